Source: an optimization exercise on an open RTL-to-GDS flow (aim: small area). Production flows keep margins and buffers that such runs may drop.
At most, simulation tests tie the RTL to the original design; equivalence was not proved.
Runs are listed by start time; runs that overlapped did not see each other's results, and the first one shown may already differ from the original design.
The series may have gaps, and a smaller design here may also do less where the tests do not look.
Function not checked in runs 5, 6 and 8 to 10: the RTL went through the layout flow alone.

==> design/flow/design.v <==
module fft_1(reset, x_re0, x_re1, x_im0, x_im1, y_re0, y_re1, y_im0, y_im1, x_re2, x_re3, x_re4, x_re5, x_re6, x_re7, x_im2, x_im3, x_im4, x_im5, x_im6, x_im7, y_re2, y_re3, y_re4, y_re5, y_re6, y_re7,  y_im2, y_im3, y_im4, y_im5, y_im6, y_im7, clk);
  input signed [15:0] x_re0, x_re1, x_re2, x_re3, x_re4, x_re5, x_re6, x_re7;
  input signed [15:0] x_im0, x_im1, x_im2, x_im3, x_im4, x_im5, x_im6, x_im7;
  input reset;
  output wire signed [15:0] y_re0, y_re1, y_re2, y_re3, y_re4, y_re5, y_re6, y_re7;
  output wire signed [15:0] y_im0, y_im1, y_im2, y_im3, y_im4, y_im5, y_im6, y_im7;
  input clk;
  wire signed [7:0] w0_re = 8'b01111111;
  wire signed [7:0] w0_im = 8'b00000000;
  wire signed [7:0] w1_re = 8'b01011010;
  wire signed [7:0] w1_im = 8'b10100100;
  wire signed [7:0] w2_re = 8'b00000000;
  wire signed [7:0] w2_im = 8'b10000000;
  wire signed [7:0] w3_re = 8'b10100100;
  wire signed [7:0] w3_im = 8'b10100100;
  reg [15:0] temp_re [0:7];
  reg [15:0] temp_im [0:7];
  wire [15:0] temp_re_temp [0:7];
  wire [15:0] temp_im_temp [0:7];
  wire [15:0] temp_re_2 [0:7];
  wire [15:0] temp_im_2 [0:7];
  always@(posedge clk) begin
    if(reset) begin
      temp_re[0] <= x_re0;
      temp_re[1] <= x_re1;
      temp_re[2] <= x_re2;
      temp_re[3] <= x_re3;
      temp_re[4] <= x_re4;
      temp_re[5] <= x_re5;
      temp_re[6] <= x_re6;
      temp_re[7] <= x_re7;
      temp_im[0] <= x_im0;
      temp_im[1] <= x_im1;
      temp_im[2] <= x_im2;
      temp_im[3] <= x_im3;
      temp_im[4] <= x_im4;
      temp_im[5] <= x_im5;
      temp_im[6] <= x_im6;
      temp_im[7] <= x_im7;
    end
  end
  butterfly B10(
    .inRe1(temp_re[0]),
    .inRe2(temp_re[4]),
    .inIm1(temp_im[0]),
    .inIm2(temp_im[4]),
    .outRe1(temp_re_temp[0]),
    .outRe2(temp_re_temp[4]),
    .outIm1(temp_im_temp[0]),
    .outIm2(temp_im_temp[4]),
    .twiddle_re(w0_re),
    .twiddle_im(w0_im)
  );
  butterfly B11(
    .inRe1(temp_re[1]),
    .inRe2(temp_re[5]),
    .inIm1(temp_im[1]),
    .inIm2(temp_im[5]),
    .outRe1(temp_re_temp[1]),
    .outRe2(temp_re_temp[5]),
    .outIm1(temp_im_temp[1]),
    .outIm2(temp_im_temp[5]),
    .twiddle_re(w1_re),
    .twiddle_im(w1_im)
  );
  butterfly B12(
    .inRe1(temp_re[2]),
    .inRe2(temp_re[6]),
    .inIm1(temp_im[2]),
    .inIm2(temp_im[6]),
    .outRe1(temp_re_temp[2]),
    .outRe2(temp_re_temp[6]),
    .outIm1(temp_im_temp[2]),
    .outIm2(temp_im_temp[6]),
    .twiddle_re(w2_re),
    .twiddle_im(w2_im)
  );
  butterfly B13(
    .inRe1(temp_re[3]),
    .inRe2(temp_re[7]),
    .inIm1(temp_im[3]),
    .inIm2(temp_im[7]),
    .outRe1(temp_re_temp[3]),
    .outRe2(temp_re_temp[7]),
    .outIm1(temp_im_temp[3]),
    .outIm2(temp_im_temp[7]),
    .twiddle_re(w3_re),
    .twiddle_im(w3_im)
  );
  butterfly B20(
    .inRe1(temp_re_temp[0]),
    .inRe2(temp_re_temp[2]),
    .inIm1(temp_im_temp[0]),
    .inIm2(temp_im_temp[2]),
    .outRe1(temp_re_2[0]),
    .outRe2(temp_re_2[2]),
    .outIm1(temp_im_2[0]),
    .outIm2(temp_im_2[2]),
    .twiddle_re(w0_re),
    .twiddle_im(w0_im)
  );
  butterfly B21(
    .inRe1(temp_re_temp[1]),
    .inRe2(temp_re_temp[3]),
    .inIm1(temp_im_temp[1]),
    .inIm2(temp_im_temp[3]),
    .outRe1(temp_re_2[1]),
    .outRe2(temp_re_2[3]),
    .outIm1(temp_im_2[1]),
    .outIm2(temp_im_2[3]),
    .twiddle_re(w2_re),
    .twiddle_im(w2_im)
  );
  butterfly B22(
    .inRe1(temp_re_temp[4]),
    .inRe2(temp_re_temp[6]),
    .inIm1(temp_im_temp[4]),
    .inIm2(temp_im_temp[6]),
    .outRe1(temp_re_2[4]),
    .outRe2(temp_re_2[6]),
    .outIm1(temp_im_2[4]),
    .outIm2(temp_im_2[6]),
    .twiddle_re(w0_re),
    .twiddle_im(w0_im)
  );
  butterfly B23(
    .inRe1(temp_re_temp[5]),
    .inRe2(temp_re_temp[7]),
    .inIm1(temp_im_temp[5]),
    .inIm2(temp_im_temp[7]),
    .outRe1(temp_re_2[5]),
    .outRe2(temp_re_2[7]),
    .outIm1(temp_im_2[5]),
    .outIm2(temp_im_2[7]),
    .twiddle_re(w2_re),
    .twiddle_im(w2_im)
  );
  butterfly B30(
    .inRe1(temp_re_2[0]),
    .inRe2(temp_re_2[1]),
    .inIm1(temp_im_2[0]),
    .inIm2(temp_im_2[1]),
    .outRe1(y_re0),
    .outRe2(y_re4),
    .outIm1(y_im0),
    .outIm2(y_im4),
    .twiddle_re(w0_re),
    .twiddle_im(w0_im)
  );
  butterfly B31(
    .inRe1(temp_re_2[2]),
    .inRe2(temp_re_2[3]),
    .inIm1(temp_im_2[2]),
    .inIm2(temp_im_2[3]),
    .outRe1(y_re2),
    .outRe2(y_re6),
    .outIm1(y_im2),
    .outIm2(y_im6),
    .twiddle_re(w0_re),
    .twiddle_im(w0_im)
  );
  butterfly B32(
    .inRe1(temp_re_2[4]),
    .inRe2(temp_re_2[5]),
    .inIm1(temp_im_2[4]),
    .inIm2(temp_im_2[5]),
    .outRe1(y_re1),
    .outRe2(y_re5),
    .outIm1(y_im1),
    .outIm2(y_im5),
    .twiddle_re(w0_re),
    .twiddle_im(w0_im)
  );
  butterfly B33(
    .inRe1(temp_re_2[6]),
    .inRe2(temp_re_2[7]),
    .inIm1(temp_im_2[6]),
    .inIm2(temp_im_2[7]),
    .outRe1(y_re3),
    .outRe2(y_re7),
    .outIm1(y_im3),
    .outIm2(y_im7),
    .twiddle_re(w0_re),
    .twiddle_im(w0_im)
  );
endmodule
module butterfly(inRe1, inIm1, inRe2, inIm2, outRe1, outIm1, outRe2, outIm2, twiddle_re, twiddle_im);
  input signed [15:0] inRe1;
  input signed [15:0] inRe2;
  input signed [15:0] inIm1;
  input signed [15:0] inIm2;
  input signed [7:0] twiddle_re;
  input signed [7:0] twiddle_im;
  output signed [15:0] outRe1;
  output signed [15:0] outRe2;
  output signed [15:0] outIm1;
  output signed [15:0] outIm2;
  reg [23:0] temp_outRe2;
  reg [23:0] temp_outIm2;
  always@(*) begin
    temp_outRe2 <= ( (twiddle_re)*(inRe1-inRe2) - (twiddle_im)*(inIm1-inIm2) );    
    temp_outIm2 <= ( (twiddle_im)*(inRe1-inRe2) + (twiddle_re)*(inIm1-inIm2) );
  end
   assign outRe1 = (inRe1 + inRe2);
   assign outIm1 = (inIm1 + inIm2);
   assign outRe2 = {temp_outRe2[22:7]};
   assign outIm2 = {temp_outIm2[22:7]};
endmodule
==> design/flow/run.sh <==
#!/bin/bash
# synth_recipe.tcl (not shown) runs the flow's synth.tcl, then flattens the netlist and writes it again
# the make line also repeats each setting of config.mk as NAME=value (left out here)
make -C /OpenROAD-flow-scripts/flow DESIGN_CONFIG=/design/flow/config.mk WORK_HOME=/design/flow/orfs CLKGATE_MAP_FILE= SYNTH_SCRIPT=/design/flow/synth_recipe.tcl finish
==> design/flow/config.mk <==
export PLATFORM = sky130hd
export DESIGN_NAME = fft_1
export DESIGN_NICKNAME = fft_1
export VERILOG_FILES = /design/flow/design.v
export SDC_FILE = /design/flow/constraint.sdc
export NUM_CORES = 4
export LEC_CHECK = 0
export CAP_MARGIN = 20
export CORE_MARGIN = 2
export CORE_UTILIZATION = 45
export PLACE_DENSITY = 0.6
export SLEW_MARGIN = 20
==> design/flow/constraint.sdc <==
create_clock -name core_clock -period 25.0 [get_ports {clk}]
set_input_delay 5.0000 -clock core_clock [delete_from_list [all_inputs] [get_ports {clk}]]
set_output_delay 5.0000 -clock core_clock [all_outputs]
set_load 0.01 [all_outputs]
==> results of run 1 <==
[sequential cells by signal (all words and copies together), names as in the netlist]
name	cells
temp_re	128
temp_im	128
[worst max path at each step]
| stage | from | endpoint | slack, ns |
|---|---|---|---|
| after floorplan | temp_re[0][0]$_DFFE_PP_ | y_re7[15] | 3.70 |
| after global placement | temp_re[0][0]$_DFFE_PP_ | y_re7[15] | 1.56 |
| after detailed placement | temp_re[0][0]$_DFFE_PP_ | y_re7[15] | 1.48 |
| after CTS | temp_re[0][0]$_DFFE_PP_ | y_re7[15] | 0.84 |
| after global routing | temp_im[4][1]$_DFFE_PP_ | y_im7[15] | 0.02 |
| final | temp_im[4][0]$_DFFE_PP_ | y_im7[15] | 1.17 |
[metal layers]
metal	global-route usage	routed length, µm
met5	0	68
met4	0.0577	6560
met3	0.0188	10200
met2	0.397	117000
met1	0.332	117000
[logic make-up after synthesis]
family,share of synthesized area
AOI/OAI and AO/OA,0.129
xor gates and xnor gates,0.101
adders and majority gates,0.486
buffers and inverters,0.119
DFF,0.0824
muxes,0.00213
and+or+nand+nor,0.0802
[timing repair]
| action | 4_1_cts | 5_1_grt |
|---|---|---|
| gates resized for setup | 0 | 4 |
| endpoints found under the setup margin | 0 | 5 |
| buffers inserted | 0 | 0 |
[Yosys cell counts, drive strengths merged, types with 43 or more instances]
master,count,share of area
nand2b,82,0.0055
edfxtp,256,0.082
o21bai,298,0.024
or3,43,0.0029
nand2,248,0.010
nor3,217,0.012
and3,60,0.0040
nor2b,95,0.0064
o21ai,293,0.016
ha,1738,0.23
a21oi,653,0.035
xor2,239,0.022
nor2,576,0.023
xnor2,815,0.077
a21o,116,0.0093
a211oi,43,0.0035
nand3,62,0.0033
fa,1178,0.25
a31oi,52,0.0035
clkbuf,95,0.0038
o21a,130,0.010
inv,2839,0.11
[stage by stage]
step	cell area, µm²	util	cells	setup WS, ns
after global placement	102000	0.492	13800	1.56
final	103000	0.498	13800	1.17
after global routing	103000	0.498	13800	0.0238
after CTS	103000	0.497	13800	0.842
after detailed placement	102000	0.492	13800	1.48
after floorplan	93300	-	10600	3.70
[layout make-up]
| type | count | area, µm² | area share |
|---|---|---|---|
| Antenna cell | 4 | 10.0 | 0.0000973 |
| Clock buffer | 39 | 891 | 0.00866 |
| Clock inverter | 22 | 239 | 0.00232 |
| Sequential cell | 256 | 7690 | 0.0748 |
| Tap cell | 2704 | 3380 | 0.0329 |
| Multi-Input combinational cell | 7430 | 74600 | 0.725 |
| Timing Repair Buffer | 544 | 5380 | 0.0523 |
| Inverter | 2843 | 10700 | 0.104 |
==> flow_summary.ini, run 1 <==
[run_status]
outcome = finished clean

[clock_network]
cts-hold-fix-buffers = 0
tritoncts_num_sinks = 256
cts_inserted_buffers = 34
clock_tree.htree_level_count = 2
cts_tree = yes
cts_max_path_buffers = 3
worst_setup_hold_path_clk_slew_ns = 0.06
root_buffer = clkbuf_16

[worst_setup_path]
worst_setup_path_end_kind = output port
worstPathMaxFanout = 9
cp_top_family = adder cells
worst-endpoint-required_ns = 20.00
combined_buffer_and_inverter_count_along_the_critical_path = 10
critPathArrivalTime_ns = 18.83
critical-path-top-cell-by-count = fa_1
setup.worst_path.class = reg -> out
worst_setup_path_start_kind = register
crit_path_depth = 64
max_stage_delay_ns = 0.83
worst_path_max_delay_cell = xnor2_1

[grt]
number_of_antenna_violations_at_the_first_check_in_global_routing = 9
grt_pass1_vias = 71300
combined_global_route_utilization_of_all_metal_layers = 0.237
grt_pass1_wl_um = 393000
pin_count_of_the_biggest_net_entering_global_routing = 107
gr-total-overflow = 0

[hold_path]
worst_hold_path_type = in -> reg
whs_endpoint = temp_re[6][2]$_DFFE_PP_
hold_start = reset
hold_depth = 1

[logic_synthesis]
synth_flop_cell = edfxtp_1
number_of_warnings_issued_by_yosys = 6
synth_async_sr_flop_share = 0
post_synthesis_register_bit_count = 256
synth_cell_types = 94
synth.net_count = 13800
yosysSeqAreaShare = 0.0824
cell_area_after_synthesis_um2 = 93300
synthesis.instances = 10600
synth_enable_flop_cells = 256
synth.avg_cell_area_um2 = 8.77

[timing]
slew_violations = 0
slew_headroom = 0.269
period_share = 0.953
hold_slack_ns = 4.92
achievable-frequency_ghz = 0.0420
rsz0062_at_grt = false
layout_min_cycle_time_ns = 23.83
setup_viol = 0
hold_viol_final = 0
worst_slew_pin_slew_ns = 1.09
fin_tns_setup_ns = 0

[placed_design]
dp_hpwl_um = 228000
gp_congestion = 0.935
numPortBuffers = 513

[die]
floorplan.initialDensity = 0.451
core_area_um2 = 207000
horizontal_die_dimension_um = 459
core.rowCount = 167
io-pin-count = 514
die_y_um = 459
die_area_um2 = 211000

[drt]
drt_drc_violations_left = 0
first_pass_iters = 6
vias = 70100
post_drt_wl_per_cell_um = 18.1
route.final.wire_length_um = 251000
drt_first_iter_violations = 3821
routed_via_density = 5.06
drt.antenna.violating_nets = 0

[flow_run]
number_of_maximum_capacitance_constraint_violations = 0

[final_layout]
syn_to_final_growth_pct = 10.2
layout_fillers = 19600
most-common-layout-cells = inv_1 (2827), ha_1 (1738), fa_1 (1178)
nNetsFinal = 14300
mostFrequentLayoutCell = inv_1
proportion_of_layout_cells_with_a_drive_suffix_above_1 = 0.0156
Power of run 1 is not shown: default switching activity piles up to over one toggle a cycle in this logic, so the estimate is an artifact.
==> run 2: changes to the inputs <==
==> design/flow/design.v (replaced) <==
module fft1_rca #(parameter N = 16) (
  input  [N-1:0] a,
  input  [N-1:0] b,
  input          ci,
  output [N-1:0] s
);
  wire [N:0] c;
  assign c[0] = ci;
  genvar i;
  generate
    for (i = 0; i < N; i = i + 1) begin : g_bit
      wire p = a[i] ^ b[i];
      assign s[i]   = p ^ c[i];
      assign c[i+1] = (a[i] & b[i]) | (p & c[i]);
    end
  endgenerate
endmodule
module fft1_sub17 (
  input  [15:0] u,
  input  [15:0] v,
  output [16:0] d
);
  fft1_rca #(17) add (.a({u[15], u}), .b(~{v[15], v}), .ci(1'b1), .s(d));
endmodule
module fft1_scale127 (
  input  [16:0] d,
  output [15:0] y
);
  fft1_rca #(16) add (.a(d[15:0]), .b(~{{6{d[16]}}, d[16:7]}), .ci(~|d[6:0]), .s(y));
endmodule
module fft1_bf_w0 (
  input  [15:0] ar, ai, br, bi,
  output [15:0] sr, si, dr_o, di_o
);
  wire [16:0] dr, di;
  fft1_rca #(16) add_r (.a(ar), .b(br), .ci(1'b0), .s(sr));
  fft1_rca #(16) add_i (.a(ai), .b(bi), .ci(1'b0), .s(si));
  fft1_sub17 sub_r (.u(ar), .v(br), .d(dr));
  fft1_sub17 sub_i (.u(ai), .v(bi), .d(di));
  fft1_scale127 sc_r (.d(dr), .y(dr_o));
  fft1_scale127 sc_i (.d(di), .y(di_o));
endmodule
module fft1_bf_w2 (
  input  [15:0] ar, ai, br, bi,
  output [15:0] sr, si, dr_o, di_o
);
  fft1_rca #(16) add_r (.a(ar), .b(br), .ci(1'b0), .s(sr));
  fft1_rca #(16) add_i (.a(ai), .b(bi), .ci(1'b0), .s(si));
  fft1_rca #(16) sub_r (.a(ai), .b(~bi), .ci(1'b1), .s(dr_o));
  fft1_rca #(16) sub_i (.a(br), .b(~ar), .ci(1'b1), .s(di_o));
endmodule
module fft1_bf_w1 (
  input  [15:0] ar, ai, br, bi,
  output [15:0] sr, si, dr_o, di_o
);
  wire [16:0] dr, di;
  wire [17:0] s, t;
  wire [21:0] s5, s45, x, t5, t45, y;
  fft1_rca #(16) add_r (.a(ar), .b(br), .ci(1'b0), .s(sr));
  fft1_rca #(16) add_i (.a(ai), .b(bi), .ci(1'b0), .s(si));
  fft1_sub17 sub_r (.u(ar), .v(br), .d(dr));
  fft1_sub17 sub_i (.u(ai), .v(bi), .d(di));
  fft1_rca #(18) add_s (.a({dr[16], dr}), .b({di[16], di}), .ci(1'b0), .s(s));
  fft1_rca #(18) add_t (.a({di[16], di}), .b(~{dr[16], dr}), .ci(1'b1), .s(t));
  fft1_rca #(22) m5s  (.a({{4{s[17]}}, s}), .b({{2{s[17]}}, s, 2'b00}), .ci(1'b0), .s(s5));
  fft1_rca #(22) m45s (.a(s5), .b({s5[18:0], 3'b000}), .ci(1'b0), .s(s45));
  fft1_rca #(22) ax   (.a(s45), .b({{5{di[16]}}, di}), .ci(1'b0), .s(x));
  fft1_rca #(22) m5t  (.a({{4{t[17]}}, t}), .b({{2{t[17]}}, t, 2'b00}), .ci(1'b0), .s(t5));
  fft1_rca #(22) m45t (.a(t5), .b({t5[18:0], 3'b000}), .ci(1'b0), .s(t45));
  fft1_rca #(22) ay   (.a(t45), .b(~{{5{dr[16]}}, dr}), .ci(1'b1), .s(y));
  assign dr_o = x[21:6];
  assign di_o = y[21:6];
endmodule
module fft1_bf_w3 (
  input  [15:0] ar, ai, br, bi,
  output [15:0] sr, si, dr_o, di_o
);
  wire [16:0] dr, di;
  wire [17:0] s, t;
  wire [20:0] t3, t23, s3, s23n;
  fft1_rca #(16) add_r (.a(ar), .b(br), .ci(1'b0), .s(sr));
  fft1_rca #(16) add_i (.a(ai), .b(bi), .ci(1'b0), .s(si));
  fft1_sub17 sub_r (.u(ar), .v(br), .d(dr));
  fft1_sub17 sub_i (.u(ai), .v(bi), .d(di));
  fft1_rca #(18) add_s (.a({dr[16], dr}), .b({di[16], di}), .ci(1'b0), .s(s));
  fft1_rca #(18) add_t (.a({di[16], di}), .b(~{dr[16], dr}), .ci(1'b1), .s(t));
  fft1_rca #(21) m3t  (.a({{3{t[17]}}, t}), .b({{2{t[17]}}, t, 1'b0}), .ci(1'b0), .s(t3));
  fft1_rca #(21) m23t (.a({t3[17:0], 3'b000}), .b(~{{3{t[17]}}, t}), .ci(1'b1), .s(t23));
  fft1_rca #(21) m3s  (.a({{3{s[17]}}, s}), .b({{2{s[17]}}, s, 1'b0}), .ci(1'b0), .s(s3));
  fft1_rca #(21) m23s (.a({{3{s[17]}}, s}), .b(~{s3[17:0], 3'b000}), .ci(1'b1), .s(s23n));
  assign dr_o = t23[20:5];
  assign di_o = s23n[20:5];
endmodule
module fft_1(reset, x_re0, x_re1, x_im0, x_im1, y_re0, y_re1, y_im0, y_im1, x_re2, x_re3, x_re4, x_re5, x_re6, x_re7, x_im2, x_im3, x_im4, x_im5, x_im6, x_im7, y_re2, y_re3, y_re4, y_re5, y_re6, y_re7,  y_im2, y_im3, y_im4, y_im5, y_im6, y_im7, clk);
  input signed [15:0] x_re0, x_re1, x_re2, x_re3, x_re4, x_re5, x_re6, x_re7;
  input signed [15:0] x_im0, x_im1, x_im2, x_im3, x_im4, x_im5, x_im6, x_im7;
  input reset;
  output wire signed [15:0] y_re0, y_re1, y_re2, y_re3, y_re4, y_re5, y_re6, y_re7;
  output wire signed [15:0] y_im0, y_im1, y_im2, y_im3, y_im4, y_im5, y_im6, y_im7;
  input clk;
  reg [15:0] temp_re [0:7];
  reg [15:0] temp_im [0:7];
  always @(posedge clk) begin
    if (reset) begin
      temp_re[0] <= x_re0; temp_re[1] <= x_re1; temp_re[2] <= x_re2; temp_re[3] <= x_re3;
      temp_re[4] <= x_re4; temp_re[5] <= x_re5; temp_re[6] <= x_re6; temp_re[7] <= x_re7;
      temp_im[0] <= x_im0; temp_im[1] <= x_im1; temp_im[2] <= x_im2; temp_im[3] <= x_im3;
      temp_im[4] <= x_im4; temp_im[5] <= x_im5; temp_im[6] <= x_im6; temp_im[7] <= x_im7;
    end
  end
  wire [15:0] ar [0:7];
  wire [15:0] ai [0:7];
  wire [15:0] br [0:7];
  wire [15:0] bi [0:7];
  fft1_bf_w0 B10 (.ar(temp_re[0]), .ai(temp_im[0]), .br(temp_re[4]), .bi(temp_im[4]),
                  .sr(ar[0]), .si(ai[0]), .dr_o(ar[4]), .di_o(ai[4]));
  fft1_bf_w1 B11 (.ar(temp_re[1]), .ai(temp_im[1]), .br(temp_re[5]), .bi(temp_im[5]),
                  .sr(ar[1]), .si(ai[1]), .dr_o(ar[5]), .di_o(ai[5]));
  fft1_bf_w2 B12 (.ar(temp_re[2]), .ai(temp_im[2]), .br(temp_re[6]), .bi(temp_im[6]),
                  .sr(ar[2]), .si(ai[2]), .dr_o(ar[6]), .di_o(ai[6]));
  fft1_bf_w3 B13 (.ar(temp_re[3]), .ai(temp_im[3]), .br(temp_re[7]), .bi(temp_im[7]),
                  .sr(ar[3]), .si(ai[3]), .dr_o(ar[7]), .di_o(ai[7]));
  fft1_bf_w0 B20 (.ar(ar[0]), .ai(ai[0]), .br(ar[2]), .bi(ai[2]),
                  .sr(br[0]), .si(bi[0]), .dr_o(br[2]), .di_o(bi[2]));
  fft1_bf_w2 B21 (.ar(ar[1]), .ai(ai[1]), .br(ar[3]), .bi(ai[3]),
                  .sr(br[1]), .si(bi[1]), .dr_o(br[3]), .di_o(bi[3]));
  fft1_bf_w0 B22 (.ar(ar[4]), .ai(ai[4]), .br(ar[6]), .bi(ai[6]),
                  .sr(br[4]), .si(bi[4]), .dr_o(br[6]), .di_o(bi[6]));
  fft1_bf_w2 B23 (.ar(ar[5]), .ai(ai[5]), .br(ar[7]), .bi(ai[7]),
                  .sr(br[5]), .si(bi[5]), .dr_o(br[7]), .di_o(bi[7]));
  fft1_bf_w0 B30 (.ar(br[0]), .ai(bi[0]), .br(br[1]), .bi(bi[1]),
                  .sr(y_re0), .si(y_im0), .dr_o(y_re4), .di_o(y_im4));
  fft1_bf_w0 B31 (.ar(br[2]), .ai(bi[2]), .br(br[3]), .bi(bi[3]),
                  .sr(y_re2), .si(y_im2), .dr_o(y_re6), .di_o(y_im6));
  fft1_bf_w0 B32 (.ar(br[4]), .ai(bi[4]), .br(br[5]), .bi(bi[5]),
                  .sr(y_re1), .si(y_im1), .dr_o(y_re5), .di_o(y_im5));
  fft1_bf_w0 B33 (.ar(br[6]), .ai(bi[6]), .br(br[7]), .bi(bi[7]),
                  .sr(y_re3), .si(y_im3), .dr_o(y_re7), .di_o(y_im7));
endmodule
==> run 2 against run 1 <==
Net effect: utilization is 5.0 points higher; cell count fell by 69%; critical path type unchanged; via count decreased by 71%; final area decreased by 57%; setup slack gained 0.21 ns; fmax up 0.88%; synthesized cell count shrank 74%; count of clock-buffer cells in the layout fell by 5; still clean on timing, DRC and antenna.
==> flow_summary.ini, run 2 <==
[timing]
period_share = 0.945
worst_slew_pin_slew_ns = 1.07
fin_tns_setup_ns = 0
setup_viol = 0
achievable-frequency_ghz = 0.0423
slew_headroom = 0.288
layout_min_cycle_time_ns = 23.62
slew_violations = 0
rsz0062_at_grt = false
hold_viol_final = 0

[worst_setup_path]
max_stage_delay_ns = 0.62
worst-endpoint-required_ns = 20.00
worst_path_max_delay_cell = fa_1
worst_setup_path_start_kind = register
cp_top_family = adder cells
combined_buffer_and_inverter_count_along_the_critical_path = 11
critPathArrivalTime_ns = 18.62
setup.worst_path.class = reg -> out
worstPathMaxFanout = 2
critical-path-top-cell-by-count = fa_1
worst_setup_path_end_kind = output port

[clock_network]
cts_setup_buffers = 0
tritoncts_num_sinks = 256
cts_tree = yes
root_buffer = clkbuf_16
cts_inserted_buffers = 31
clock_tree.htree_level_count = 1
cts-hold-fix-buffers = 0
cts_max_path_buffers = 3
post_cts_resized = 0
worst_setup_hold_path_clk_slew_ns = 0.07

[logic_synthesis]
number_of_warnings_issued_by_yosys = 5
yosysSeqAreaShare = 0.210
post_synth_main_area_contributors = fa_1 (61%), edfxtp_1 (21%), inv_1 (12%)
synth_most_common_cell = inv_1
cell_area_after_synthesis_um2 = 36500
synthesis.instances = 2729
synth.net_count = 4198
synth.cells.most_frequent = inv_1 (1130), fa_1 (1120), edfxtp_1 (256)
synth_async_sr_flop_share = 0
synth_enable_flop_cells = 256
synth_cell_types = 25
post_synthesis_register_bit_count = 256
synth.avg_cell_area_um2 = 13.4
yosys.area.top_type_share = 0.614
synth_flop_cell = edfxtp_1
synth_area_leader_cell = fa_1

[drt]
vias = 20600
routed_via_density = 4.73
first_pass_iters = 7
drt_first_iter_violations = 1133
post_drt_wl_per_cell_um = 25.6
drt.antenna.violating_nets = 0
drt_drc_violations_left = 0
route.final.wire_length_um = 111000

[hold_path]
worst_hold_path_type = in -> reg

[final_layout]
diodes = 0
most-common-layout-cells = inv_1 (1130), fa_1 (1120), clkdlybuf4s50_1 (512)
proportion_of_layout_cells_with_a_drive_suffix_above_1 = 0.0173
nNetsFinal = 4738
postLayoutCoreUtil = 0.547
finish.cell_count_without_fillers = 4354
mostFrequentLayoutCell = inv_1
syn_to_final_growth_pct = 20.5
largestRegisters = temp_im: 128 flops, temp_re: 128 flops
layout_fillers = 6841

[grt]
combined_global_route_utilization_of_all_metal_layers = 0.281
pin_count_of_the_biggest_net_entering_global_routing = 100
use_met2 = 0.466
grt_pass1_wl_um = 162000
number_of_antenna_violations_at_the_first_check_in_global_routing = 2
global_route.usage.met3 = 0.0633
grt_most_used_layer = met2
grt_pass1_vias = 24600
gr-total-overflow = 0
met1_usage = 0.369

[die]
horizontal_die_dimension_um = 289
io-pin-count = 514
die_y_um = 289
core.rowCount = 104
die_area_um2 = 83500
floorplan.initialDensity = 0.454
core_area_um2 = 80400

[placed_design]
gp_congestion = 0.955
placedCellCount = 4296
dp_hpwl_um = 105000
numPortBuffers = 513

[run_status]
outcome = finished clean

[flow_run]
number_of_maximum_capacitance_constraint_violations = 0
## run 2: stage by stage
step                      setup WS (ns)  instance area (µm²)  hold WS (ns)
after global placement             2.21                42900          5.55
after global routing              0.587                44000          4.93
after detailed placement           1.96                42900          5.56
final                              1.38                44000          4.90
after floorplan                    3.49                36500          5.10
after CTS                          1.31                44000          4.92
## run 2: routing by layer
metal / wire length [µm] / part of all wire
met1: 43200 / 0.39
met2: 54800 / 0.49
met3: 8450 / 0.076
met4: 4890 / 0.044
met5: 7 / 0.000063
## run 2: area by class of cell
class / count / area [µm²] / area share
tap: 1060 / 1330 / 0.0301
inverter: 1131 / 4250 / 0.0965
clock inverter: 24 / 268 / 0.00609
clock buffer: 34 / 787 / 0.0179
multi-input combinational: 1334 / 24500 / 0.558
timing repair buffer: 515 / 5150 / 0.117
sequential: 256 / 7690 / 0.175
## run 2: kinds of logic (layout without fill, tap and decap cells)
group	after synthesis	after routing	synth area share
buffers and inverters	1139	1704	0.118
flip-flops	256	256	0.210
AND/OR/NAND/NOR	34	34	0.00579
AO/OA/AOI/OAI	12	12	0.00195
XOR/XNOR	77	77	0.0189
adder cells (fa/ha/maj)	1211	1211	0.645
## run 2: worst paths after layout
kind / endpoint / cells after the start / start
max: y_im7[15] / 54 / temp_im[4][0]$_DFFE_PP_
min: temp_im[4][0]$_DFFE_PP_ / 1 / reset
Power of run 2 is left out for the same reason.
--- run 3: outline of the changes from run 2 ---
design/flow/design.v: 139 -> 3728 lines; modules unchanged: 0
  fft1_fa: new, 4 lines
  fft_1: edited, 46 -> 3724 lines, shown in part
  removed: fft1_rca, fft1_sub17, fft1_scale127, fft1_bf_w0, fft1_bf_w2, fft1_bf_w1, fft1_bf_w3
==> module fft1_fa as of run 3 <==
module fft1_fa (input a, input b, input c, output s, output co);
  assign s = a ^ b ^ c;
  assign co = (a & b) | (a & c) | (b & c);
endmodule
==> module fft_1 as of run 3, first 34 of 3724 lines <==
module fft_1(reset, x_re0, x_re1, x_im0, x_im1, y_re0, y_re1, y_im0, y_im1, x_re2, x_re3, x_re4, x_re5, x_re6, x_re7, x_im2, x_im3, x_im4, x_im5, x_im6, x_im7, y_re2, y_re3, y_re4, y_re5, y_re6, y_re7,  y_im2, y_im3, y_im4, y_im5, y_im6, y_im7, clk);
  input signed [15:0] x_re0, x_re1, x_re2, x_re3, x_re4, x_re5, x_re6, x_re7;
  input signed [15:0] x_im0, x_im1, x_im2, x_im3, x_im4, x_im5, x_im6, x_im7;
  input reset;
  output wire signed [15:0] y_re0, y_re1, y_re2, y_re3, y_re4, y_re5, y_re6, y_re7;
  output wire signed [15:0] y_im0, y_im1, y_im2, y_im3, y_im4, y_im5, y_im6, y_im7;
  input clk;
  reg [15:0] temp_re [0:7];
  reg [15:0] temp_im [0:7];
  always @(posedge clk) begin
    if (reset) begin
      temp_re[0] <= x_re0; temp_re[1] <= x_re1; temp_re[2] <= x_re2; temp_re[3] <= x_re3;
      temp_re[4] <= x_re4; temp_re[5] <= x_re5; temp_re[6] <= x_re6; temp_re[7] <= x_re7;
      temp_im[0] <= x_im0; temp_im[1] <= x_im1; temp_im[2] <= x_im2; temp_im[3] <= x_im3;
      temp_im[4] <= x_im4; temp_im[5] <= x_im5; temp_im[6] <= x_im6; temp_im[7] <= x_im7;
    end
  end
  wire g1;
  assign g1 = temp_re[0][0] ^ temp_re[4][0];
  wire g2;
  assign g2 = temp_re[0][0] & temp_re[4][0];
  wire s3, c4;
  fft1_fa us3 (.a(temp_re[0][1]), .b(temp_re[4][1]), .c(g2), .s(s3), .co(c4));
  wire s5, c6;
  fft1_fa us5 (.a(temp_re[0][2]), .b(temp_re[4][2]), .c(c4), .s(s5), .co(c6));
  wire s7, c8;
  fft1_fa us7 (.a(temp_re[0][3]), .b(temp_re[4][3]), .c(c6), .s(s7), .co(c8));
  wire s9, c10;
  fft1_fa us9 (.a(temp_re[0][4]), .b(temp_re[4][4]), .c(c8), .s(s9), .co(c10));
  wire s11, c12;
  fft1_fa us11 (.a(temp_re[0][5]), .b(temp_re[4][5]), .c(c10), .s(s11), .co(c12));
  wire s13, c14;
  fft1_fa us13 (.a(temp_re[0][6]), .b(temp_re[4][6]), .c(c12), .s(s13), .co(c14));
  wire s15, c16;
--- a/design/flow/config.mk
+++ b/design/flow/config.mk
@@ -11,2 +11,3 @@
 export PLACE_DENSITY = 0.6
 export SLEW_MARGIN = 20
+export SYNTH_HIERARCHICAL = 1
==> run 3 against run 2 <==
Net effect: sequential cell count unchanged; hold slack gained 0.0067 ns; via count decreased by 8.2%; non-clock buffer count is 6 higher; first-iteration DRC count increased by 1.9%; cell count fell by 12%; sequential share of layout area is 0.50 points higher; count of clock-buffer cells in the layout grew 2; wire length fell by 2.5%; final area is 2.8% lower; synthesized area down 4.2%; fmax fell by 2.9%; highest routed layer unchanged.
==> flow_summary.ini, run 3 <==
[timing]
period_share = 0.973
fin_tns_setup_ns = 0
achievable-frequency_ghz = 0.0411
final_critical_path_setup_slack_ns = 0.665
hold_viol_final = 0
slew_headroom = 0.349
rsz0062_at_grt = false
setup_viol = 0
layout_min_cycle_time_ns = 24.33
slew_violations = 0
worst_slew_pin_slew_ns = 0.974

[final_layout]
mostFrequentLayoutCell = fa_1
syn_to_final_growth_pct = 22.2
nNetsFinal = 4205
finish.cell_count_without_fillers = 3832
largestRegisters = temp_im: 128 flops, temp_re: 128 flops
proportion_of_layout_cells_with_a_drive_suffix_above_1 = 0.0312
most-common-layout-cells = fa_1 (1110), inv_1 (600), clkdlybuf4s50_1 (512)
postLayoutCoreUtil = 0.554

[flow_run]
number_of_maximum_capacitance_constraint_violations = 0

[clock_network]
cts_inserted_buffers = 34
cts_setup_buffers = 0
cts_tree = yes
tritoncts_num_sinks = 256
root_buffer = clkbuf_16
clock_tree.htree_level_count = 2
cts-hold-fix-buffers = 0
worst_setup_hold_path_clk_slew_ns = 0.06
cts_max_path_buffers = 3

[grt]
gr-total-overflow = 0
combined_global_route_utilization_of_all_metal_layers = 0.284
pin_count_of_the_biggest_net_entering_global_routing = 79
grt_pass1_vias = 22600
grt_pass1_wl_um = 157000
number_of_antenna_violations_at_the_first_check_in_global_routing = 7

[worst_setup_path]
critical-path-top-cell-by-count = fa_1
worst_path_max_delay_cell = fa_1
critPathArrivalTime_ns = 19.33
worst-endpoint-required_ns = 20.00
max_stage_delay_ns = 0.68
setup.worst_path.class = reg -> out
worst_setup_path_start_kind = register
worstPathMaxFanout = 2
worst_setup_path_end_kind = output port

[drt]
first_pass_iters = 5
drt_drc_violations_left = 0
route.final.wire_length_um = 109000
post_drt_wl_per_cell_um = 28.3
routed_via_density = 4.94
drt_first_iter_violations = 1155
drt.antenna.violating_nets = 0
vias = 18900

[hold_path]
worst_hold_path_type = in -> reg
whs_endpoint = temp_re[7][8]$_DFFE_PP_
hold_start = reset
hold_depth = 1

[logic_synthesis]
synth_most_common_cell = fa_1
synth_async_sr_flop_share = 0
synth.avg_cell_area_um2 = 15.9
post_synthesis_register_bit_count = 256
synth_area_leader_cell = fa_1
synth_enable_flop_cells = 256
cell_area_after_synthesis_um2 = 35000
post_synth_main_area_contributors = fa_1 (64%), edfxtp_1 (22%), inv_1 (6.4%)
synth.net_count = 3648
synth.cells.most_frequent = fa_1 (1122), inv_1 (600), edfxtp_1 (256)
synth_flop_cell = edfxtp_1
yosysSeqAreaShare = 0.220
synth_cell_types = 24
synthesis.instances = 2206
yosys.area.top_type_share = 0.642
number_of_warnings_issued_by_yosys = 11

[run_status]
outcome = finished clean

[placed_design]
gp_congestion = 0.930
dp_hpwl_um = 102000
placedCellCount = 3766
numPortBuffers = 513
preCtsSetupSlack_ns = 0.896

[die]
die_area_um2 = 80000
die_y_um = 283
horizontal_die_dimension_um = 283
core.rowCount = 102
floorplan.initialDensity = 0.453
io-pin-count = 514
core_area_um2 = 77200
==> run 3: cell types whose count changed after synthesis, moves of 5 or more <==
cell,change
inv_1,-530
ha_1,-29
xor2_1,+13
xnor3_1,+12
or4_1,+10
buf_4,-8
maj3_1,+8
nand4_1,-8
xor3_1,+8
xor3_2,+5
==> run 3: repair_timing <==
item                                   in CTS  in global routing
endpoints found under the hold margin       0                  0
gates resized for setup                     0                 15
setup endpoints to repair                   0                  2
==> run 3: worst max-delay path by stage <==
| stage | start | end | slack, ns | cells after the start |
|---|---|---|---|---|
| after global placement | temp_re[0][0]$_DFFE_PP_ | y_re7[15] | 1.27 | 49 |
| after CTS | temp_re[0][0]$_DFFE_PP_ | y_re7[15] | 0.30 | 49 |
| after floorplan | temp_im[0][0]$_DFFE_PP_ | y_im7[15] | 2.49 | 48 |
| after global routing | temp_re[0][0]$_DFFE_PP_ | y_re7[15] | 0.01 | 50 |
| final | temp_re[0][0]$_DFFE_PP_ | y_re7[15] | 0.67 | 50 |
| after detailed placement | temp_re[0][0]$_DFFE_PP_ | y_re7[15] | 0.90 | 49 |
==> run 3: final cells by class <==
cell class                      instances  area (µm²)
Fill cell                            6298       34400
Multi-Input combinational cell       1349       25100
Sequential cell                       256        7690
Timing Repair Buffer                  521        5200
Inverter                              601        2260
Tap cell                             1040        1300
Clock buffer                           36         858
Clock inverter                         24         338
Antenna cell                            5        12.5
==> run 3: worst max-delay path, delay by kind of cell, from the launching register on <==
family | cells | cell delay, ns
DFF | 1 | 0.40
xor gates and xnor gates | 3 | 0.48
buffers and inverters | 6 | 0.97
adders and majority gates | 41 | 16.93
==> run 3: routing by layer <==
layer,vias up,track usage,share of wire
met5,-,0,0.00026
met4,4,0.0718,0.026
met3,112,0.0793,0.082
met2,641,0.467,0.50
met1,10600,0.376,0.39
li1,7597,-,-
==> run 3: cells by family after synthesis <==
logic type                 count (synthesis)  share of synthesized area
AOI/OAI and AO/OA                          7                    0.00157
xor gates and xnor gates                 116                     0.0417
adders and majority gates               1192                      0.666
DFF                                      256                      0.220
and+or+nand+nor                           34                    0.00661
buffers and inverters                    601                     0.0644
==> run 3: stage by stage <==
step,hold WS [ns],cell area (µm²)
2_1_floorplan,5.10,35000
3_3_place_gp,5.52,41500
4_1_cts,4.92,42700
5_1_grt,4.95,42800
6_report,4.91,42800
3_5_place_dp,5.52,41500
==> run 3: modules after synthesis (local to each module, per instance) <==
module,cells,area [µm²],flip-flops and latches,times used
fft1_fa,1,20.0,0,1122
fft_1,1084,12500,256,1
Power of run 3 is left out for the same reason.
==> run 4: changes to the inputs <==
==> design/flow/flow/run.sh (new file) <==
#!/bin/bash
# Standard ORFS layout, with the port buffers made of the smallest buffer
# (buffer_ports otherwise picks clkdlybuf4s50_1, a delay cell).
set -euo pipefail
export BUFFER_PORTS_ARGS="-buffer_cell sky130_fd_sc_hd__buf_1"
bash standard.sh > standard.log 2>&1
==> design/flow/standard.sh (new file) <==
#!/bin/bash
# synth_recipe.tcl (not shown) runs the flow's synth.tcl, then flattens the netlist and writes it again
# the make line also repeats each setting of config.mk as NAME=value (left out here)
make -C /OpenROAD-flow-scripts/flow DESIGN_CONFIG=/design/flow/config.mk WORK_HOME=/design/flow/orfs CLKGATE_MAP_FILE= SYNTH_SCRIPT=/design/flow/synth_recipe.tcl "${@:-finish}"
removed: design/flow/run.sh
==> run 4 against run 3 <==
Net effect: still clean on timing, DRC and antenna; utilization shrank 4.2 points; count of clock-buffer cells in the layout grew 5; fmax grew 0.67%; sequential share of layout area grew 1.5 points; wire length shrank 1.2%; die area is the same; sequential cell count is the same; non-clock buffer count shrank 1; via count grew 1.3%; first-iteration DRC count grew 21%; largest cell class unchanged.
==> flow_summary.ini, run 4 <==
[worst_setup_path]
combined_buffer_and_inverter_count_along_the_critical_path = 6
worst_setup_path_end_kind = output port
critPathArrivalTime_ns = 19.17
worst_path_max_delay_cell = fa_1
setup.worst_path.class = reg -> out
worstPathMaxFanout = 2
max_stage_delay_ns = 0.61
worst_setup_path_start_kind = register
worst-endpoint-required_ns = 20.00
cp_top_family = adder cells
critical-path-top-cell-by-count = fa_1

[final_layout]
proportion_of_layout_cells_with_a_drive_suffix_above_1 = 0.0272
mostFrequentLayoutCell = fa_1
most-common-layout-cells = fa_1 (1122), inv_1 (600), buf_1 (512)
syn_to_final_growth_pct = 12.9
multi_input_logic_area_um2 = 25100
layout_fillers = 6637
largestRegisters = temp_im: 128 flops, temp_re: 128 flops
nNetsFinal = 4206
seqCellArea_um2 = 7690

[logic_synthesis]
synth_most_common_cell = fa_1
yosys.area.top_type_share = 0.642
post_synth_main_area_contributors = fa_1 (64%), edfxtp_1 (22%), inv_1 (6.4%)
synth.cells.most_frequent = fa_1 (1122), inv_1 (600), edfxtp_1 (256)
post_synthesis_register_bit_count = 256
synth_area_leader_cell = fa_1
synth_cell_types = 24
synth.avg_cell_area_um2 = 15.9
synth_flop_cell = edfxtp_1
yosysSeqAreaShare = 0.220
synthesis.instances = 2206
synth.net_count = 3648
cell_area_after_synthesis_um2 = 35000
number_of_warnings_issued_by_yosys = 11
synth_async_sr_flop_share = 0
synth_enable_flop_cells = 256

[clock_network]
cts_setup_buffers = 0
worst_setup_hold_path_clk_slew_ns = 0.06
cts_inserted_buffers = 36
clock_tree.htree_level_count = 2
cts_max_path_buffers = 3
root_buffer = clkbuf_16
tritoncts_num_sinks = 256
cts_tree = yes

[die]
die_area_um2 = 80000
die_y_um = 283
io-pin-count = 514
core_area_um2 = 77200
horizontal_die_dimension_um = 283
core.rowCount = 102
floorplan.initialDensity = 0.453

[run_status]
outcome = finished clean

[grt]
grt_pass1_wl_um = 155000
combined_global_route_utilization_of_all_metal_layers = 0.280
number_of_antenna_violations_at_the_first_check_in_global_routing = 6
pin_count_of_the_biggest_net_entering_global_routing = 71
gr-total-overflow = 0
grt_pass1_vias = 22700

[timing]
hold_viol_final = 0
setup_viol = 0
layout_min_cycle_time_ns = 24.17
rsz0062_at_grt = false
fin_tns_setup_ns = 0
worst_slew_pin_slew_ns = 1.04
slew_headroom = 0.305
slew_violations = 0
achievable-frequency_ghz = 0.0414
period_share = 0.967

[drt]
route.final.wire_length_um = 107000
post_drt_wl_per_cell_um = 27.9
routed_via_density = 4.99
drt_first_iter_violations = 1396
drt_drc_violations_left = 0
first_pass_iters = 5
drt.antenna.violating_nets = 0
vias = 19200

[placed_design]
dp_hpwl_um = 101000
numPortBuffers = 513
gp_congestion = 0.943

[hold_path]
hold_start = x_re0[3]
hold_depth = 1
whs_endpoint = temp_re[0][3]$_DFFE_PP_
worst_hold_path_type = in -> reg

[flow_run]
number_of_maximum_capacitance_constraint_violations = 0
==> run 4: cell counts after synthesis <==
Identical to the previous run, type by type.
==> run 4: how the worst max path moves through the flow <==
stage	depth (start not counted)	slack, ns	to	start
final	50	0.83	y_re7[15]	temp_re[0][0]$_DFFE_PP_
after floorplan	48	2.49	y_im7[15]	temp_im[0][0]$_DFFE_PP_
after global routing	49	0.14	y_im7[15]	temp_im[0][0]$_DFFE_PP_
after global placement	49	1.69	y_re7[15]	temp_re[0][0]$_DFFE_PP_
after detailed placement	49	1.22	y_re7[15]	temp_re[0][0]$_DFFE_PP_
after CTS	49	0.62	y_re7[15]	temp_re[0][0]$_DFFE_PP_
==> run 4: metal layers <==
layer  wire length (µm)  up-vias  GRT usage
met3               7900      105     0.0569
met2              54200      657      0.466
met5                  0        -          0
met1              42600    10800      0.382
met4               2500        0     0.0640
li1                   -     7610          -
==> run 4: repair_timing <==
item,CTS,global route
resized for setup,0,1
endpoints found under the setup margin,0,1
hold buffers,0,0
==> run 4: logic make-up (layout without fill, tap and decap cells) <==
logic type      Yosys count  count (layout)  share of synthesized area
fa+ha+maj              1192            1192                      0.666
buf+inv                 601            1186                     0.0644
flops                   256             256                      0.220
xor+xnor                116             116                     0.0417
simple gates             34              34                    0.00661
compound gates            7               7                    0.00157
other cells               0               6                          0
==> run 4: final cells by class <==
type,count,area share
flip-flops and latches,256,0.195
multi-input cells,1349,0.634
clock inverters,24,0.00734
diodes,6,0.000380
inverters,601,0.0571
clock buffers,41,0.0233
well taps,1040,0.0329
repair buffers,520,0.0501
==> run 4: per-module statistics from Yosys (local to each module, per instance) <==
module | cells | times used | flip-flops and latches
fft1_fa | 1 | 1122 | 0
fft_1 | 1084 | 1 | 256
==> run 4: per-stage QoR <==
stage	cell area, µm²	utilization	hold WS, ns	instances	setup slack (ns)
global route	39500	0.512	4.58	3836	0.144
global placement	38300	0.496	5.17	3766	1.69
finish	39500	0.512	4.60	3837	0.827
CTS	39500	0.512	4.56	3831	0.616
floorplan	35000	-	5.10	2206	2.49
detailed placement	38300	0.496	5.17	3766	1.22
Power of run 4 is left out for the same reason.
## Run 5: large edit since run 4, in outline
design/flow/design.v: 3728 -> 3666 lines; modules unchanged: 1
  fft_1: edited, 3724 -> 3662 lines, shown in part
==> module fft_1, changes in run 5, first 41 of 7342 lines <==
@@ -16,3709 +16,3647 @@
     end
   end
+  wire g0;
+  assign g0 = temp_re[0][0] ^ temp_re[4][0];
   wire g1;
-  assign g1 = temp_re[0][0] ^ temp_re[4][0];
+  assign g1 = temp_re[0][0] & temp_re[4][0];
   wire g2;
-  assign g2 = temp_re[0][0] & temp_re[4][0];
-  wire s3, c4;
-  fft1_fa us3 (.a(temp_re[0][1]), .b(temp_re[4][1]), .c(g2), .s(s3), .co(c4));
-  wire s5, c6;
-  fft1_fa us5 (.a(temp_re[0][2]), .b(temp_re[4][2]), .c(c4), .s(s5), .co(c6));
-  wire s7, c8;
-  fft1_fa us7 (.a(temp_re[0][3]), .b(temp_re[4][3]), .c(c6), .s(s7), .co(c8));
-  wire s9, c10;
-  fft1_fa us9 (.a(temp_re[0][4]), .b(temp_re[4][4]), .c(c8), .s(s9), .co(c10));
-  wire s11, c12;
-  fft1_fa us11 (.a(temp_re[0][5]), .b(temp_re[4][5]), .c(c10), .s(s11), .co(c12));
-  wire s13, c14;
-  fft1_fa us13 (.a(temp_re[0][6]), .b(temp_re[4][6]), .c(c12), .s(s13), .co(c14));
-  wire s15, c16;
-  fft1_fa us15 (.a(temp_re[0][7]), .b(temp_re[4][7]), .c(c14), .s(s15), .co(c16));
-  wire s17, c18;
-  fft1_fa us17 (.a(temp_re[0][8]), .b(temp_re[4][8]), .c(c16), .s(s17), .co(c18));
-  wire s19, c20;
-  fft1_fa us19 (.a(temp_re[0][9]), .b(temp_re[4][9]), .c(c18), .s(s19), .co(c20));
-  wire s21, c22;
-  fft1_fa us21 (.a(temp_re[0][10]), .b(temp_re[4][10]), .c(c20), .s(s21), .co(c22));
-  wire s23, c24;
-  fft1_fa us23 (.a(temp_re[0][11]), .b(temp_re[4][11]), .c(c22), .s(s23), .co(c24));
-  wire s25, c26;
-  fft1_fa us25 (.a(temp_re[0][12]), .b(temp_re[4][12]), .c(c24), .s(s25), .co(c26));
-  wire s27, c28;
-  fft1_fa us27 (.a(temp_re[0][13]), .b(temp_re[4][13]), .c(c26), .s(s27), .co(c28));
-  wire s29, c30;
-  fft1_fa us29 (.a(temp_re[0][14]), .b(temp_re[4][14]), .c(c28), .s(s29), .co(c30));
+  assign g2 = temp_re[0][15] ^ temp_re[4][15] ^ c13;
+  wire g3;
+  assign g3 = temp_im[0][0] ^ temp_im[4][0];
--- a/design/flow/config.mk
+++ b/design/flow/config.mk
@@ -8,6 +8,9 @@
 export CAP_MARGIN = 20
 export CORE_MARGIN = 2
-export CORE_UTILIZATION = 45
-export PLACE_DENSITY = 0.6
+export CORE_UTILIZATION = 60
+export CTS_BUF_LIST = sky130_fd_sc_hd__clkbuf_8
+export CTS_CLUSTER_DIAMETER = 60
+export CTS_CLUSTER_SIZE = 16
+export PLACE_DENSITY = 0.7
 export SLEW_MARGIN = 20
 export SYNTH_HIERARCHICAL = 1
==> run 5 against run 4 <==
Net effect: via count grew 0.61%; utilization rose by 16 points; non-clock buffer count is the same; cell count fell by 8.1%; fmax is 0.22% higher; largest cell class unchanged; critical path type unchanged; synthesized cell count is 1.0% lower; count of clock-buffer cells in the layout decreased by 10; first-iteration DRC count shrank 0.36%; global-route usage is 7.8 points higher.
==> flow_summary.ini, run 5 <==
[clock_network]
cts_max_path_buffers = 3
cts_setup_buffers = 0
cts_inserted_buffers = 31
post_cts_resized = 0
clock_tree.htree_level_count = 1
tritoncts_num_sinks = 256
worst_setup_hold_path_clk_slew_ns = 0.10
root_buffer = clkbuf_8
cts-hold-fix-buffers = 0
cts_tree = yes

[logic_synthesis]
synth_simple_gate_area_share = 0.00685
cell_area_after_synthesis_um2 = 34900
yosys-mux-area-fraction = 0
synth.avg_cell_area_um2 = 16.0
synth_enable_flop_cells = 256
synth_flop_cell = edfxtp_1
post_synthesis_adder_cell_area_fraction = 0.668
synth.net_count = 3625
synthesis.instances = 2184
synth.cells.most_frequent = fa_1 (1122), inv_1 (568), edfxtp_1 (256)
synth_cell_types = 27
post_synth_main_area_contributors = fa_1 (64%), edfxtp_1 (22%), inv_1 (6.1%)
synth_area_leader_cell = fa_1
post_synthesis_register_bit_count = 256
synth_async_sr_flop_share = 0
synth_top_family_by_area = adder cells
yosys.area.top_type_share = 0.643
synth_most_common_cell = fa_1
synth_xor_xnor_area_share = 0.0428
yosysSeqAreaShare = 0.220
synth_compound_gate_area_share = 0.00118
number_of_warnings_issued_by_yosys = 11

[worst_setup_path]
worst_path_max_delay_cell = fa_1
max_stage_delay_ns = 0.57
worst-endpoint-required_ns = 20.00
setup.worst_path.class = reg -> out
worst_setup_path_end_kind = output port
critPathArrivalTime_ns = 19.12
worstPathMaxFanout = 6
critical-path-top-cell-by-count = fa_1
worst_setup_path_start_kind = register

[drt]
routed_via_density = 5.46
first_pass_iters = 5
post_drt_wl_per_cell_um = 28.6
drt_first_iter_violations = 1391
drt_drc_violations_left = 0
vias = 19300
route.final.wire_length_um = 101000
drt.antenna.violating_nets = 0

[grt]
gr-total-overflow = 0
grt_pass1_vias = 22700
combined_global_route_utilization_of_all_metal_layers = 0.357
pin_count_of_the_biggest_net_entering_global_routing = 82
grt_pass1_wl_um = 146000
number_of_antenna_violations_at_the_first_check_in_global_routing = 7

[timing]
achievable-frequency_ghz = 0.0415
worst_slew_pin_slew_ns = 1.08
rsz0062_at_grt = false
setup_viol = 0
period_share = 0.965
hold_viol_final = 0
slew_violations = 0
hold_slack_ns = 4.48
fin_tns_setup_ns = 0
layout_min_cycle_time_ns = 24.12
slew_headroom = 0.277

[die]
horizontal_die_dimension_um = 245
core.rowCount = 88
die_y_um = 245
die_area_um2 = 60100
core_area_um2 = 57600
io-pin-count = 514
floorplan.initialDensity = 0.606

[final_layout]
mostFrequentLayoutCell = fa_1
nNetsFinal = 4178
proportion_of_layout_cells_with_a_drive_suffix_above_1 = 0.0257
largestRegisters = temp_im: 128 flops, temp_re: 128 flops
syn_to_final_growth_pct = 10.4
most-common-layout-cells = fa_1 (1122), inv_1 (570), buf_1 (512)
layout_fillers = 4315

[placed_design]
numPortBuffers = 513
dp_hpwl_um = 95400
gp_congestion = 0.994

[flow_run]
number_of_maximum_capacitance_constraint_violations = 0

[run_status]
outcome = finished clean

[hold_path]
worst_hold_path_type = in -> reg
[run 5: path summary, 6_finish.rpt]
| check | startpoint | end | slack [ns] | depth (start not counted) |
|---|---|---|---|---|
| min | x_re2[5] | temp_re[2][5]$_DFFE_PP_ | 4.48 | 1 |
| max | temp_re[0][0]$_DFFE_PP_ | y_re7[15] | 0.88 | 53 |
[run 5: final cells by class]
class | instances | area [µm²] | share of cell area
tap | 765 | 957 | 0.0248
inverter | 569 | 2140 | 0.0554
antenna | 2 | 5.00 | 0.000130
sequential | 256 | 7690 | 0.199
clock buffer | 31 | 427 | 0.0111
multi-input combinational | 1359 | 25100 | 0.651
clock inverter | 25 | 277 | 0.00717
timing repair buffer | 520 | 1980 | 0.0514
[run 5: worst max-delay path: cells and delay by family, from the launching register on]
| family | cells | cell delay, ns |
|---|---|---|
| adder cells (fa/ha/maj) | 39 | 15.68 |
| XOR/XNOR | 8 | 1.84 |
| buffers and inverters | 6 | 0.53 |
| flip-flops | 1 | 0.41 |
[run 5: per-layer routing]
layer / global-route usage / share of wire / vias to the layer above
li1: - / - / 7542
met1: 0.496 / 0.39 / 10700
met2: 0.559 / 0.48 / 842
met3: 0.0904 / 0.087 / 151
met4: 0.129 / 0.045 / 4
met5: 0 / 0.00026 / -
[run 5: cells by family (layout without fill, tap and decap cells)]
logic type	count (synthesis)	count (layout)
buf+inv	569	1145
simple gates	38	38
flops	256	256
compound gates	5	5
fa+ha+maj	1192	1192
other cells	0	2
xor+xnor	124	124
[run 5: stage by stage]
step	util	cells	cell area, µm²	setup slack, ns
after floorplan	-	2184	34900	2.56
after global placement	0.657	3469	37900	1.85
after detailed placement	0.657	3469	37900	1.42
after CTS	0.670	3525	38600	0.731
after global routing	0.670	3526	38600	0.0442
final	0.670	3527	38600	0.881
[run 5: modules after synthesis (local to each module, per instance)]
module | cells | flip-flops and latches | cell area, µm²
fft_1 | 1062 | 256 | 12500
fft1_fa | 1 | 0 | 20.0
Power of run 5 is left out for the same reason.
==> run 6: changes to the inputs <==
--- a/design/flow/config.mk
+++ b/design/flow/config.mk
@@ -9,7 +9,7 @@
 export CORE_MARGIN = 2
 export CORE_UTILIZATION = 60
-export CTS_BUF_LIST = sky130_fd_sc_hd__clkbuf_8
-export CTS_CLUSTER_DIAMETER = 60
-export CTS_CLUSTER_SIZE = 16
+export CTS_BUF_LIST = sky130_fd_sc_hd__clkbuf_4
+export CTS_CLUSTER_DIAMETER = 50
+export CTS_CLUSTER_SIZE = 10
 export PLACE_DENSITY = 0.7
 export SLEW_MARGIN = 20
==> run 6 against run 5 <==
Net effect: cell count up 0.48%; fmax down 0.54%; sequential cell count unchanged; global-route usage up 0.22 points; first-iteration DRC count down 2.7%; synthesized cell count unchanged; final area down 0.20%; critical endpoint is now y_im7[15]; largest cell class unchanged.
==> flow_summary.ini, run 6 <==
[die]
floorplan.initialDensity = 0.606
core_area_um2 = 57600
io-pin-count = 514
horizontal_die_dimension_um = 245
die_y_um = 245
core.rowCount = 88
die_area_um2 = 60100

[logic_synthesis]
yosysSeqAreaShare = 0.220
synth_enable_flop_cells = 256
post_synth_main_area_contributors = fa_1 (64%), edfxtp_1 (22%), inv_1 (6.1%)
number_of_warnings_issued_by_yosys = 11
synth.avg_cell_area_um2 = 16.0
post_synthesis_register_bit_count = 256
synth_cell_types = 27
synth_flop_cell = edfxtp_1
yosys.area.top_type_share = 0.643
cell_area_after_synthesis_um2 = 34900
synthesis.instances = 2184
synth.cells.most_frequent = fa_1 (1122), inv_1 (568), edfxtp_1 (256)
synth_async_sr_flop_share = 0
synth_area_leader_cell = fa_1
synth.net_count = 3625
synth_most_common_cell = fa_1

[clock_network]
worst_setup_hold_path_clk_slew_ns = 0.11
cts_max_path_buffers = 3
cts-hold-fix-buffers = 0
cts_tree = yes
cts_setup_buffers = 0
root_buffer = clkbuf_4
clock_tree.htree_level_count = 2
tritoncts_num_sinks = 256
cts_inserted_buffers = 43

[worst_setup_path]
worst_path_max_delay_cell = fa_1
worst_setup_path_startpoint = temp_im[0][0]$_DFFE_PP_
worst-endpoint-required_ns = 20.00
max_stage_delay_ns = 0.67
worst_setup_path_start_kind = register
critPathArrivalTime_ns = 19.25
worst_setup_path_end_kind = output port
critical-path-top-cell-by-count = fa_1
setup.worst_path.class = reg -> out
worstPathMaxFanout = 2

[timing]
slew_violations = 0
setup_viol = 0
period_share = 0.970
layout_min_cycle_time_ns = 24.25
achievable-frequency_ghz = 0.0412
slew_headroom = 0.280
final_critical_path_setup_slack_ns = 0.751
rsz0062_at_grt = false
fin_tns_setup_ns = 0
hold_viol_final = 0
worst_slew_pin_slew_ns = 1.08

[grt]
pin_count_of_the_biggest_net_entering_global_routing = 82
met1_usage = 0.502
grt_most_used_layer = met2
global_route.usage.met3 = 0.0873
combined_global_route_utilization_of_all_metal_layers = 0.359
grt_pass1_vias = 22700
gr-total-overflow = 0
number_of_antenna_violations_at_the_first_check_in_global_routing = 6
grt_pass1_wl_um = 146000
use_met2 = 0.558

[final_layout]
multi_input_logic_area_um2 = 25100
mostFrequentLayoutCell = fa_1
most-common-layout-cells = fa_1 (1122), inv_1 (568), buf_1 (512)
syn_to_final_growth_pct = 10.2
stdcell_area_um2 = 38500
seqCellArea_um2 = 7690
largestRegisters = temp_im: 128 flops, temp_re: 128 flops
nNetsFinal = 4190
proportion_of_layout_cells_with_a_drive_suffix_above_1 = 0.0321
layout_fillers = 4334

[placed_design]
preCtsSetupSlack_ns = 1.42
numPortBuffers = 513
gp_congestion = 0.994
place_area_um2 = 37900
dp_hpwl_um = 95400

[drt]
drt_drc_violations_left = 0
route.final.wire_length_um = 101000
first_pass_iters = 7
drt.antenna.violating_nets = 0
drt_first_iter_violations = 1354
routed_via_density = 5.45
vias = 19300
post_drt_wl_per_cell_um = 28.5

[hold_path]
whs_endpoint = temp_im[7][7]$_DFFE_PP_
hold_start = x_im7[7]
worst_hold_path_type = in -> reg
hold_depth = 1

[run_status]
outcome = finished clean

[flow_run]
number_of_maximum_capacitance_constraint_violations = 0
-- run 6: cell count changes in the layout (fill, tap and decap cells not counted), sizes merged --
cell | previous run | this run
diode | 2 | 4
inv | 586 | 577
bufinv | 1 | 3
clkinv | 4 | 8
clkbuf | 32 | 50
-- run 6: critical path, delay by kind of cell, from the launching register on --
kind | cells | cell delay [ns]
XOR/XNOR | 3 | 0.49
adder cells (fa/ha/maj) | 41 | 16.99
flip-flops | 1 | 0.41
buffers and inverters | 6 | 0.53
-- run 6: how the worst max path moves through the flow --
stage                 to  depth (start not counted)  slack, ns
2_1_floorplan  y_re7[15]                         52       2.56
4_1_cts        y_im7[15]                         51       0.55
6_report       y_im7[15]                         50       0.75
3_3_place_gp   y_re7[15]                         53       1.85
3_5_place_dp   y_im7[15]                         51       1.42
5_1_grt        y_re7[15]                         53       0.06
-- run 6: area by class of cell --
type,instances,area share
diodes,4,0.000260
clock buffers,49,0.00956
clock inverters,22,0.00621
inverters,569,0.0555
multi-input cells,1359,0.652
flip-flops and latches,256,0.200
well taps,765,0.0249
repair buffers,520,0.0515
-- run 6: repair_timing --
item	in CTS	in global routing
endpoints found under the setup margin	0	2
resized for setup	0	2
endpoints found under the hold margin	0	0
-- run 6: Yosys stat by module (local to each module, per instance) --
module | flops+latches | times used | area, µm²
fft_1 | 256 | 1 | 12500
fft1_fa | 0 | 1122 | 20.0
-- run 6: kinds of logic after synthesis --
kind of cell               synth area share
buffers and inverters                0.0612
AOI/OAI and AO/OA                   0.00118
and+or+nand+nor                     0.00684
adders and majority gates             0.668
xor gates and xnor gates             0.0428
DFF                                   0.220
-- run 6: layer usage --
layer	vias up	routed length (µm)
li1	7574	-
met2	866	48700
met3	141	8860
met1	10700	39100
met5	-	0
met4	0	4430
-- run 6: metrics by stage --
stage	std cells	hold slack (ns)	util
CTS	3540	4.26	0.668
floorplan	2184	5.10	-
finish	3544	4.33	0.668
global placement	3469	5.17	0.657
detailed placement	3469	5.17	0.657
global route	3541	4.31	0.668
Power of run 6 is left out for the same reason.
==> run 7: too many edits to list; what changed since run 6 <==
design/flow/design.v: 3666 -> 3775 lines; modules unchanged: 1
  fft_1: edited, 3662 -> 3771 lines, shown in part
==> module fft_1, changes in run 7, first 56 of 6278 lines <==
@@ -6,988 +6,1259 @@
   output wire signed [15:0] y_im0, y_im1, y_im2, y_im3, y_im4, y_im5, y_im6, y_im7;
   input clk;
-  reg [15:0] temp_re [0:7];
-  reg [15:0] temp_im [0:7];
+  reg [251:0] stage2;
   always @(posedge clk) begin
     if (reset) begin
-      temp_re[0] <= x_re0; temp_re[1] <= x_re1; temp_re[2] <= x_re2; temp_re[3] <= x_re3;
-      temp_re[4] <= x_re4; temp_re[5] <= x_re5; temp_re[6] <= x_re6; temp_re[7] <= x_re7;
-      temp_im[0] <= x_im0; temp_im[1] <= x_im1; temp_im[2] <= x_im2; temp_im[3] <= x_im3;
-      temp_im[4] <= x_im4; temp_im[5] <= x_im5; temp_im[6] <= x_im6; temp_im[7] <= x_im7;
+      stage2[0] <= g100;
+      stage2[1] <= g106;
+      stage2[2] <= s502;
+      stage2[3] <= s503;
+      stage2[4] <= s504;
+      stage2[5] <= s505;
+      stage2[6] <= s506;
+      stage2[7] <= s507;
+      stage2[8] <= s508;
+      stage2[9] <= s509;
+      stage2[10] <= s510;
+      stage2[11] <= s511;
+      stage2[12] <= s512;
+      stage2[13] <= s513;
+      stage2[14] <= s514;
+      stage2[15] <= g108;
+      stage2[16] <= g103;
+      stage2[17] <= g109;
+      stage2[18] <= s515;
+      stage2[19] <= s516;
+      stage2[20] <= s517;
+      stage2[21] <= s518;
+      stage2[22] <= s519;
+      stage2[23] <= s520;
+      stage2[24] <= s521;
+      stage2[25] <= s522;
+      stage2[26] <= s523;
+      stage2[27] <= s524;
+      stage2[28] <= s525;
+      stage2[29] <= s526;
+      stage2[30] <= s527;
+      stage2[31] <= g111;
+      stage2[32] <= g119;
+      stage2[33] <= g122;
+      stage2[34] <= s586;
+      stage2[35] <= s587;
+      stage2[36] <= s588;
+      stage2[37] <= s589;
+      stage2[38] <= s590;
+      stage2[39] <= s591;
+      stage2[40] <= s592;
+      stage2[41] <= s593;
+      stage2[42] <= s594;
+      stage2[43] <= s595;
==> run 7 against run 6 <==
Net effect: global-route usage down 1.9 points; non-clock buffer count is 1 higher; die area down 2.9%.
==> flow_summary.ini, run 7 <==
[run_status]
outcome = finished clean

[clock_network]
cts_inserted_buffers = 42
cts_max_path_buffers = 3
clock_tree.htree_level_count = 2
worst_setup_hold_path_clk_slew_ns = 0.10
cts-hold-fix-buffers = 0
cts_setup_buffers = 0
cts_tree = yes
post_cts_resized = 0
tritoncts_num_sinks = 252
root_buffer = clkbuf_4

[logic_synthesis]
synth.net_count = 3542
yosysSeqAreaShare = 0.223
synth_async_sr_flop_share = 0
synth_cell_types = 22
post_synthesis_register_bit_count = 252
yosys.area.top_type_share = 0.648
number_of_warnings_issued_by_yosys = 7
cell_area_after_synthesis_um2 = 33900
synth_most_common_cell = fa_1
synth.avg_cell_area_um2 = 15.9
synth.cells.most_frequent = fa_1 (1096), inv_1 (527), edfxtp_1 (252)
post_synth_main_area_contributors = fa_1 (65%), edfxtp_1 (22%), inv_1 (5.8%)
synth_area_leader_cell = fa_1
synth_flop_cell = edfxtp_1
synthesis.instances = 2128
synth_enable_flop_cells = 252

[timing]
layout_min_cycle_time_ns = 18.42
slew_headroom = 0.275
rsz0062_at_grt = false
hold_viol_final = 0
worst_slew_pin_slew_ns = 1.09
setup_viol = 0
achievable-frequency_ghz = 0.0543
fin_tns_setup_ns = 0
period_share = 0.737
slew_violations = 0
final_critical_path_setup_slack_ns = 6.58

[placed_design]
gp_congestion = 0.983
numPortBuffers = 513
placedCellCount = 3405
dp_hpwl_um = 87300
preCtsSetupSlack_ns = 5.61

[worst_setup_path]
max_stage_delay_ns = 0.80
critPathArrivalTime_ns = 18.93
worstPathMaxFanout = 7
critical-path-top-cell-by-count = fa_1
worst_setup_path_end_kind = register
worst_path_max_delay_cell = xnor2_1
worst-endpoint-required_ns = 25.51
worst_setup_path_start_kind = input port
setup.worst_path.class = in -> reg

[hold_path]
worst_hold_path_type = in -> reg
whs_endpoint = stage2[211]$_DFFE_PP_
hold_depth = 1
hold_start = reset

[grt]
grt_pass1_vias = 21800
number_of_antenna_violations_at_the_first_check_in_global_routing = 7
grt_pass1_wl_um = 138000
gr-total-overflow = 0
combined_global_route_utilization_of_all_metal_layers = 0.340
pin_count_of_the_biggest_net_entering_global_routing = 170

[drt]
vias = 18900
routed_via_density = 5.42
route.final.wire_length_um = 93200
drt_first_iter_violations = 1249
first_pass_iters = 5
drt_drc_violations_left = 0
post_drt_wl_per_cell_um = 26.8
drt.antenna.violating_nets = 0

[die]
core_area_um2 = 56100
die_area_um2 = 58400
io-pin-count = 514
die_y_um = 242
horizontal_die_dimension_um = 242
floorplan.initialDensity = 0.604
core.rowCount = 87

[final_layout]
largestRegisters = stage2: 252 flops
postLayoutCoreUtil = 0.669
most-common-layout-cells = fa_1 (1096), inv_1 (527), buf_1 (512)
largest-register = stage2
syn_to_final_growth_pct = 10.7
largest_register_ff_count = 252
finish.cell_count_without_fillers = 3480
mostFrequentLayoutCell = fa_1
proportion_of_layout_cells_with_a_drive_suffix_above_1 = 0.0309
nNetsFinal = 4107

[flow_run]
number_of_maximum_capacitance_constraint_violations = 0
[run 7: area by class of cell]
type	count	area (µm²)
tap	756	946
sequential	252	7570
clock buffer	44	330
fill	4196	18600
inverter	528	1980
multi-input combinational	1348	24400
clock inverter	26	288
antenna	5	12.5
timing repair buffer	521	2000
[run 7: kinds of logic (layout without fill, tap and decap cells)]
family                     after synthesis  count (layout)  share of synthesized area
and+or+nand+nor                         34              34                    0.00635
AOI/OAI and AO/OA                       14              14                    0.00270
xor gates and xnor gates               141             141                     0.0384
buffers and inverters                  528            1119                     0.0585
DFF                                    252             252                      0.223
adders and majority gates             1159            1159                      0.671
other                                    0               5                          0
[run 7: stage by stage]
step / instance area, µm² / hold slack, ns
final: 37500 / 4.81
after global placement: 36800 / 5.59
after CTS: 37400 / 4.77
after detailed placement: 36800 / 5.59
after global routing: 37500 / 4.79
after floorplan: 33900 / 5.11
[run 7: how the worst max path moves through the flow]
| stage | slack, ns | cells past startpoint | end | from |
|---|---|---|---|---|
| 2_1_floorplan | 6.45 | 38 | stage2[221]$_DFFE_PP_ | x_im0[0] |
| 3_3_place_gp | 5.96 | 39 | stage2[205]$_DFFE_PP_ | x_re0[0] |
| 5_1_grt | 6.15 | 38 | stage2[221]$_DFFE_PP_ | x_im4[0] |
| 6_report | 6.58 | 38 | stage2[221]$_DFFE_PP_ | x_im4[0] |
| 3_5_place_dp | 5.61 | 38 | stage2[221]$_DFFE_PP_ | x_im4[0] |
| 4_1_cts | 6.51 | 38 | stage2[221]$_DFFE_PP_ | x_im4[0] |
[run 7: critical path: cells and delay by family]
family                   cells  cell delay, ns
XOR/XNOR                     4            1.25
buffers and inverters        3            0.27
adder cells (fa/ha/maj)     31           12.38
[run 7: Yosys stat by module, one instance, submodules excluded]
module | copies in the design | flip-flops and latches
fft1_fa | 1096 | 0
fft_1 | 1 | 252
[run 7: per-layer routing]
layer,up-vias,part of all wire,GRT usage
li1,7460,-,-
met1,10500,0.36,0.443
met2,693,0.52,0.573
met3,166,0.068,0.0572
met4,0,0.053,0.150
met5,-,0,0
Power of run 7 is left out for the same reason.
## Run 8: large edit since run 7, in outline
design/flow/design.v: 3775 -> 4065 lines; modules unchanged: 1
  fft1_x2: new, 3 lines
  fft1_xn2: new, 3 lines
  fft1_an2: new, 3 lines
  fft1_nd2: new, 3 lines
  fft1_or2: new, 3 lines
  fft1_nr2: new, 3 lines
  fft1_or4: new, 3 lines
  fft1_or3: new, 3 lines
  fft1_nd4: new, 3 lines
  fft1_nd3: new, 3 lines
  fft1_nd2b: new, 3 lines
  fft1_mj: new, 3 lines
  fft_1: edited, 3771 -> 4025 lines, shown in part
==> module fft1_x2 as of run 8 <==
module fft1_x2 (input a, input b, output y);
  assign y = a ^ b;
endmodule
==> module fft1_xn2 as of run 8 <==
module fft1_xn2 (input a, input b, output y);
  assign y = ~(a ^ b);
endmodule
==> module fft1_an2 as of run 8 <==
module fft1_an2 (input a, input b, output y);
  assign y = a & b;
endmodule
==> module fft1_nd2 as of run 8 <==
module fft1_nd2 (input a, input b, output y);
  assign y = ~(a & b);
endmodule
==> module fft1_or2 as of run 8 <==
module fft1_or2 (input a, input b, output y);
  assign y = a | b;
endmodule
==> module fft1_nr2 as of run 8 <==
module fft1_nr2 (input a, input b, output y);
  assign y = ~(a | b);
endmodule
==> module fft1_or4 as of run 8 <==
module fft1_or4 (input a, input b, input c, input d, output y);
  assign y = a | b | c | d;
endmodule
==> module fft1_or3 as of run 8 <==
module fft1_or3 (input a, input b, input c, output y);
  assign y = a | b | c;
endmodule
==> module fft1_nd4 as of run 8 <==
module fft1_nd4 (input a, input b, input c, input d, output y);
  assign y = ~(a & b & c & d);
endmodule
==> module fft1_nd3 as of run 8 <==
module fft1_nd3 (input a, input b, input c, output y);
  assign y = ~(a & b & c);
endmodule
==> module fft1_nd2b as of run 8 <==
module fft1_nd2b (input a, input b, output y);
  assign y = a | ~b;
endmodule
==> module fft1_mj as of run 8 <==
module fft1_mj (input a, input b, input c, output y);
  assign y = (a & b) | (a & c) | (b & c);
endmodule
==> module fft_1, changes in run 8, first 56 of 4812 lines <==
@@ -264,539 +264,795 @@
   end
   wire g0;
-  assign g0 = x_re0[0] ^ ~x_re4[0];
+  fft1_x2 ug0 (.a(x_re0[0]), .b(x_re4[0]), .y(g0));
   wire g1;
-  assign g1 = x_re0[0] | ~x_re4[0];
+  fft1_nd2b ug1 (.a(x_re0[0]), .b(x_re4[0]), .y(g1));
   wire g2;
-  assign g2 = x_re0[15] ^ ~x_re4[15] ^ c14;
+  wire t1;
+  fft1_x2 ut1 (.a(x_re0[15]), .b(x_re4[15]), .y(t1));
+  fft1_xn2 ug2 (.a(t1), .b(c14), .y(g2));
   wire g3;
-  assign g3 = x_im0[0] ^ ~x_im4[0];
+  fft1_x2 ug3 (.a(x_im0[0]), .b(x_im4[0]), .y(g3));
   wire g4;
-  assign g4 = x_im0[0] | ~x_im4[0];
+  fft1_nd2b ug4 (.a(x_im0[0]), .b(x_im4[0]), .y(g4));
   wire g5;
-  assign g5 = x_im0[15] ^ ~x_im4[15] ^ c29;
+  wire t2;
+  fft1_x2 ut2 (.a(x_im0[15]), .b(x_im4[15]), .y(t2));
+  fft1_xn2 ug5 (.a(t2), .b(c29), .y(g5));
   wire g6;
-  assign g6 = s0 ^ x_re4[0];
+  fft1_x2 ug6 (.a(s0), .b(x_re4[0]), .y(g6));
   wire g7;
-  assign g7 = s0 & x_re4[0];
+  fft1_an2 ug7 (.a(s0), .b(x_re4[0]), .y(g7));
   wire g8;
-  assign g8 = s14 ^ x_re4[14] ^ ~c42;
+  wire t3;
+  fft1_x2 ut3 (.a(s14), .b(x_re4[14]), .y(t3));
+  fft1_xn2 ug8 (.a(t3), .b(c42), .y(g8));
   wire g9;
-  assign g9 = s15 ^ x_im4[0];
+  fft1_x2 ug9 (.a(s15), .b(x_im4[0]), .y(g9));
   wire g10;
-  assign g10 = s15 & x_im4[0];
+  fft1_an2 ug10 (.a(s15), .b(x_im4[0]), .y(g10));
   wire g11;
-  assign g11 = s29 ^ x_im4[14] ^ ~c55;
+  wire t4;
+  fft1_x2 ut4 (.a(s29), .b(x_im4[14]), .y(t4));
+  fft1_x2 ug11 (.a(t4), .b(c55), .y(g11));
   wire g12;
-  assign g12 = ~(~g0 | s0 | s1 | s2 | s3 | s4 | s5);
+  wire t5;
+  fft1_or4 ut5 (.a(g0), .b(s0), .c(s1), .d(s2), .y(t5));
+  wire t6;
+  fft1_or3 ut6 (.a(s3), .b(s4), .c(s5), .y(t6));
+  fft1_nr2 ug12 (.a(t5), .b(t6), .y(g12));
   wire g13;
-  assign g13 = s14 ^ ~g2 ^ ~c70;
+  wire t7;
==> run 8 against run 7 <==
Net effect: fmax increased by 2.9%; hold slack improved by 0.024 ns; synthesized cell count increased by 0.94%; final area decreased by 0.52%; setup slack improved by 0.53 ns; sequential cell count unchanged; wire length increased by 1.2%; utilization increased by 0.43 points; highest routed layer unchanged.
==> flow_summary.ini, run 8 <==
[die]
die_y_um = 241
io-pin-count = 514
horizontal_die_dimension_um = 241
core.rowCount = 86
core_area_um2 = 55400
die_area_um2 = 58200
floorplan.initialDensity = 0.610

[hold_path]
hold_depth = 3
whs_endpoint = stage2[147]$_DFFE_PP_
hold_start = x_re6[4]
worst_hold_path_type = in -> reg

[worst_setup_path]
max_stage_delay_ns = 0.63
worst_setup_path_end_kind = register
cp_top_family = adder cells
worst_path_max_delay_cell = fa_1
worstPathMaxFanout = 4
setup.worst_path.class = in -> reg
critPathArrivalTime_ns = 18.48
worst-endpoint-required_ns = 25.59
critical-path-top-cell-by-count = fa_1
combined_buffer_and_inverter_count_along_the_critical_path = 4
worst_setup_path_start_kind = input port

[placed_design]
place_area_um2 = 36800
numPortBuffers = 513
dp_hpwl_um = 88200
gp_congestion = 0.991

[timing]
worst_slew_pin_slew_ns = 1.04
rsz0062_at_grt = false
slew_headroom = 0.300
layout_min_cycle_time_ns = 17.89
period_share = 0.716
setup_viol = 0
achievable-frequency_ghz = 0.0559
slew_violations = 0
hold_viol_final = 0
fin_tns_setup_ns = 0

[logic_synthesis]
synth_flop_cell = edfxtp_1
post_synth_main_area_contributors = fa_1 (65%), edfxtp_1 (22%), inv_1 (5.3%)
yosys.area.top_type_share = 0.649
number_of_warnings_issued_by_yosys = 7
synth_cell_types = 13
post_synthesis_register_bit_count = 252
synth.avg_cell_area_um2 = 15.7
yosysSeqAreaShare = 0.224
synth.net_count = 3502
synth_async_sr_flop_share = 0
synth_enable_flop_cells = 252
synth_most_common_cell = fa_1
cell_area_after_synthesis_um2 = 33800
synth.cells.most_frequent = fa_1 (1096), inv_1 (480), edfxtp_1 (252)
synth_area_leader_cell = fa_1
synthesis.instances = 2148

[final_layout]
layout_fillers = 4046
stdcell_area_um2 = 37300
seqCellArea_um2 = 7570
largestRegisters = stage2: 252 flops
nNetsFinal = 4069
multi_input_logic_area_um2 = 24500
postLayoutCoreUtil = 0.673
mostFrequentLayoutCell = fa_1
largest-register = stage2
largest_register_ff_count = 252
syn_to_final_growth_pct = 10.4
proportion_of_layout_cells_with_a_drive_suffix_above_1 = 0.0347
most-common-layout-cells = fa_1 (1096), buf_1 (512), inv_1 (480)

[clock_network]
cts_setup_buffers = 0
cts_max_path_buffers = 3
root_buffer = clkbuf_4
clock_tree.htree_level_count = 2
cts_tree = yes
cts_inserted_buffers = 39
worst_setup_hold_path_clk_slew_ns = 0.12
tritoncts_num_sinks = 252
post_cts_resized = 0
cts-hold-fix-buffers = 0

[drt]
route.final.wire_length_um = 94300
routed_via_density = 5.42
drt.antenna.violating_nets = 0
first_pass_iters = 5
drt_drc_violations_left = 0
post_drt_wl_per_cell_um = 27.0
drt_first_iter_violations = 1208
vias = 18900

[run_status]
outcome = finished clean

[grt]
combined_global_route_utilization_of_all_metal_layers = 0.346
number_of_antenna_violations_at_the_first_check_in_global_routing = 7
grt_pass1_vias = 21600
gr-total-overflow = 0
grt_pass1_wl_um = 137000
pin_count_of_the_biggest_net_entering_global_routing = 76

[flow_run]
number_of_maximum_capacitance_constraint_violations = 0
run 8: cell count changes after synthesis, sizes merged, moves of 4 or more:
cell,delta
nand2b,+16
a21oi,-4
ha,-60
or3,+14
or2,+14
xnor2,-8
inv,-48
maj3,+10
nor4,-14
xor2,+71
nor2,+36
and2,+6
run 8: area by class of cell:
type                       count  share of cell area
clock inverter                19             0.00443
multi-input combinational   1416               0.656
clock buffer                  43             0.00865
inverter                     480              0.0483
antenna                        2            0.000134
timing repair buffer         526              0.0543
tap                          748              0.0251
sequential                   252               0.203
run 8: worst max-delay path by stage:
stage,startpoint,to,cells past startpoint
floorplan,x_re0[0],stage2[205]$_DFFE_PP_,34
global placement,x_re4[0],stage2[205]$_DFFE_PP_,35
detailed placement,x_re4[0],stage2[205]$_DFFE_PP_,35
CTS,x_re4[0],stage2[205]$_DFFE_PP_,35
global route,x_re4[0],stage2[205]$_DFFE_PP_,37
finish,x_im4[0],stage2[221]$_DFFE_PP_,37
run 8: Yosys stat by module, one instance, submodules excluded:
module	times used	flops+latches
fft1_nd2b	16	0
fft1_or3	14	0
fft1_an2	6	0
fft1_or4	14	0
fft1_nr2	38	0
fft1_or2	14	0
fft_1	1	252
fft1_fa	1096	0
fft1_xn2	94	0
fft1_nd2	3	0
fft1_x2	108	0
fft1_mj	13	0
run 8: through the flow:
stage / setup WS, ns / instances / hold slack [ns]
finish: 7.11 / 3486 / 4.84
CTS: 6.88 / 3484 / 4.79
global placement: 6.33 / 3422 / 5.60
detailed placement: 6.04 / 3422 / 5.63
global route: 6.72 / 3485 / 4.84
floorplan: 6.78 / 2148 / 5.11
run 8: cell families after synthesis:
| kind of cell | count (synthesis) | synth area share |
|---|---|---|
| buf+inv | 480 | 0.0533 |
| fa+ha+maj | 1109 | 0.654 |
| simple gates | 105 | 0.0169 |
| xor+xnor | 202 | 0.0523 |
| flops | 252 | 0.224 |
run 8: per-layer routing:
layer  share of wire  wire [µm]  vias up  track usage
met1            0.37      34800    10600        0.464
met5               0          0        -            0
met4           0.038       3550        0        0.117
met3           0.072       6750      132       0.0585
met2            0.52      49100      742        0.585
li1                -          -     7479            -
Power of run 8 is left out for the same reason.
==> run 9: too many edits to list; what changed since run 8 <==
design/flow/design.v: 4065 -> 4025 lines; modules unchanged: 13
  fft_1: edited, 4025 -> 3985 lines, shown in part
==> module fft_1 as of run 9, first 53 of 3985 lines <==
module fft_1(reset, x_re0, x_re1, x_im0, x_im1, y_re0, y_re1, y_im0, y_im1, x_re2, x_re3, x_re4, x_re5, x_re6, x_re7, x_im2, x_im3, x_im4, x_im5, x_im6, x_im7, y_re2, y_re3, y_re4, y_re5, y_re6, y_re7,  y_im2, y_im3, y_im4, y_im5, y_im6, y_im7, clk);
  input signed [15:0] x_re0, x_re1, x_re2, x_re3, x_re4, x_re5, x_re6, x_re7;
  input signed [15:0] x_im0, x_im1, x_im2, x_im3, x_im4, x_im5, x_im6, x_im7;
  input reset;
  output wire signed [15:0] y_re0, y_re1, y_re2, y_re3, y_re4, y_re5, y_re6, y_re7;
  output wire signed [15:0] y_im0, y_im1, y_im2, y_im3, y_im4, y_im5, y_im6, y_im7;
  input clk;
  reg [251:0] stage2;
  always @(posedge clk) begin
    if (reset) begin
      stage2[0] <= g102;
      stage2[1] <= g108;
      stage2[2] <= s500;
      stage2[3] <= s501;
      stage2[4] <= s502;
      stage2[5] <= s503;
      stage2[6] <= s504;
      stage2[7] <= s505;
      stage2[8] <= s506;
      stage2[9] <= s507;
      stage2[10] <= s508;
      stage2[11] <= s509;
      stage2[12] <= s510;
      stage2[13] <= s511;
      stage2[14] <= s512;
      stage2[15] <= g110;
      stage2[16] <= g105;
      stage2[17] <= g111;
      stage2[18] <= s513;
      stage2[19] <= s514;
      stage2[20] <= s515;
      stage2[21] <= s516;
      stage2[22] <= s517;
      stage2[23] <= s518;
      stage2[24] <= s519;
      stage2[25] <= s520;
      stage2[26] <= s521;
      stage2[27] <= s522;
      stage2[28] <= s523;
      stage2[29] <= s524;
      stage2[30] <= s525;
      stage2[31] <= g113;
      stage2[32] <= g123;
      stage2[33] <= g126;
      stage2[34] <= s582;
      stage2[35] <= s583;
      stage2[36] <= s584;
      stage2[37] <= s585;
      stage2[38] <= s586;
      stage2[39] <= s587;
      stage2[40] <= s588;
      stage2[41] <= s589;
      stage2[42] <= s590;
==> run 9 against run 8 <==
Net effect: global-route usage is 0.15 points higher; still clean on timing, DRC and antenna; non-clock buffer count grew 3; cell count decreased by 0.14%; critical path depth decreased by 1; via count fell by 0.65%; critical path type unchanged; first-iteration DRC count grew 1.1%; hold slack lost 0.061 ns; synthesized cell count decreased by 0.93%.
==> flow_summary.ini, run 9 <==
[run_status]
outcome = finished clean

[final_layout]
nNetsFinal = 4049
multi_input_logic_area_um2 = 24300
largest-register = stage2
postLayoutCoreUtil = 0.675
seqCellArea_um2 = 7570
largestRegisters = stage2: 252 flops
stdcell_area_um2 = 37300
layout_fillers = 4120
mostFrequentLayoutCell = fa_1
largest_register_ff_count = 252
proportion_of_layout_cells_with_a_drive_suffix_above_1 = 0.0367
most-common-layout-cells = fa_1 (1090), buf_1 (512), inv_1 (465)
syn_to_final_growth_pct = 10.9

[worst_setup_path]
worst_setup_path_start_kind = input port
setup.worst_path.class = in -> reg
worst_path_max_delay_cell = fa_1
critical-path-top-cell-by-count = fa_1
max_stage_delay_ns = 0.61
critPathArrivalTime_ns = 18.68
critical_path.endpoint = stage2[205]$_DFFE_PP_
worst_setup_path_startpoint = x_re0[0]
worst_setup_path_end_kind = register
worst-endpoint-required_ns = 25.52
worstPathMaxFanout = 4

[grt]
number_of_antenna_violations_at_the_first_check_in_global_routing = 7
combined_global_route_utilization_of_all_metal_layers = 0.347
pin_count_of_the_biggest_net_entering_global_routing = 90
grt_pass1_vias = 21800
gr-total-overflow = 0
grt_pass1_wl_um = 137000

[clock_network]
cts_tree = yes
cts_inserted_buffers = 42
post_cts_resized = 0
clock_tree.htree_level_count = 2
cts-hold-fix-buffers = 0
cts_max_path_buffers = 3
tritoncts_num_sinks = 252
cts_setup_buffers = 0
worst_setup_hold_path_clk_slew_ns = 0.11
root_buffer = clkbuf_4

[die]
die_y_um = 241
die_area_um2 = 57900
floorplan.initialDensity = 0.609
horizontal_die_dimension_um = 241
io-pin-count = 514
core.rowCount = 86
core_area_um2 = 55200

[logic_synthesis]
synth.net_count = 3476
synth.cells.most_frequent = fa_1 (1090), inv_1 (465), edfxtp_1 (252)
synth_enable_flop_cells = 252
yosys.area.top_type_share = 0.649
synth_cell_types = 14
synth_area_leader_cell = fa_1
synth.avg_cell_area_um2 = 15.8
number_of_warnings_issued_by_yosys = 7
synth_flop_cell = edfxtp_1
cell_area_after_synthesis_um2 = 33600
post_synth_main_area_contributors = fa_1 (65%), edfxtp_1 (23%), inv_1 (5.2%)
synth_most_common_cell = fa_1
yosysSeqAreaShare = 0.225
synth_async_sr_flop_share = 0
post_synthesis_register_bit_count = 252
synthesis.instances = 2128

[drt]
first_pass_iters = 5
post_drt_wl_per_cell_um = 27.0
route.final.wire_length_um = 93900
drt.antenna.violating_nets = 0
vias = 18800
routed_via_density = 5.40
drt_drc_violations_left = 0
drt_first_iter_violations = 1221

[placed_design]
numPortBuffers = 513
dp_hpwl_um = 88000
gp_congestion = 1.00
place_area_um2 = 36600

[timing]
worst_slew_pin_slew_ns = 1.02
setup_viol = 0
fin_tns_setup_ns = 0
period_share = 0.726
slew_headroom = 0.316
layout_min_cycle_time_ns = 18.16
slew_violations = 0
hold_viol_final = 0
achievable-frequency_ghz = 0.0551
rsz0062_at_grt = false

[hold_path]
worst_hold_path_type = in -> reg
hold_start = reset

[flow_run]
number_of_maximum_capacitance_constraint_violations = 0
## run 9: changes by cell type in the layout (fill, tap and decap cells not counted), sizes merged, moves of 8 or more
cell and change:
or3 -11, xnor2 -13, xor2 +19, inv -14, nand2b +8, or4 -12
## run 9: critical path: cells and delay by family
family	cells	cell delay, ns
and+or+nand+nor	1	0.11
adders and majority gates	31	12.98
buffers and inverters	3	0.40
xor gates and xnor gates	1	0.16
## run 9: cells by family (layout without fill, tap and decap cells)
kind of cell / after synthesis / in the layout / synth area share
adders and majority gates: 1103 / 1103 / 0.654
buffers and inverters: 465 / 1065 / 0.0519
DFF: 252 / 252 / 0.225
xor gates and xnor gates: 208 / 208 / 0.0542
and+or+nand+nor: 100 / 100 / 0.0152
other: 0 / 5 / 0
## run 9: per-layer routing
| metal | wire (µm) | global-route usage | vias to the layer above |
|---|---|---|---|
| li1 | - | - | 7430 |
| met1 | 35200 | 0.467 | 10400 |
| met2 | 48800 | 0.587 | 794 |
| met3 | 6800 | 0.0634 | 144 |
| met4 | 3210 | 0.109 | 0 |
| met5 | 0 | 0 | - |
## run 9: layout make-up
type | instances | share of cell area
diodes | 5 | 0.000336
clock buffers | 47 | 0.00947
clock inverters | 24 | 0.00641
inverters | 465 | 0.0468
multi-input cells | 1411 | 0.653
flip-flops and latches | 252 | 0.203
well taps | 748 | 0.0251
repair buffers | 529 | 0.0555
## run 9: through the flow
step / setup WS (ns) / std cells / hold slack (ns)
floorplan: 6.99 / 2128 / 5.11
global placement: 6.24 / 3404 / 5.54
detailed placement: 5.93 / 3404 / 5.54
CTS: 6.86 / 3475 / 4.71
global route: 6.44 / 3480 / 4.75
finish: 6.84 / 3481 / 4.78
## run 9: worst min path at each step
stage                             to  slack, ns  depth (start not counted)
3_3_place_gp   stage2[187]$_DFFE_PP_       5.54                          1
3_5_place_dp   stage2[188]$_DFFE_PP_       5.54                          1
6_report       stage2[169]$_DFFE_PP_       4.78                          1
5_1_grt        stage2[137]$_DFFE_PP_       4.75                          1
4_1_cts        stage2[169]$_DFFE_PP_       4.71                          1
2_1_floorplan    stage2[0]$_DFFE_PP_       5.11                          0
## run 9: per-module statistics from Yosys (local to each module, per instance), a selection
module	cell area [µm²]	copies in the design
fft1_xn2	8.76	81
fft1_nd4	6.26	5
fft1_nd2	3.75	7
fft1_mj	11.3	13
fft1_or2	6.26	11
fft1_or4	7.51	2
fft1_fa	20.0	1090
fft1_nr2	3.75	40
fft1_x2	8.76	127
Power of run 9 is left out for the same reason.
==> run 10: changes to the inputs <==
--- a/design/flow/config.mk
+++ b/design/flow/config.mk
@@ -6,5 +6,5 @@
 export NUM_CORES = 4
 export LEC_CHECK = 0
-export CAP_MARGIN = 20
+export CAP_MARGIN = 0
 export CORE_MARGIN = 2
 export CORE_UTILIZATION = 60
@@ -13,4 +13,4 @@
 export CTS_CLUSTER_SIZE = 10
 export PLACE_DENSITY = 0.7
-export SLEW_MARGIN = 20
+export SLEW_MARGIN = 0
 export SYNTH_HIERARCHICAL = 1
==> run 10 against run 9 <==
Net effect: setup slack improved by 0.012 ns; largest cell class unchanged; wire length barely moved; cell count did not move; sequential cell count did not move; critical path type unchanged; non-clock buffer count fell by 1; synthesized area did not move.
==> flow_summary.ini, run 10 <==
[grt]
gr-total-overflow = 0
grt_pass1_vias = 21800
combined_global_route_utilization_of_all_metal_layers = 0.347
number_of_antenna_violations_at_the_first_check_in_global_routing = 7
grt_pass1_wl_um = 137000
pin_count_of_the_biggest_net_entering_global_routing = 90

[timing]
rsz0062_at_grt = false
slew_headroom = 0.256
period_share = 0.726
fin_tns_setup_ns = 0
achievable-frequency_ghz = 0.0551
setup_viol = 0
layout_min_cycle_time_ns = 18.15
hold_viol_final = 0
slew_violations = 0
worst_slew_pin_slew_ns = 1.12

[die]
die_area_um2 = 57900
horizontal_die_dimension_um = 241
io-pin-count = 514
die_y_um = 241
floorplan.initialDensity = 0.609
core.rowCount = 86
core_area_um2 = 55200

[final_layout]
proportion_of_layout_cells_with_a_drive_suffix_above_1 = 0.0345
largestRegisters = stage2: 252 flops
largest_register_ff_count = 252
mostFrequentLayoutCell = fa_1
postLayoutCoreUtil = 0.674
stdcell_area_um2 = 37200
most-common-layout-cells = fa_1 (1090), buf_1 (512), inv_1 (465)
largest-register = stage2
layout_fillers = 4128
syn_to_final_growth_pct = 10.7
nNetsFinal = 4048

[logic_synthesis]
synthesis.instances = 2128
yosys.area.top_type_share = 0.649
cell_area_after_synthesis_um2 = 33600
number_of_warnings_issued_by_yosys = 7
synth.avg_cell_area_um2 = 15.8
synth_area_leader_cell = fa_1
synth.net_count = 3476
synth_async_sr_flop_share = 0
synth_enable_flop_cells = 252
synth_most_common_cell = fa_1
post_synthesis_register_bit_count = 252
synth_flop_cell = edfxtp_1
yosysSeqAreaShare = 0.225
synth_cell_types = 14
post_synth_main_area_contributors = fa_1 (65%), edfxtp_1 (23%), inv_1 (5.2%)
synth.cells.most_frequent = fa_1 (1090), inv_1 (465), edfxtp_1 (252)

[drt]
drt_drc_violations_left = 0
first_pass_iters = 5
drt_first_iter_violations = 1174
drt.antenna.violating_nets = 0
vias = 18800
post_drt_wl_per_cell_um = 27.0
routed_via_density = 5.41
route.final.wire_length_um = 93900

[clock_network]
cts-hold-fix-buffers = 0
post_cts_resized = 0
worst_setup_hold_path_clk_slew_ns = 0.11
cts_setup_buffers = 0
tritoncts_num_sinks = 252
cts_tree = yes
root_buffer = clkbuf_4
cts_max_path_buffers = 3
clock_tree.htree_level_count = 2
cts_inserted_buffers = 42

[placed_design]
gp_congestion = 1.00
numPortBuffers = 513
dp_hpwl_um = 88000
place_area_um2 = 36600

[hold_path]
worst_hold_path_type = in -> reg
hold_start = reset

[worst_setup_path]
worst_setup_path_end_kind = register
max_stage_delay_ns = 0.65
worst_path_max_delay_cell = fa_1
critical-path-top-cell-by-count = fa_1
worst_setup_path_start_kind = input port
worst_setup_path_startpoint = x_re0[0]
critPathArrivalTime_ns = 18.66
worstPathMaxFanout = 4
critical_path.endpoint = stage2[205]$_DFFE_PP_
worst-endpoint-required_ns = 25.52
setup.worst_path.class = in -> reg

[flow_run]
number_of_maximum_capacitance_constraint_violations = 0

[run_status]
outcome = finished clean
==> run 10: cell counts after synthesis <==
Identical to the previous run, type by type.
==> run 10: layer usage <==
metal / wire length, µm / GRT usage
met1: 35000 / 0.467
met2: 48700 / 0.587
met3: 6940 / 0.0634
met4: 3260 / 0.109
met5: 0 / 0
==> run 10: cell families after synthesis <==
| family | share of synthesized area |
|---|---|
| adder cells (fa/ha/maj) | 0.654 |
| XOR/XNOR | 0.0542 |
| AND/OR/NAND/NOR | 0.0152 |
| buffers and inverters | 0.0519 |
| flip-flops | 0.225 |
==> run 10: final cells by class <==
cell class | instances | area, µm² | area share
Inverter | 465 | 1750 | 0.0469
Clock buffer | 47 | 353 | 0.00949
Multi-Input combinational cell | 1411 | 24300 | 0.653
Clock inverter | 24 | 239 | 0.00642
Tap cell | 748 | 936 | 0.0252
Antenna cell | 6 | 15.0 | 0.000404
Sequential cell | 252 | 7570 | 0.203
Timing Repair Buffer | 528 | 2040 | 0.0549
==> run 10: worst min path at each step <==
stage / endpoint / slack, ns / cells after the start
finish: stage2[169]$_DFFE_PP_ / 4.77 / 1
global route: stage2[137]$_DFFE_PP_ / 4.75 / 1
CTS: stage2[169]$_DFFE_PP_ / 4.71 / 1
detailed placement: stage2[188]$_DFFE_PP_ / 5.54 / 1
global placement: stage2[187]$_DFFE_PP_ / 5.54 / 1
floorplan: stage2[0]$_DFFE_PP_ / 5.11 / 0
==> run 10: stage by stage <==
step	setup slack [ns]	hold WS (ns)	instances
3_3_place_gp	6.24	5.54	3404
6_report	6.85	4.77	3481
3_5_place_dp	5.93	5.54	3404
5_1_grt	6.44	4.75	3479
4_1_cts	6.86	4.71	3475
2_1_floorplan	6.99	5.11	2128
==> run 10: critical path: cells and delay by family <==
kind | cells | cell delay [ns]
buffers and inverters | 3 | 0.41
AND/OR/NAND/NOR | 1 | 0.11
adder cells (fa/ha/maj) | 31 | 12.98
XOR/XNOR | 1 | 0.17
==> run 10: Yosys stat by module, one instance, submodules excluded <==
module,flip-flops and latches,copies in the design
fft1_nr2,0,40
fft1_or3,0,3
fft1_fa,0,1090
fft1_or4,0,2
fft1_x2,0,127
fft1_or2,0,11
fft1_an2,0,8
fft1_mj,0,13
fft1_nd4,0,5
fft1_nd2,0,7
fft1_xn2,0,81
fft_1,252,1
fft1_nd2b,0,24
Power of run 10 is left out for the same reason.
--- run 11: outline of the changes from run 10 ---
design/flow/design.v: 4025 -> 4003 lines; modules unchanged: 13
  fft_1: edited, 3985 -> 3963 lines, shown in part
==> module fft_1 as of run 11, first 59 of 3963 lines <==
module fft_1(reset, x_re0, x_re1, x_im0, x_im1, y_re0, y_re1, y_im0, y_im1, x_re2, x_re3, x_re4, x_re5, x_re6, x_re7, x_im2, x_im3, x_im4, x_im5, x_im6, x_im7, y_re2, y_re3, y_re4, y_re5, y_re6, y_re7,  y_im2, y_im3, y_im4, y_im5, y_im6, y_im7, clk);
  input signed [15:0] x_re0, x_re1, x_re2, x_re3, x_re4, x_re5, x_re6, x_re7;
  input signed [15:0] x_im0, x_im1, x_im2, x_im3, x_im4, x_im5, x_im6, x_im7;
  input reset;
  output wire signed [15:0] y_re0, y_re1, y_re2, y_re3, y_re4, y_re5, y_re6, y_re7;
  output wire signed [15:0] y_im0, y_im1, y_im2, y_im3, y_im4, y_im5, y_im6, y_im7;
  input clk;
  reg [249:0] held;
  always @(posedge clk) begin
    if (reset) begin
      held[0] <= g0;
      held[1] <= g6;
      held[2] <= s30;
      held[3] <= s31;
      held[4] <= s32;
      held[5] <= s33;
      held[6] <= s34;
      held[7] <= s35;
      held[8] <= s36;
      held[9] <= s37;
      held[10] <= s38;
      held[11] <= s39;
      held[12] <= s40;
      held[13] <= s41;
      held[14] <= s42;
      held[15] <= g8;
      held[16] <= g3;
      held[17] <= g9;
      held[18] <= s43;
      held[19] <= s44;
      held[20] <= s45;
      held[21] <= s46;
      held[22] <= s47;
      held[23] <= s48;
      held[24] <= s49;
      held[25] <= s50;
      held[26] <= s51;
      held[27] <= s52;
      held[28] <= s53;
      held[29] <= s54;
      held[30] <= s55;
      held[31] <= g11;
      held[32] <= g63;
      held[33] <= g66;
      held[34] <= s295;
      held[35] <= s296;
      held[36] <= s297;
      held[37] <= s298;
      held[38] <= s299;
      held[39] <= s300;
      held[40] <= s301;
      held[41] <= s302;
      held[42] <= s303;
      held[43] <= s304;
      held[44] <= s305;
      held[45] <= s306;
      held[46] <= s307;
      held[47] <= g68;
      held[48] <= g60;
==> run 11 against run 10 <==
Net effect: via count is 0.50% lower; fmax is 8.9% lower; largest cell class unchanged; count of clock-buffer cells in the layout is 3 lower; critical path depth is 1 lower; sequential share of layout area hardly changed; global-route usage is 0.87 points higher; hold slack worse by 0.15 ns; die area is 0.31% lower; still clean.
==> flow_summary.ini, run 11 <==
[drt]
dr.max_layer_used = met5
drt_first_iter_violations = 1235
drt.antenna.violating_nets = 0
post_drt_wl_per_cell_um = 27.9
m1WireLength_um = 34100
drt_drc_violations_left = 0
route.final.wire_length_um = 96200
vias = 18700
first_pass_iters = 7
routed_via_density = 5.42
wl_met2_um = 48300
detailroute.wirelength.met3_um = 8810

[logic_synthesis]
synth_async_sr_flop_share = 0
cell_area_after_synthesis_um2 = 33500
synth_cell_types = 14
synth_area_leader_cell = fa_1
yosys.area.top_type_share = 0.651
yosysSeqAreaShare = 0.224
number_of_warnings_issued_by_yosys = 7
post_synth_main_area_contributors = fa_1 (65%), edfxtp_1 (22%), inv_1 (5.1%)
synth_most_common_cell = fa_1
post_synthesis_register_bit_count = 250
synth_flop_cell = edfxtp_1
synth_enable_flop_cells = 250
synth.cells.most_frequent = fa_1 (1090), inv_1 (456), edfxtp_1 (250)
synth.net_count = 3464
synth.avg_cell_area_um2 = 15.8
synthesis.instances = 2116

[final_layout]
syn_to_final_growth_pct = 10.4
finish.cell_count_without_fillers = 3452
largest_register_ff_count = 250
nNetsFinal = 4027
largestRegisters = held: 250 flops
proportion_of_layout_cells_with_a_drive_suffix_above_1 = 0.0311
layout_fillers = 4039
largest-register = held
mostFrequentLayoutCell = fa_1
most-common-layout-cells = fa_1 (1090), buf_1 (512), inv_1 (456)

[timing]
fin_tns_setup_ns = 0
slew_headroom = 0.259
hold_viol_final = 0
worst_slew_pin_slew_ns = 1.11
layout_min_cycle_time_ns = 19.91
period_share = 0.797
setup_viol = 0
rsz0062_at_grt = false
achievable-frequency_ghz = 0.0502
slew_violations = 0

[clock_network]
cts_tree = yes
cts_setup_buffers = 0
cts-hold-fix-buffers = 0
cts_inserted_buffers = 40
root_buffer = clkbuf_4
cts_max_path_buffers = 3
clock_tree.htree_level_count = 2
worst_setup_hold_path_clk_slew_ns = 0.11
tritoncts_num_sinks = 250
post_cts_resized = 0

[grt]
grt_pass1_vias = 21700
pin_count_of_the_biggest_net_entering_global_routing = 89
gr-total-overflow = 0
number_of_antenna_violations_at_the_first_check_in_global_routing = 9
combined_global_route_utilization_of_all_metal_layers = 0.356
grt_pass1_wl_um = 139000

[die]
core_area_um2 = 55200
floorplan.initialDensity = 0.607
core.rowCount = 86
die_y_um = 240
horizontal_die_dimension_um = 240
die_area_um2 = 57800
io-pin-count = 514

[hold_path]
worst_hold_path_type = in -> reg

[worst_setup_path]
worst_setup_path_end_kind = output port
critical-path-top-cell-by-count = fa_1
worst-endpoint-required_ns = 20.00
max_stage_delay_ns = 0.57
combined_buffer_and_inverter_count_along_the_critical_path = 2
worst_path_max_delay_cell = fa_1
worst_setup_path_start_kind = register
critPathArrivalTime_ns = 14.91
setup.worst_path.class = reg -> out
cp_top_family = adder cells
worstPathMaxFanout = 4

[flow_run]
number_of_maximum_capacitance_constraint_violations = 0

[placed_design]
numPortBuffers = 513
placedCellCount = 3385
gp_congestion = 1.02
dp_hpwl_um = 90400

[run_status]
outcome = finished clean
==> run 11: cell count changes in the layout (fill, tap and decap cells not counted), sizes merged, moves of 3 or more <==
cell and change:
xor2 +10, inv -8, xnor2 -10, clkinv -4, clkbuf -3, buf -7
==> run 11: Yosys stat by module (local to each module, per instance), excerpt <==
module / area (µm²) / cells / flops+latches / times used
fft1_or4: 7.51 / 1 / 0 / 2
fft1_nd4: 6.26 / 1 / 0 / 6
fft1_or3: 6.26 / 1 / 0 / 2
fft1_xn2: 8.76 / 1 / 0 / 71
fft1_fa: 20.0 / 1 / 0 / 1090
fft1_nr2: 3.75 / 1 / 0 / 42
fft1_an2: 6.26 / 1 / 0 / 8
fft1_nd2: 3.75 / 1 / 0 / 7
fft1_x2: 8.76 / 1 / 0 / 137
==> run 11: logic make-up after synthesis <==
| kind of cell | after synthesis | share of synthesized area |
|---|---|---|
| flip-flops | 250 | 0.224 |
| buffers and inverters | 456 | 0.0511 |
| adder cells (fa/ha/maj) | 1103 | 0.656 |
| XOR/XNOR | 208 | 0.0544 |
| AND/OR/NAND/NOR | 99 | 0.0149 |
==> run 11: worst paths after layout <==
check	start	end	slack, ns	cells past startpoint
max	held[0]$_DFFE_PP_	y_re6[15]	5.09	35
min	x_re0[4]	held[5]$_DFFE_PP_	4.62	2
==> run 11: layout make-up <==
| type | count | area, µm² | share of cell area |
|---|---|---|---|
| multi-input combinational | 1410 | 24300 | 0.657 |
| timing repair buffer | 521 | 1990 | 0.0538 |
| clock inverter | 19 | 213 | 0.00575 |
| antenna | 4 | 10.0 | 0.000271 |
| inverter | 456 | 1710 | 0.0463 |
| sequential | 250 | 7510 | 0.203 |
| tap | 748 | 936 | 0.0253 |
| clock buffer | 44 | 330 | 0.00893 |
==> run 11: routing by layer <==
metal	vias up	GRT usage
met5	-	0
met4	2	0.153
met3	176	0.108
met2	723	0.577
met1	10400	0.451
li1	7383	-
==> run 11: through the flow <==
step / setup slack (ns) / util / hold slack, ns / cell area, µm²
final: 5.09 / 0.670 / 4.62 / 37000
after detailed placement: 5.91 / 0.660 / 5.40 / 36400
after global placement: 6.20 / 0.660 / 5.40 / 36400
after floorplan: 6.67 / - / 5.11 / 33500
after global routing: 4.69 / 0.670 / 4.58 / 37000
after CTS: 5.00 / 0.670 / 4.55 / 37000
Power of run 11 is left out for the same reason.
==> run 12: changes to the inputs <==
==> design/flow/flow/run.sh (replaced) <==
#!/bin/bash
# Standard ORFS layout with two changes:
#  - the port buffers are the smallest buffer (buffer_ports otherwise picks
#    clkdlybuf4s50_1, a delay cell);
#  - clock tree synthesis adds no dummy loads at the clock tree leaves.
set -euo pipefail
export BUFFER_PORTS_ARGS="-buffer_cell sky130_fd_sc_hd__buf_1"
export CTS_ARGS="-sink_clustering_enable -repair_clock_nets -sink_clustering_size 10 -sink_clustering_max_diameter 50 -buf_list sky130_fd_sc_hd__clkbuf_4 -dont_use_dummy_load"
bash standard.sh > standard.log 2>&1
==> run 12 against run 11 <==
Net effect: final area down 0.66%; die area stayed put; setup slack improved by 0.060 ns; sequential cell count is the same; largest cell class unchanged; critical path depth stayed put.
==> flow_summary.ini, run 12 <==
[final_layout]
layout_fillers = 4077
largest_register_ff_count = 250
largestRegisters = held: 250 flops
nNetsFinal = 4027
finish.cell_count_without_fillers = 3429
proportion_of_layout_cells_with_a_drive_suffix_above_1 = 0.0232
syn_to_final_growth_pct = 9.66
most-common-layout-cells = fa_1 (1090), buf_1 (512), inv_1 (456)
largest-register = held
mostFrequentLayoutCell = fa_1

[logic_synthesis]
synth_area_leader_cell = fa_1
yosys.area.top_type_share = 0.651
synth_async_sr_flop_share = 0
synth_cell_types = 14
synth.avg_cell_area_um2 = 15.8
number_of_warnings_issued_by_yosys = 7
synthesis.instances = 2116
post_synth_main_area_contributors = fa_1 (65%), edfxtp_1 (22%), inv_1 (5.1%)
yosysSeqAreaShare = 0.224
synth_enable_flop_cells = 250
synth_most_common_cell = fa_1
synth.net_count = 3464
synth_flop_cell = edfxtp_1
synth.cells.most_frequent = fa_1 (1090), inv_1 (456), edfxtp_1 (250)
cell_area_after_synthesis_um2 = 33500
post_synthesis_register_bit_count = 250

[timing]
slew_violations = 0
achievable-frequency_ghz = 0.0504
worst_slew_pin_slew_ns = 1.10
layout_min_cycle_time_ns = 19.85
fin_tns_setup_ns = 0
rsz0062_at_grt = false
period_share = 0.794
hold_slack_ns = 4.63
slew_headroom = 0.267
setup_viol = 0
hold_viol_final = 0

[clock_network]
clock_tree.htree_level_count = 2
cts_inserted_buffers = 40
cts_max_path_buffers = 3
post_cts_resized = 0
root_buffer = clkbuf_4
cts_setup_buffers = 0
cts-hold-fix-buffers = 0
worst_setup_hold_path_clk_slew_ns = 0.11
tritoncts_num_sinks = 250
cts_tree = yes

[grt]
global_route.usage.met3 = 0.108
combined_global_route_utilization_of_all_metal_layers = 0.355
use_met2 = 0.577
number_of_antenna_violations_at_the_first_check_in_global_routing = 9
gr-total-overflow = 0
met1_usage = 0.451
grt_most_used_layer = met2
grt_pass1_vias = 21700
pin_count_of_the_biggest_net_entering_global_routing = 89
grt_pass1_wl_um = 138000

[die]
io-pin-count = 514
core_area_um2 = 55200
die_area_um2 = 57800
die_y_um = 240
core.rowCount = 86
horizontal_die_dimension_um = 240
floorplan.initialDensity = 0.607

[placed_design]
placedCellCount = 3385
dp_hpwl_um = 90400
numPortBuffers = 513
gp_congestion = 1.02

[run_status]
outcome = finished clean

[worst_setup_path]
worst-endpoint-required_ns = 20.00
max_stage_delay_ns = 0.57
critPathArrivalTime_ns = 14.85
setup.worst_path.class = reg -> out
worstPathMaxFanout = 4
worst_path_max_delay_cell = fa_1
worst_setup_path_start_kind = register
worst_setup_path_end_kind = output port
critical-path-top-cell-by-count = fa_1

[flow_run]
number_of_maximum_capacitance_constraint_violations = 0

[hold_path]
worst_hold_path_type = in -> reg
hold_depth = 2

[drt]
drt_first_iter_violations = 1251
first_pass_iters = 5
routed_via_density = 5.44
vias = 18600
post_drt_wl_per_cell_um = 28.0
route.final.wire_length_um = 96000
drt_drc_violations_left = 0
drt.antenna.violating_nets = 0
==> run 12: cell counts after synthesis <==
Identical to the previous run, type by type.
==> run 12: final cells by class <==
cell class / instances / area, µm² / share of cell area
antenna: 4 / 10.0 / 0.000272
inverter: 456 / 1710 / 0.0466
tap: 748 / 936 / 0.0255
multi-input combinational: 1410 / 24300 / 0.661
sequential: 250 / 7510 / 0.204
timing repair buffer: 521 / 1990 / 0.0541
clock buffer: 40 / 300 / 0.00817
==> run 12: per-stage QoR <==
stage                      util  setup WS (ns)  instance area, µm²
final                     0.666           5.15               36700
after global routing      0.665           4.71               36700
after global placement    0.660           6.20               36400
after floorplan               -           6.67               33500
after detailed placement  0.660           5.91               36400
after CTS                 0.665           5.04               36700
==> run 12: worst paths after layout <==
path,start,end
setup / recovery,held[0]$_DFFE_PP_,y_re6[15]
hold / removal,x_re0[4],held[5]$_DFFE_PP_
==> run 12: routing by layer <==
layer	vias to the layer above	wire length, µm
met3	170	8760
met1	10400	34100
met2	772	48300
met5	-	11
met4	2	4850
li1	7348	-
==> run 12: kinds of logic after synthesis <==
logic type	synth area share
buffers and inverters	0.0511
DFF	0.224
adders and majority gates	0.656
xor gates and xnor gates	0.0544
and+or+nand+nor	0.0149
==> run 12: modules after synthesis, one instance, submodules excluded <==
module,times used,cell area (µm²),cells inside
fft1_nd4,6,6.26,1
fft1_fa,1090,20.0,1
fft_1,1,9220,706
fft1_or4,2,7.51,1
fft1_nr2,42,3.75,1
fft1_nd2,7,3.75,1
fft1_xn2,71,8.76,1
fft1_or2,9,6.26,1
fft1_or3,2,6.26,1
fft1_mj,13,11.3,1
fft1_an2,8,6.26,1
fft1_x2,137,8.76,1
fft1_nd2b,23,6.26,1
==> run 12: worst max-delay path: cells and delay by family, from the launching register on <==
kind	cells	cell delay [ns]
buffers and inverters	2	0.30
adders and majority gates	31	12.89
DFF	1	0.49
xor gates and xnor gates	1	0.16
and+or+nand+nor	1	0.25
Power of run 12 is left out for the same reason.
--- run 13: outline of the changes from run 12 ---
design/flow/design.v: 4003 -> 3999 lines; modules unchanged: 13
  fft_1: edited, 3963 -> 3959 lines, shown in part
==> module fft_1, changes in run 13, first 64 of 4209 lines <==
@@ -312,9 +312,11 @@
   fft1_xn2 ug18 (.a(x_re1[0]), .b(x_re5[0]), .y(g18));
   wire g19;
-  fft1_nd2b ug19 (.a(x_re1[0]), .b(x_re5[0]), .y(g19));
+  wire i0;
+  assign i0 = ~x_re5[0];
+  fft1_nr2 ug19 (.a(x_re1[0]), .b(i0), .y(g19));
   wire g20;
   wire t7;
   fft1_x2 ut7 (.a(x_re1[15]), .b(x_re5[15]), .y(t7));
-  fft1_x2 ug20 (.a(t7), .b(c98), .y(g20));
+  fft1_xn2 ug20 (.a(t7), .b(c98), .y(g20));
   wire g21;
   fft1_xn2 ug21 (.a(x_im1[0]), .b(x_im5[0]), .y(g21));
@@ -326,7 +328,7 @@
   fft1_xn2 ug23 (.a(t8), .b(c113), .y(g23));
   wire g24;
-  fft1_x2 ug24 (.a(s84), .b(x_re5[0]), .y(g24));
+  fft1_xn2 ug24 (.a(s84), .b(x_re5[0]), .y(g24));
   wire g25;
-  fft1_nd2 ug25 (.a(s84), .b(x_re5[0]), .y(g25));
+  fft1_nr2 ug25 (.a(s84), .b(i0), .y(g25));
   wire g26;
   wire t9;
@@ -352,7 +354,7 @@
   fft1_xn2 ug33 (.a(s140), .b(g18), .y(g33));
   wire g34;
-  wire i0;
-  assign i0 = ~s140;
-  fft1_nr2 ug34 (.a(g18), .b(i0), .y(g34));
+  wire i1;
+  assign i1 = ~s140;
+  fft1_nr2 ug34 (.a(g18), .b(i1), .y(g34));
   wire g35;
   wire t12;
@@ -362,13 +364,13 @@
   fft1_xn2 ug36 (.a(s156), .b(g30), .y(g36));
   wire g37;
-  wire i1;
-  assign i1 = ~s156;
-  fft1_nr2 ug37 (.a(g30), .b(i1), .y(g37));
+  wire i2;
+  assign i2 = ~s156;
+  fft1_nr2 ug37 (.a(g30), .b(i2), .y(g37));
   wire g38;
   fft1_xn2 ug38 (.a(s171), .b(g30), .y(g38));
   wire g39;
-  wire i2;
-  assign i2 = ~s171;
-  fft1_nr2 ug39 (.a(g30), .b(i2), .y(g39));
+  wire i3;
+  assign i3 = ~s171;
+  fft1_nr2 ug39 (.a(g30), .b(i3), .y(g39));
   wire g40;
   wire t13;
@@ -394,13 +396,13 @@
   fft1_xn2 ug48 (.a(s141), .b(g30), .y(g48));
   wire g49;
-  wire i3;
-  assign i3 = ~s141;
-  fft1_nr2 ug49 (.a(g30), .b(i3), .y(g49));
+  wire i4;
+  assign i4 = ~s141;
+  fft1_nr2 ug49 (.a(g30), .b(i4), .y(g49));
==> run 13 against run 12 <==
Net effect: still clean on timing, DRC and antenna; via count about the same; non-clock buffer count increased by 3; synthesized cell count barely moved; first-iteration DRC count shrank 0.80%; global-route usage shrank 0.94 points; sequential cell count unchanged; count of clock-buffer cells in the layout decreased by 3; synthesized area is essentially flat; setup slack improved by 0.099 ns; critical path depth decreased by 1; sequential share of layout area hardly changed; critical path type unchanged.
==> flow_summary.ini, run 13 <==
[final_layout]
syn_to_final_growth_pct = 9.64
largestRegisters = held: 250 flops
largest-register = held
proportion_of_layout_cells_with_a_drive_suffix_above_1 = 0.0232
mostFrequentLayoutCell = fa_1
most-common-layout-cells = fa_1 (1090), buf_1 (512), inv_1 (454)
finish.cell_count_without_fillers = 3424
largest_register_ff_count = 250
nNetsFinal = 4025

[logic_synthesis]
synth_cell_types = 14
synth_enable_flop_cells = 250
yosysSeqAreaShare = 0.224
yosys.area.top_type_share = 0.651
synth.cells.most_frequent = fa_1 (1090), inv_1 (454), edfxtp_1 (250)
post_synth_main_area_contributors = fa_1 (65%), edfxtp_1 (22%), inv_1 (5.1%)
number_of_warnings_issued_by_yosys = 7
cell_area_after_synthesis_um2 = 33500
synthesis.instances = 2114
post_synthesis_register_bit_count = 250
synth.avg_cell_area_um2 = 15.8
synth_most_common_cell = fa_1
synth.net_count = 3462
synth_flop_cell = edfxtp_1
synth_area_leader_cell = fa_1
synth_async_sr_flop_share = 0

[clock_network]
root_buffer = clkbuf_4
cts_setup_buffers = 0
cts-hold-fix-buffers = 0
post_cts_resized = 0
cts_tree = yes
worst_setup_hold_path_clk_slew_ns = 0.12
cts_inserted_buffers = 37
cts_max_path_buffers = 3
clock_tree.htree_level_count = 2
tritoncts_num_sinks = 250

[hold_path]
worst_hold_path_type = in -> reg
whs_endpoint = held[50]$_DFFE_PP_
hold_start = x_im6[1]
hold_depth = 2

[flow_run]
number_of_maximum_capacitance_constraint_violations = 0

[die]
die_area_um2 = 57700
core_area_um2 = 55200
horizontal_die_dimension_um = 240
core.rowCount = 86
floorplan.initialDensity = 0.607
io-pin-count = 514
die_y_um = 240

[worst_setup_path]
critical-path-top-cell-by-count = fa_1
setup.worst_path.class = reg -> out
worst_path_max_delay_cell = xor2_1
cp_top_family = adder cells
worst-endpoint-required_ns = 20.00
worst_setup_path_startpoint = held[80]$_DFFE_PP_
worst_setup_path_end_kind = output port
critPathArrivalTime_ns = 14.76
worst_setup_path_start_kind = register
max_stage_delay_ns = 0.76
combined_buffer_and_inverter_count_along_the_critical_path = 1
worstPathMaxFanout = 7

[grt]
grt_pass1_vias = 21700
number_of_antenna_violations_at_the_first_check_in_global_routing = 4
gr-total-overflow = 0
pin_count_of_the_biggest_net_entering_global_routing = 82
grt_pass1_wl_um = 136000
combined_global_route_utilization_of_all_metal_layers = 0.346

[timing]
worst_slew_pin_slew_ns = 1.05
period_share = 0.790
fin_tns_setup_ns = 0
achievable-frequency_ghz = 0.0506
layout_min_cycle_time_ns = 19.76
slew_headroom = 0.298
slew_violations = 0
rsz0062_at_grt = false
hold_viol_final = 0
setup_viol = 0

[placed_design]
gp_congestion = 1.04
placedCellCount = 3386
numPortBuffers = 513
dp_hpwl_um = 87200

[drt]
drt_drc_violations_left = 0
drt_first_iter_violations = 1241
routed_via_density = 5.45
drt.antenna.violating_nets = 0
post_drt_wl_per_cell_um = 27.1
first_pass_iters = 5
vias = 18700
route.final.wire_length_um = 92800

[run_status]
outcome = finished clean
[run 13: cell types whose count changed after synthesis, sizes merged]
cell / previous run / this run
nor2: 42 / 44
xnor2: 71 / 68
inv: 456 / 454
nand2b: 23 / 22
xor2: 137 / 140
nand2: 7 / 6
[run 13: area by class of cell]
class                   count  area, µm²
multi-input cells        1410      24300
fillers                  4076      18500
flip-flops and latches    250       7510
repair buffers            524       2010
inverters                 454       1700
well taps                 748        936
clock buffers              37        278
diodes                      1       2.50
[run 13: worst max path at each step]
stage                      endpoint  slack, ns  depth (start not counted)
final                     y_im7[15]       5.24                         34
after global routing      y_im7[15]       4.66                         34
after CTS                 y_im7[15]       5.06                         34
after detailed placement  y_im7[15]       5.87                         34
after global placement    y_im7[15]       6.22                         34
after floorplan           y_re6[15]       6.66                         33
[run 13: metal layers]
metal | vias to the layer above | track usage | wire, µm
met5 | - | 0 | 27
met4 | 4 | 0.104 | 3090
met3 | 146 | 0.102 | 9110
met2 | 837 | 0.567 | 47100
met1 | 10300 | 0.455 | 33500
li1 | 7338 | - | -
[run 13: cells by family after synthesis]
group | after synthesis | synth area share
adders and majority gates | 1103 | 0.656
buffers and inverters | 454 | 0.0509
DFF | 250 | 0.224
xor gates and xnor gates | 208 | 0.0544
and+or+nand+nor | 99 | 0.0148
[run 13: modules after synthesis, one instance, submodules excluded]
module	flip-flops and latches	cell area (µm²)	times used
fft1_an2	0	6.26	8
fft1_fa	0	20.0	1090
fft1_mj	0	11.3	13
fft1_nd2	0	3.75	6
fft1_nd2b	0	6.26	22
fft1_nd4	0	6.26	6
fft1_nr2	0	3.75	44
fft1_or2	0	6.26	9
fft1_or3	0	6.26	2
fft1_or4	0	7.51	2
fft1_x2	0	8.76	140
fft1_xn2	0	8.76	68
fft_1	250	9210	1
[run 13: per-stage QoR]
step | setup WS [ns] | cell area (µm²) | hold slack (ns) | utilization
after floorplan | 6.66 | 33500 | 5.11 | -
after global placement | 6.22 | 36400 | 5.43 | 0.660
after detailed placement | 5.87 | 36400 | 5.42 | 0.660
after CTS | 5.06 | 36700 | 4.64 | 0.665
after global routing | 4.66 | 36700 | 4.67 | 0.665
final | 5.24 | 36700 | 4.71 | 0.665
Power of run 13 is left out for the same reason.
==> run 14: changes to the inputs <==
--- a/design/flow/config.mk
+++ b/design/flow/config.mk
@@ -12,5 +12,5 @@
 export CTS_CLUSTER_DIAMETER = 50
 export CTS_CLUSTER_SIZE = 10
-export PLACE_DENSITY = 0.7
+export PLACE_DENSITY = 0.8
 export SLEW_MARGIN = 0
 export SYNTH_HIERARCHICAL = 1
==> run 14 against run 13 <==
Net effect: synthesized area unchanged; still clean; highest routed layer unchanged; final area barely moved; cell count hardly changed; synthesized cell count is the same; critical path depth did not move.
==> flow_summary.ini, run 14 <==
[hold_path]
hold_depth = 2
worst_hold_path_type = in -> reg
hold_start = x_im2[0]
whs_endpoint = held[48]$_DFFE_PP_

[logic_synthesis]
synth_async_sr_flop_share = 0
synth_most_common_cell = fa_1
cell_area_after_synthesis_um2 = 33500
synth_enable_flop_cells = 250
post_synth_main_area_contributors = fa_1 (65%), edfxtp_1 (22%), inv_1 (5.1%)
synthesis.instances = 2114
yosys.area.top_type_share = 0.651
synth_flop_cell = edfxtp_1
synth.avg_cell_area_um2 = 15.8
post_synthesis_register_bit_count = 250
synth_area_leader_cell = fa_1
synth.cells.most_frequent = fa_1 (1090), inv_1 (454), edfxtp_1 (250)
synth_cell_types = 14
synth.net_count = 3462
yosysSeqAreaShare = 0.224
number_of_warnings_issued_by_yosys = 7

[placed_design]
gp_congestion = 1.06
dp_hpwl_um = 86400
numPortBuffers = 513

[timing]
worst_slew_pin_slew_ns = 1.13
achievable-frequency_ghz = 0.0504
hold_viol_final = 0
slew_headroom = 0.247
slew_violations = 0
rsz0062_at_grt = false
period_share = 0.794
setup_viol = 0
fin_tns_setup_ns = 0
layout_min_cycle_time_ns = 19.86

[worst_setup_path]
worst_setup_path_start_kind = register
setup.worst_path.class = reg -> out
max_stage_delay_ns = 0.81
worst_setup_path_end_kind = output port
worst_path_max_delay_cell = xor2_1
critical-path-top-cell-by-count = fa_1
critPathArrivalTime_ns = 14.86
worst-endpoint-required_ns = 20.00
worstPathMaxFanout = 7

[final_layout]
largestRegisters = held: 250 flops
seqCellArea_um2 = 7510
layout_fillers = 4048
multi_input_logic_area_um2 = 24300
nNetsFinal = 4022
proportion_of_layout_cells_with_a_drive_suffix_above_1 = 0.0221
most-common-layout-cells = fa_1 (1090), buf_1 (512), inv_1 (454)
largest-register = held
largest_register_ff_count = 250
mostFrequentLayoutCell = fa_1
syn_to_final_growth_pct = 9.58

[drt]
vias = 18600
routed_via_density = 5.44
first_pass_iters = 5
post_drt_wl_per_cell_um = 27.0
drt_first_iter_violations = 1275
drt_drc_violations_left = 0
drt.antenna.violating_nets = 0
route.final.wire_length_um = 92300

[clock_network]
worst_setup_hold_path_clk_slew_ns = 0.11
cts_max_path_buffers = 3
cts-hold-fix-buffers = 0
tritoncts_num_sinks = 250
cts_tree = yes
post_cts_resized = 0
root_buffer = clkbuf_4
cts_setup_buffers = 0
clock_tree.htree_level_count = 2
cts_inserted_buffers = 38

[run_status]
outcome = finished clean

[grt]
number_of_antenna_violations_at_the_first_check_in_global_routing = 5
grt_pass1_wl_um = 135000
pin_count_of_the_biggest_net_entering_global_routing = 86
combined_global_route_utilization_of_all_metal_layers = 0.343
gr-total-overflow = 0
grt_pass1_vias = 21800

[die]
horizontal_die_dimension_um = 240
floorplan.initialDensity = 0.607
die_area_um2 = 57700
io-pin-count = 514
core.rowCount = 86
core_area_um2 = 55200
die_y_um = 240

[flow_run]
number_of_maximum_capacitance_constraint_violations = 0
[run 14: cell counts after synthesis]
Identical to the previous run, type by type.
[run 14: kinds of logic (layout without fill, tap and decap cells)]
group,count (synthesis),after routing,synth area share
other,0,3,0
adder cells (fa/ha/maj),1103,1103,0.656
AND/OR/NAND/NOR,99,99,0.0148
XOR/XNOR,208,208,0.0544
flip-flops,250,250,0.224
buffers and inverters,454,1012,0.0509
[run 14: routing by layer]
metal / up-vias / global-route usage / wire, µm
met5: - / 0 / 10
met2: 915 / 0.562 / 46600
met3: 208 / 0.102 / 9320
met1: 10200 / 0.427 / 31500
met4: 2 / 0.156 / 4930
li1: 7334 / - / -
[run 14: how the worst max path moves through the flow]
stage	from	end	slack [ns]
after floorplan	held[0]$_DFFE_PP_	y_re6[15]	6.66
after global placement	held[80]$_DFFE_PP_	y_im7[15]	6.25
after detailed placement	held[0]$_DFFE_PP_	y_re6[15]	5.89
after CTS	held[0]$_DFFE_PP_	y_re6[15]	5.04
after global routing	held[0]$_DFFE_PP_	y_re6[15]	4.57
final	held[0]$_DFFE_PP_	y_re6[15]	5.14
[run 14: metrics by stage]
stage	util	hold WS, ns	cells	worst slack (ns)	area [µm²]
CTS	0.665	4.57	3420	5.04	36700
finish	0.665	4.65	3423	5.14	36700
detailed placement	0.660	5.39	3382	5.89	36400
global placement	0.660	5.41	3382	6.25	36400
global route	0.665	4.59	3423	4.57	36700
floorplan	-	5.11	2114	6.66	33500
[run 14: area by class of cell]
type,instances,share of cell area
Sequential cell,250,0.205
Inverter,454,0.0464
Multi-Input combinational cell,1410,0.662
Tap cell,748,0.0255
Timing Repair Buffer,520,0.0540
Antenna cell,3,0.000205
Clock buffer,38,0.00777
[run 14: worst max-delay path, delay by kind of cell, from the launching register on]
| family | cells | cell delay, ns |
|---|---|---|
| and+or+nand+nor | 1 | 0.20 |
| adders and majority gates | 30 | 12.32 |
| xor gates and xnor gates | 2 | 0.96 |
| buffers and inverters | 1 | 0.18 |
| DFF | 1 | 0.46 |
[run 14: per-module statistics from Yosys (local to each module, per instance), a selection]
| module | times used | cell area (µm²) | flops+latches | cells |
|---|---|---|---|---|
| fft1_nd4 | 6 | 6.26 | 0 | 1 |
| fft1_mj | 13 | 11.3 | 0 | 1 |
| fft1_nr2 | 44 | 3.75 | 0 | 1 |
| fft1_or4 | 2 | 7.51 | 0 | 1 |
| fft1_fa | 1090 | 20.0 | 0 | 1 |
| fft1_xn2 | 68 | 8.76 | 0 | 1 |
| fft1_nd2 | 6 | 3.75 | 0 | 1 |
| fft1_an2 | 8 | 6.26 | 0 | 1 |
| fft1_or2 | 9 | 6.26 | 0 | 1 |
| fft1_or3 | 2 | 6.26 | 0 | 1 |
| fft1_nd2b | 22 | 6.26 | 0 | 1 |
Power of run 14 is left out for the same reason.

-- static timing again, ports no longer ideal --
Ports are ideal in the flow. The routed layouts listed here were re-timed in OpenROAD. Step 1, drivers: a clkbuf_16 drives clk and a buf_2 each remaining input, both assumed. Step 2 moves the port delays by t, midway between the first and last clock arrival at a register: inputs arrive t later, outputs are due t later. That takes back most of the time a late clock gives input paths. Slacks: no drivers / after step 1 / after step 2; pairs: no drivers / after step 1.
| run | t (ns) | setup slack, ns | worst hold slack (ns) | clock arrival spread, ns | worst data-port slew with drivers (ns) |
|---|---|---|---|---|---|
| run 1 | 0.647 | 1.169 / 1.091 / 1.737 | 4.922 / 4.882 / 5.528 | 0.031 / 0.031 | 0.11 |
| run 2 | 0.663 | 1.376 / 1.314 / 1.977 | 4.904 / 4.881 / 5.543 | 0.021 / 0.021 | 0.10 |
| run 3 | 0.635 | 0.665 / 0.597 / 1.233 | 4.911 / 4.881 / 5.516 | 0.035 / 0.035 | 0.16 |
| run 4 | 0.627 | 0.827 / 0.756 / 1.383 | 4.599 / 4.554 / 5.181 | 0.024 / 0.024 | 0.09 |
| run 5 | 0.717 | 0.881 / 0.820 / 1.537 | 4.478 / 4.439 / 5.156 | 0.049 / 0.048 | 0.09 |
| run 6 | 0.837 | 0.751 / 0.690 / 1.526 | 4.331 / 4.298 / 5.134 | 0.103 / 0.103 | 0.08 |
| run 7 | 0.817 | 6.579 / 6.603 / 5.786 | 4.812 / 4.779 / 5.596 | 0.052 / 0.052 | 0.09 |
| run 8 | 0.820 | 7.105 / 7.134 / 6.315 | 4.837 / 4.833 / 5.653 | 0.113 / 0.113 | 0.08 |
| run 9 | 0.794 | 6.843 / 6.869 / 6.075 | 4.776 / 4.743 / 5.537 | 0.044 / 0.044 | 0.09 |
| run 10 | 0.791 | 6.854 / 6.883 / 6.092 | 4.771 / 4.738 / 5.529 | 0.050 / 0.051 | 0.09 |
| run 11 | 0.809 | 5.085 / 5.031 / 5.840 | 4.622 / 4.596 / 5.406 | 0.079 / 0.079 | 0.15 |
| run 12 | 0.773 | 5.145 / 5.091 / 5.864 | 4.625 / 4.600 / 5.373 | 0.132 / 0.132 | 0.13 |
| run 13 | 0.696 | 5.244 / 5.192 / 5.887 | 4.713 / 4.690 / 5.385 | 0.160 / 0.161 | 0.12 |
| run 14 | 0.756 | 5.143 / 5.089 / 5.845 | 4.646 / 4.617 / 5.373 | 0.101 / 0.101 | 0.10 |
After both steps every run listed still meets setup and hold. For run 7, which loses most, drivers alone change the setup slack by +0.024 ns; drivers and shift together by -0.793 ns.
